From an optimization exercise on the open Yosys and OpenROAD flow, aimed at small area; shortcuts taken in it are not production practice. At most, simulation tests tie the RTL to the original design; equivalence was not proved. Runs are listed by start time; runs that overlapped did not see each other's results, and the first one shown may already differ from the original design. The series may have gaps, and a smaller design here may also do less where the tests do not look. Function not checked in runs 2 to 11: the RTL went through the layout flow alone. Power and IR drop assume default switching activity.

===== design.v =====
`timescale 1ns / 1ps
module fifo #(parameter WIDTH=64, parameter DEPTH=8)(input clk, res_n, shift_in, shift_out,
                                                    input [WIDTH-1:0] data_in,
                                                    output reg full, empty,
                                                    output reg [WIDTH-1:0] data_out);
    reg [WIDTH-1:0] mem [0:DEPTH-1];
    reg [2:0] rd, wr;
    reg [3:0] cnt;
    always @(posedge clk) begin
        full <= (cnt == DEPTH);
        empty <= (cnt == 0);
        data_out <= mem[rd];
        if (res_n && shift_in)
            mem[wr] <= data_in;
        if (!res_n) begin
            rd <= 3'd0;
            wr <= 3'd0;
            cnt <= 4'd0;
        end else begin
            if (shift_out) rd <= rd + 3'd1;
            if (shift_in) wr <= wr + 3'd1;
            cnt <= cnt + {3'd0, shift_in} - {3'd0, shift_out};
        end
    end
endmodule

===== run.sh =====
#!/bin/bash
# synth_recipe.tcl (not shown) runs the flow's synth.tcl, then flattens the netlist and writes it again
# the make line also repeats each setting of config.mk as NAME=value (left out here)
make -C /OpenROAD-flow-scripts/flow DESIGN_CONFIG=/design/flow/config.mk WORK_HOME=/design/flow/orfs CLKGATE_MAP_FILE= SYNTH_SCRIPT=/design/flow/synth_recipe.tcl finish

===== config.mk =====
export PLATFORM = sky130hd
export DESIGN_NAME = fifo
export DESIGN_NICKNAME = fifo
export VERILOG_FILES = /design/flow/design.v
export SDC_FILE = /design/flow/constraint.sdc
export NUM_CORES = 4
export LEC_CHECK = 0
export CAP_MARGIN = 20
export CORE_MARGIN = 2
export CORE_UTILIZATION = 40
export PLACE_DENSITY = 0.6
export SLEW_MARGIN = 20

===== constraint.sdc =====
create_clock -name core_clock -period 5.0 [get_ports {clk}]
set_input_delay 1.0000 -clock core_clock [delete_from_list [all_inputs] [get_ports {clk}]]
set_output_delay 1.0000 -clock core_clock [all_outputs]
set_load 0.01 [all_outputs]

==> results of run 1 <==
-- how the worst min path moves through the flow --
stage | to | slack (ns) | cells past startpoint
2_1_floorplan | empty$_DFF_P_ | 0.49 | 2
3_3_place_gp | empty$_DFF_P_ | 0.53 | 2
3_5_place_dp | full$_DFF_P_ | 0.53 | 2
4_1_cts | full$_DFF_P_ | 0.52 | 2
5_1_grt | full$_DFF_P_ | 0.55 | 2
6_report | full$_DFF_P_ | 0.52 | 2
-- through the flow --
step / setup TNS, ns / area (sq um)
2_1_floorplan: -135.45 / 21100
3_3_place_gp: 0 / 23400
3_5_place_dp: 0 / 23400
4_1_cts: 0 / 25200
5_1_grt: 0 / 25200
6_report: 0 / 25200
-- where the power goes --
part           leakage, nW  switching (mW)  internal (mW)
Sequential            5.27          0.0970           5.49
Combinational         1.76           0.343          0.469
Clock                0.911            1.79           2.43
-- layer usage --
layer / track usage, % / vias up / share of wire, %
met5: 0 / - / 0.020
met4: 4.05 / 2 / 1.9
met3: 3.15 / 64 / 5.1
met2: 25.2 / 190 / 50
met1: 20.0 / 4833 / 43
li1: - / 4008 / -
-- cell families (layout without fill, tap and decap cells) --
group | after synthesis | after routing | share of synthesized area [%]
buf+inv | 43 | 272 | 1.21
compound gates | 2 | 2 | 0.0592
simple gates | 29 | 29 | 0.723
flops | 588 | 588 | 80.0
other cells | 0 | 2 | 0
fa+ha+maj | 9 | 9 | 0.569
mux | 195 | 195 | 17.2
xor+xnor | 5 | 5 | 0.207
-- synth_stat cells, drive strengths merged, types with 2 or more instances --
library cell / number
edfxtp: 512
mux4: 128
dfxtp: 76
mux2: 64
buf: 25
clkbuf: 11
ha: 8
inv: 7
and2: 6
nand2: 6
nor2: 4
nor3: 4
mux2i: 3
nor2b: 3
xnor2: 3
and3: 2
nand2b: 2
xor2: 2
-- cell type report --
| class | count | area (sq um) | share of cell area [%] |
|---|---|---|---|
| flip-flops and latches | 588 | 16900 | 67.0 |
| repair buffers | 153 | 1530 | 6.07 |
| multi-input cells | 240 | 4030 | 16.0 |
| clock buffers | 77 | 1570 | 6.24 |
| inverters | 7 | 26.3 | 0.104 |
| clock inverters | 35 | 305 | 1.21 |
| diodes | 2 | 5.00 | 0.0198 |
| well taps | 688 | 861 | 3.41 |
-- worst max-delay path, stage by stage --
cell	delay, ns
clkdlybuf4s50_1	0.46
buf_4	0.18
or3b_2	0.53
nor2_4	0.12
buf_4	0.65
-- flip-flops by register name (all words and copies together), names as in the netlist --
| register | cells |
|---|---|
| full | 1 |
| empty | 1 |
| mem | 512 |
| data_out | 64 |
| rd | 3 |
| cnt | 4 |
| wr | 3 |
==> flow_metrics.tcl, run 1 <==
set metrics [dict create \
    r2r-end "data_out[36]$_DFF_P_" \
    core_area_sq_um 52300 \
    cts-hold-fix-buffers 0 \
    grt_pass1_vias 9883 \
    regToRegStartpoint "rd[0]$_SDFFE_PN0P_" \
    synth-seq-cells 588 \
    dp_cells 1676 \
    crit_arrival_ns 2.96 \
    cts.clk_slew.worst_paths_ns 0.06 \
    path_class "input port to flop" \
    power_mw 10.6 \
    worstMarginPinSlew_ns 0.964 \
    run_status "no timing/DRC/antenna violations" \
    post_cts_buffers 0 \
    synth_top_cell_area_share_pct 72.8 \
    yosysWarnings 1 \
    synth_edf_count 512 \
    worstHoldStart "cnt[0]$_SDFF_PN0_" \
    rsz0062_at_grt "false" \
    final_util_pct 48.2 \
    rows 84 \
    reg2regPathDepth 3 \
    grt_max_degree 73 \
    grt_usage_pct 15.0 \
    clk_path_buf_depth 3 \
    ys_seq_area_share_pct 80.0 \
    fmax_ghz 0.365 \
    cts_tree "done" \
    pre_cts_slack_ns 1.61 \
    crit_start "res_n" \
    crit_path_end "mem[4][27]$_DFFE_PP_" \
    nFillCells 4295 \
    gr-total-overflow 0 \
    cts_sinks 588 \
    ff2ff_setup_slack_ns 2.50 \
    initialDrtViolationCount 621 \
    hp-class "flop to flop" \
    crit_path_start_kind "input port" \
    avgSynthCellArea_sq_um 24.2 \
    finalCritPeriodShare_pct 54.8 \
    p_per_area_nw_per_um2 421 \
    netlist_instances 871 \
    final_common_cell "edfxtp_1" \
    fin_nets 1126 \
    hold_viol_final 0 \
    via_per_inst 5.08 \
    clk_latency_ns 0.62 \
    crit_fanout 45 \
    syn_area_sq_um 21100 \
    cts_resized 0 \
    cp_data_required_time_ns 5.22 \
    leakage_nw 7.94 \
    place_hpwl_um 21700 \
    relSlewSlack_pct 35.7 \
    cts_inserted_buffers 59 \
    final_cell_mix "edfxtp_1, clkdlybuf4s50_1, mux4_2" \
    maxSlewViolCount 0 \
    min_period_ns 2.74 \
    h-tree-depth 2 \
    drive_above_1_share_pct 27.7 \
    port_buffers 133 \
    vias 9097 \
    die-area_sq_um 54600 \
    die_y_um 234 \
    drc 0 \
    synth-main-ff-cell "edfxtp_1" \
    async_flop_share_pct 0 \
    timing.final.ws_setup_ns 2.26 \
    yosysTopAreaCell "edfxtp_1" \
    end_kind "flop" \
    ant_nets 0 \
    grt_pass1_wl_um 60900 \
    routabilityCongestion 0.665 \
    syn2layout_area_growth_pct 19.5 \
    fp.dieW_um 234 \
    wl_per_cell_um 22.3 \
    skew_ns 0.0310 \
    drv_cap 0 \
    fin_cells 1790 \
    start_util_pct 40.3 \
    root_buffer "clkbuf_16" \
    io_pins 134 \
    peakVddDrop_v 0.000296 \
    antenna_found_initial 2 \
    synth_area_leaders "edfxtp_1, mux4_2, dfxtp_1" \
    ys_types 26 \
    hold_ws_ns 0.523 \
    first_pass_iters 4 \
    setup_viol 0 \
    routed_wl_um 39900 \
]
==> run 2, diff against run 1 <==
--- a/design.v
+++ b/design.v
@@ -4,20 +4,28 @@
                                                     output reg full, empty,
                                                     output reg [WIDTH-1:0] data_out);
     reg [WIDTH-1:0] mem [0:DEPTH-1];
-    reg [2:0] rd, wr;
+    reg [DEPTH-1:0] rd;    
+    reg [2:0] wr;
     reg [3:0] cnt;
+    reg [WIDTH-1:0] head;
+    integer i;
+    always @(*) begin
+        head = {WIDTH{1'b0}};
+        for (i = 0; i < DEPTH; i = i + 1)
+            head = head | (mem[i] & {WIDTH{rd[i]}});
+    end
     always @(posedge clk) begin
         full <= (cnt == DEPTH);
         empty <= (cnt == 0);
-        data_out <= mem[rd];
+        data_out <= head;
         if (res_n && shift_in)
             mem[wr] <= data_in;
         if (!res_n) begin
-            rd <= 3'd0;
+            rd <= {{(DEPTH-1){1'b0}}, 1'b1};
             wr <= 3'd0;
             cnt <= 4'd0;
         end else begin
-            if (shift_out) rd <= rd + 3'd1;
+            if (shift_out) rd <= {rd[DEPTH-2:0], rd[DEPTH-1]};
             if (shift_in) wr <= wr + 3'd1;
             cnt <= cnt + {3'd0, shift_in} - {3'd0, shift_out};
         end
==> flow_metrics.tcl, run 2 <==
set metrics [dict create \
    routabilityCongestion 0.747 \
    via_per_inst 5.44 \
    cp_data_required_time_ns 5.31 \
    cpPeakStageDelay_ns 0.73 \
    final.setup.tns_ns 0 \
    fin_cells 1909 \
    relSlewSlack_pct 27.1 \
    drv_cap 0 \
    end_kind "flop" \
    maxSlewViolCount 0 \
    final_util_pct 48.3 \
    crit_fanout 23 \
    cts_inserted_buffers 58 \
    peakVddDrop_v 0.000279 \
    reg_top3 "mem (512), data_out (64), rd (8)" \
    rsz0062_at_grt "false" \
    fmax_ghz 0.354 \
    hold_viol_final 0 \
    fin_nets 1262 \
    routed_wl_um 44600 \
    ys_types 25 \
    path_class "input port to flop" \
    netlist_top_cells_count "edfxtp_1, a22oi_1, dfxtp_1, nand4_1, buf_6" \
    netlist_instances 1035 \
    run_status "no timing/DRC/antenna violations" \
    p_per_area_nw_per_um2 432 \
    largest_register_ffs 512 \
    place_hpwl_um 23100 \
    cts_resized 0 \
    h-tree-depth 2 \
    synth-seq-cells 593 \
    path_cells "clkdlybuf4s50_1, nand2b_1, nor2_4, buf_4" \
    fp.dieW_um 230 \
    start_util_pct 40.6 \
    io_pins 134 \
    cts_sinks 593 \
    vias 10392 \
    yosysTopAreaCell "edfxtp_1" \
    die_y_um 230 \
    first_pass_iters 7 \
    syn_area_sq_um 20300 \
    synth_area_leaders "edfxtp_1, a22oi_1, dfxtp_1" \
    cts_tree "done" \
    async_flop_share_pct 0 \
    finalCritPeriodShare_pct 56.5 \
    rows 82 \
    post_cts_buffers 0 \
    clk_latency_ns 0.62 \
    dp_cells 1798 \
    grt_pass1_vias 10775 \
    worstMarginPinSlew_ns 1.09 \
    crit_arrival_ns 3.13 \
    timing.final.ws_setup_ns 2.17 \
    port_buffers 133 \
    final_common_cell "edfxtp_1" \
    gr-total-overflow 0 \
    hp-class "flop to flop" \
    avgSynthCellArea_sq_um 19.7 \
    antenna_found_initial 3 \
    grt_max_degree 67 \
    wl_per_cell_um 23.4 \
    final_cell_mix "edfxtp_1, a22oi_1, clkdlybuf4s50_1" \
    clk_path_buf_depth 3 \
    core_area_sq_um 50200 \
    synth-main-ff-cell "edfxtp_1" \
    crit_slowest_cell "nor2_4" \
    drive_above_1_share_pct 11.4 \
    drc 0 \
    synth_top_cell_area_share_pct 75.6 \
    die-area_sq_um 52700 \
    grt_usage_pct 16.8 \
    pre_cts_slack_ns 1.50 \
    grt_pass1_wl_um 67100 \
    synth.most_common_cell "edfxtp_1" \
    syn2layout_area_growth_pct 19.1 \
    ys_seq_area_share_pct 83.5 \
    cts-hold-fix-buffers 0 \
    cts.clk_slew.worst_paths_ns 0.06 \
    crit_path_start_kind "input port" \
    root_buffer "clkbuf_16" \
    initialDrtViolationCount 858 \
    synth_edf_count 512 \
    leakage_nw 7.58 \
    min_period_ns 2.83 \
    setup_viol 0 \
    power_mw 10.5 \
    skew_ns 0.0283 \
    ant_nets 0 \
    regMostFlops "mem" \
    yosysWarnings 1 \
]
run 2: per-layer routing:
metal  up-vias  track usage, %  share of wire [%]
met5         -               0              0.054
met4         4            4.95                2.0
met3        68            2.66                5.4
met2       312            28.0                 49
met1      5409            22.7                 43
li1       4599               -                  -
run 2: through the flow:
stage	cell area [sq um]	hold WS, ns
after floorplan	20400	0.440
after global routing	24200	0.519
after detailed placement	22300	0.461
after global placement	22300	0.474
final	24200	0.488
after CTS	24200	0.491
run 2: cell type report:
class                           count  area, sq um
Tap cell                          672          841
Clock inverter                     36          393
Sequential cell                   593        17000
Fill cell                        4082        25900
Clock buffer                       74         1540
Antenna cell                        1         2.50
Inverter                            7         26.3
Multi-Input combinational cell    376         2920
Timing Repair Buffer              150         1480
run 2: worst max-delay path: cells and delay by family:
kind | cells | cell delay [ns]
buffers and inverters | 2 | 1.06
AND/OR/NAND/NOR | 2 | 1.05
run 2: cell families after synthesis:
| kind of cell | after synthesis | share of synthesized area (%) |
|---|---|---|
| adders and majority gates | 8 | 0.529 |
| xor gates and xnor gates | 3 | 0.129 |
| DFF | 593 | 83.5 |
| and+or+nand+nor | 97 | 2.84 |
| muxes | 10 | 0.492 |
| AOI/OAI and AO/OA | 258 | 10.0 |
| buffers and inverters | 66 | 2.49 |
run 2: worst paths after layout:
| path | start | to | slack [ns] | cells past startpoint |
|---|---|---|---|---|
| setup / recovery | shift_in | mem[3][8]$_DFFE_PP_ | 2.17 | 4 |
| hold / removal | mem[5][50]$_DFFE_PP_ | data_out[50]$_DFF_P_ | 0.49 | 2 |
| setup reg to reg | wr[0]$_SDFFE_PN0P_ | mem[3][8]$_DFFE_PP_ | 2.76 | 3 |
| hold reg to reg | mem[5][50]$_DFFE_PP_ | data_out[50]$_DFF_P_ | 0.49 | 2 |
run 2: power by group:
group,switching [mW],internal (mW)
Sequential,0.0921,5.51
Clock,1.82,2.55
Combinational,0.255,0.250
==> run 3, diff against run 2 <==
--- a/config.mk
+++ b/config.mk
@@ -7,6 +7,9 @@
 export LEC_CHECK = 0
 export CAP_MARGIN = 20
 export CORE_MARGIN = 2
-export CORE_UTILIZATION = 40
-export PLACE_DENSITY = 0.6
+export CORE_UTILIZATION = 60
+export CTS_BUF_LIST = sky130_fd_sc_hd__clkbuf_8
+export CTS_CLUSTER_DIAMETER = 40
+export CTS_CLUSTER_SIZE = 16
+export PLACE_DENSITY = 0.75
 export SLEW_MARGIN = 20
==> flow_metrics.tcl, run 3 <==
set metrics [dict create \
    run_status "no timing/DRC/antenna violations" \
    relSlewSlack_pct 27.4 \
    cp_data_required_time_ns 5.28 \
    syn2layout_area_growth_pct 14.7 \
    grt_usage_pct 23.0 \
    fin_nets 1259 \
    diodes 0 \
    yosysTopAreaCell "edfxtp_1" \
    root_buffer "clkbuf_8" \
    drv_cap 0 \
    synth-xor-area-share_pct 0.129 \
    gr-total-overflow 0 \
    rows 67 \
    fp.dieW_um 188 \
    hold_ws_ns 0.479 \
    path_class "input port to flop" \
    drive_above_1_share_pct 11.9 \
    crit_fanout 47 \
    first_pass_iters 5 \
    drc 0 \
    h-tree-depth 2 \
    cts_tree "done" \
    avgSynthCellArea_sq_um 19.7 \
    routed_wl_um 39900 \
    core_area_sq_um 33400 \
    grt_pass1_wl_um 61200 \
    fmax_ghz 0.352 \
    switching_share_pct 21.7 \
    async_flop_share_pct 0 \
    cts.clk_slew.worst_paths_ns 0.09 \
    wl_per_cell_um 23.8 \
    netlist_instances 1035 \
    pwr-share-seq_pct 59.9 \
    min_period_ns 2.84 \
    via_per_inst 6.11 \
    final.setup.tns_ns 0 \
    ys_seq_area_share_pct 83.5 \
    port_buffers 133 \
    final_util_pct 69.8 \
    cts-hold-fix-buffers 0 \
    skew_ns 0.0204 \
    synth_fa_ha_area_share_pct 0.529 \
    synth-seq-cells 593 \
    io_pins 134 \
    finalCritPeriodShare_pct 56.8 \
    die_y_um 188 \
    cts_inserted_buffers 58 \
    synth-main-ff-cell "edfxtp_1" \
    timing.final.ws_setup_ns 2.16 \
    final_common_cell "edfxtp_1" \
    reg_top3 "mem (512), data_out (64), rd (8)" \
    worstMarginPinSlew_ns 1.09 \
    antenna_found_initial 2 \
    synth_top_family_by_area "compound AO/OA/AOI/OAI gates" \
    crit_path_start_kind "input port" \
    p_per_area_nw_per_um2 400 \
    clk_path_buf_depth 3 \
    crit_arrival_ns 3.12 \
    hold_viol_final 0 \
    cts_resized 0 \
    synth_compound_area_share_pct 10.0 \
    die-area_sq_um 35400 \
    netlist_top_cells_count "edfxtp_1, a22oi_1, dfxtp_1, nand4_1, buf_6" \
    synth_area_leaders "edfxtp_1, a22oi_1, dfxtp_1" \
    syn_area_sq_um 20300 \
    hp-class "flop to flop" \
    grt_max_degree 67 \
    final_cell_mix "edfxtp_1, a22oi_1, clkdlybuf4s50_1" \
    p_comb_share_pct 5.3 \
    routabilityCongestion 0.725 \
    maxSlewViolCount 0 \
    place_hpwl_um 19900 \
    initialDrtViolationCount 1143 \
    end_kind "flop" \
    synth.most_common_cell "edfxtp_1" \
    synth_edf_count 512 \
    ant_nets 0 \
    rsz0062_at_grt "false" \
    ys_types 25 \
    regMostFlops "mem" \
    p_int_mw 7.30 \
    grt_pass1_vias 10434 \
    start_util_pct 60.8 \
    cts_sinks 593 \
    largest_register_ffs 512 \
    synthMuxAreaShare_pct 0.492 \
    clk_latency_ns 0.62 \
    synth_top_cell_area_share_pct 75.6 \
    post_cts_buffers 0 \
    power_mw 9.33 \
    leakage_nw 7.32 \
    p_switching_mw 2.03 \
    peakVddDrop_v 0.000279 \
    pre_cts_slack_ns 1.53 \
    yosysWarnings 1 \
    clkPwrFrac_pct 34.7 \
    setup_viol 0 \
    vias 10265 \
    synthSimpleGateAreaFrac_pct 2.84 \
]
==> run 3: final timing paths <==
check,startpoint,to,slack (ns),depth (start not counted)
setup / recovery,res_n,mem[0][52]$_DFFE_PP_,2.16,5
hold / removal,mem[6][9]$_DFFE_PP_,data_out[9]$_DFF_P_,0.48,2
setup reg to reg,wr[0]$_SDFFE_PN0P_,mem[0][52]$_DFFE_PP_,2.72,3
hold reg to reg,mem[6][9]$_DFFE_PP_,data_out[9]$_DFF_P_,0.48,2
==> run 3: area by class of cell <==
cell class | instances | area [sq um]
clock inverter | 46 | 458
timing repair buffer | 147 | 1470
multi-input combinational | 376 | 2920
clock buffer | 63 | 867
fill | 2035 | 10100
sequential | 593 | 17000
inverter | 7 | 26.3
tap | 448 | 561
==> run 3: metal layers <==
metal  up-vias  global-route usage (%)  wire (um)
li1       4581                       -          -
met5         -                       0         27
met1      5160                    32.3      16600
met2       455                    37.3      19400
met4         4                    6.72        736
met3        65                    4.42       3210
==> run 3: logic make-up (layout without fill, tap and decap cells) <==
logic type / after synthesis / after routing
XOR/XNOR: 3 / 3
AND/OR/NAND/NOR: 97 / 97
multiplexers: 10 / 10
adder cells (fa/ha/maj): 8 / 8
AO/OA/AOI/OAI: 258 / 258
buffers and inverters: 66 / 263
flip-flops: 593 / 593
==> run 3: stage by stage <==
| step | area [sq um] | cells |
|---|---|---|
| 2_1_floorplan | 20400 | 1035 |
| 3_3_place_gp | 22000 | 1571 |
| 3_5_place_dp | 22000 | 1571 |
| 4_1_cts | 23300 | 1680 |
| 5_1_grt | 23300 | 1680 |
| 6_report | 23300 | 1680 |
==> run 3: power by group through the flow <==
| stage | combinational [mW] | sequential (mW) | clock [mW] |
|---|---|---|---|
| floorplan | 0.217 | 5.69 | 0 |
| global placement | 0.485 | 5.70 | 0 |
| detailed placement | 0.496 | 5.70 | 0 |
| CTS | 0.501 | 5.59 | 3.29 |
| global route | 0.546 | 5.60 | 3.48 |
| finish | 0.498 | 5.59 | 3.24 |
==> run 3: critical path: stages <==
cell             delay, ns
clkdlybuf4s50_1       0.45
buf_4                 0.20
or3b_1                0.46
nor2_4                0.59
buf_12                0.38
==> run 4, diff against run 3 <==
==> config.mk (replaced) <==
export PLATFORM = sky130hd
export DESIGN_NAME = fifo
export DESIGN_NICKNAME = fifo
export VERILOG_FILES = /design/flow/design.v
export SDC_FILE = /design/flow/constraint.sdc
export NUM_CORES = 4
export LEC_CHECK = 0
export CAP_MARGIN = 0
export CORE_MARGIN = 2
export CORE_UTILIZATION = 60
export CTS_BUF_LIST = sky130_fd_sc_hd__clkbuf_16
export CTS_CLUSTER_DIAMETER = 60
export CTS_CLUSTER_SIZE = 30
export PLACE_DENSITY = 0.75
export SLEW_MARGIN = 0
==> flow_metrics.tcl, run 4 <==
set metrics [dict create \
    run_status "no timing/DRC/antenna violations" \
    grt_pass1_vias 10123 \
    drc 0 \
    avgSynthCellArea_sq_um 19.7 \
    setup_viol 0 \
    syn2layout_area_growth_pct 13.6 \
    register_area_sq_um 17000 \
    synth_top_cell_area_share_pct 75.6 \
    final_cell_area_sq_um 23100 \
    vias 10116 \
    synth_top_family_by_area "compound AO/OA/AOI/OAI gates" \
    yosysWarnings 1 \
    skew_ns 0.0276 \
    finalCritPeriodShare_pct 57.2 \
    pre_cts_slack_ns 1.53 \
    power_mw 8.98 \
    grt_usage_pct 22.4 \
    yosysTopAreaCell "edfxtp_1" \
    ant_nets 0 \
    synth_compound_area_share_pct 10.0 \
    clk_latency_ns 0.60 \
    ys_seq_area_share_pct 83.5 \
    place_area_sq_um 22000 \
    netlist_instances 1035 \
    port_buffers 133 \
    hold_viol_final 0 \
    crit_fanout 47 \
    path_cells "clkdlybuf4s50_1, buf_4, or3b_1, nor2_4, buf_12" \
    synth-main-ff-cell "edfxtp_1" \
    clk_path_buf_depth 3 \
    synth_edf_count 512 \
    reg_top3 "mem (512), data_out (64), rd (8)" \
    grt_pass1_wl_um 60100 \
    synthSimpleGateAreaFrac_pct 2.84 \
    gr-total-overflow 0 \
    cpPeakStageDelay_ns 0.57 \
    place_hpwl_um 19900 \
    netlist_top_cells_count "edfxtp_1, a22oi_1, dfxtp_1, nand4_1, buf_6" \
    peakVddDrop_v 0.000306 \
    maxSlewViolCount 0 \
    via_per_inst 6.21 \
    cts-hold-fix-buffers 0 \
    syn_area_sq_um 20300 \
    min_period_ns 2.86 \
    nFillCells 2057 \
    rsz0062_at_grt "false" \
    cts.clk_slew.worst_paths_ns 0.10 \
    crit_slowest_cell "nor2_4" \
    cts_resized 0 \
    root_buffer "clkbuf_16" \
    ys_types 25 \
    cts_tree "done" \
    synth-seq-cells 593 \
    drive_above_1_share_pct 8.81 \
    io_pins 134 \
    final_cell_mix "edfxtp_1, a22oi_1, clkdlybuf4s50_1" \
    routed_wl_um 39300 \
    post_cts_buffers 0 \
    synthMuxAreaShare_pct 0.492 \
    leakage_nw 7.15 \
    fin_nets 1232 \
    start_util_pct 60.8 \
    final.setup.tns_ns 0 \
    async_flop_share_pct 0 \
    die-area_sq_um 35400 \
    die_y_um 188 \
    first_pass_iters 6 \
    synth_area_leaders "edfxtp_1, a22oi_1, dfxtp_1" \
    rows 67 \
    p_per_area_nw_per_um2 389 \
    routabilityCongestion 0.725 \
    crit_arrival_ns 3.12 \
    cts_sinks 593 \
    regMostFlops "mem" \
    final_common_cell "edfxtp_1" \
    synth.most_common_cell "edfxtp_1" \
    cts_inserted_buffers 31 \
    antenna_found_initial 2 \
    end_kind "flop" \
    synth_fa_ha_area_share_pct 0.529 \
    path_class "input port to flop" \
    largest_register_ffs 512 \
    crit_path_start_kind "input port" \
    timing.final.ws_setup_ns 2.14 \
    fmax_ghz 0.350 \
    core_area_sq_um 33400 \
    worstMarginPinSlew_ns 1.08 \
    cp_data_required_time_ns 5.26 \
    grt_max_degree 67 \
    synth-xor-area-share_pct 0.129 \
    final_util_pct 69.1 \
    wl_per_cell_um 24.1 \
    h-tree-depth 1 \
    relSlewSlack_pct 28.1 \
    hp-class "flop to flop" \
    fp.dieW_um 188 \
    drv_cap 0 \
    initialDrtViolationCount 1133 \
    multi_input_area_sq_um 2920 \
]
[run 4: cell count changes in the layout (fill, tap and decap cells not counted), moves of 2 or more]
cell        before  now
inv_1           17   10
bufinv_16        6    0
clkinv_8         0    6
clkinv_2         8    2
clkinvlp_4       2    0
clkbuf_8        63    0
clkinv_1         3    1
clkbuf_16        0   31
inv_6            6    2
inv_12           1    4
[run 4: worst paths after layout]
kind / slack (ns) / endpoint / depth (start not counted) / startpoint
min: 0.48 / data_out[9]$_DFF_P_ / 2 / mem[6][9]$_DFFE_PP_
min reg2reg: 0.48 / data_out[9]$_DFF_P_ / 2 / mem[6][9]$_DFFE_PP_
max reg2reg: 2.73 / mem[0][41]$_DFFE_PP_ / 3 / wr[0]$_SDFFE_PN0P_
max: 2.14 / mem[0][41]$_DFFE_PP_ / 5 / res_n
[run 4: area by class of cell]
type | count | share of cell area (%)
clock inverters | 27 | 1.39
multi-input cells | 376 | 12.6
flip-flops and latches | 593 | 73.7
inverters | 7 | 0.114
well taps | 448 | 2.43
clock buffers | 31 | 3.36
repair buffers | 147 | 6.38
diodes | 1 | 0.0108
[run 4: cell families after synthesis]
group / count (synthesis)
adders and majority gates: 8
AOI/OAI and AO/OA: 258
and+or+nand+nor: 97
DFF: 593
buffers and inverters: 66
xor gates and xnor gates: 3
muxes: 10
[run 4: metal layers]
metal | track usage [%] | up-vias | part of all wire, %
li1 | - | 4514 | -
met1 | 32.7 | 5138 | 43
met2 | 36.6 | 410 | 48
met3 | 2.99 | 52 | 7.2
met4 | 5.24 | 2 | 1.8
met5 | 0 | - | 0.033
[run 4: power breakdown]
| part | internal, mW | switching [mW] | total (mW) |
|---|---|---|---|
| sequential | 5.50 | 0.0894 | 5.59 |
| clock | 1.25 | 1.65 | 2.90 |
| combinational | 0.251 | 0.245 | 0.496 |
| total | 7.00 | 1.98 | 8.98 |
[run 4: through the flow]
| step | hold WS (ns) | cells |
|---|---|---|
| 2_1_floorplan | 0.440 | 1035 |
| 3_3_place_gp | 0.456 | 1571 |
| 3_5_place_dp | 0.458 | 1571 |
| 4_1_cts | 0.480 | 1629 |
| 5_1_grt | 0.487 | 1630 |
| 6_report | 0.480 | 1630 |
[run 4: critical path, delay by kind of cell]
kind                   cells  cell delay (ns)
buffers and inverters      3             1.04
and+or+nand+nor            2             1.03
==> run 5, diff against run 4 <==
==> flow/run.sh (new file) <==
#!/bin/bash
# Standard layout, with the port buffers made from the smallest buffer cell.
set -euo pipefail
export BUFFER_PORTS_ARGS="-buffer_cell sky130_fd_sc_hd__buf_1"
bash standard.sh finish > standard_flow.log 2>&1
==> standard.sh (new file) <==
#!/bin/bash
# synth_recipe.tcl (not shown) runs the flow's synth.tcl, then flattens the netlist and writes it again
# the make line also repeats each setting of config.mk as NAME=value (left out here)
make -C /OpenROAD-flow-scripts/flow DESIGN_CONFIG=/design/flow/config.mk WORK_HOME=/design/flow/orfs CLKGATE_MAP_FILE= SYNTH_SCRIPT=/design/flow/synth_recipe.tcl "${@:-finish}"
removed: run.sh
==> flow_metrics.tcl, run 5 <==
set metrics [dict create \
    synth-main-ff-cell "edfxtp_1" \
    ff2ff_setup_slack_ns 2.57 \
    synth_top_cell_area_share_pct 75.6 \
    regToRegStartpoint "wr[0]$_SDFFE_PN0P_" \
    cts_tree "done" \
    cts_resized 0 \
    setup_viol 0 \
    drive_above_1_share_pct 8.58 \
    antenna_found_initial 3 \
    fin_nets 1229 \
    initialDrtViolationCount 981 \
    min_period_ns 2.93 \
    die_y_um 188 \
    grt_pass1_vias 10363 \
    die-area_sq_um 35400 \
    root_buffer "clkbuf_16" \
    netlist_top_cells_count "edfxtp_1, a22oi_1, dfxtp_1, nand4_1, buf_6" \
    clk_latency_ns 0.59 \
    run_status "no timing/DRC/antenna violations" \
    r2r-end "mem[4][11]$_DFFE_PP_" \
    timing.final.ws_setup_ns 2.07 \
    start_util_pct 60.8 \
    syn_area_sq_um 20300 \
    met3_usage_pct 3.63 \
    yosysWarnings 1 \
    peakVddDrop_v 0.000418 \
    cts_inserted_buffers 30 \
    grt_pass1_wl_um 61400 \
    avgSynthCellArea_sq_um 19.7 \
    rsz0062_at_grt "false" \
    yosysTopAreaCell "edfxtp_1" \
    grt_usage_pct 22.8 \
    crit_fanout 29 \
    p_switching_mw 1.95 \
    skew_ns 0.0180 \
    drc 0 \
    async_flop_share_pct 0 \
    final_cell_area_sq_um 22300 \
    final.setup.tns_ns 0 \
    worstHoldStart "mem[4][57]$_DFFE_PP_" \
    gr-usage-met2_pct 37.5 \
    gr-total-overflow 0 \
    path_cells "buf_1, or3b_1, nor2_4, buf_4" \
    synth.most_common_cell "edfxtp_1" \
    path_class "input port to flop" \
    finalCritPeriodShare_pct 58.6 \
    busiest_layer "met2" \
    fp.dieW_um 188 \
    clk_path_buf_depth 3 \
    place_area_sq_um 21100 \
    final_cell_mix "edfxtp_1, a22oi_1, buf_1" \
    grt_max_degree 67 \
    cpPeakStageDelay_ns 0.60 \
    synth-seq-cells 593 \
    routabilityCongestion 0.741 \
    reg_top3 "mem (512), data_out (64), rd (8)" \
    p_int_mw 7.07 \
    end_kind "flop" \
    wl_per_cell_um 24.8 \
    hold_depth 2 \
    core_area_sq_um 33400 \
    netlist_instances 1035 \
    clkPwrFrac_pct 33.8 \
    p_per_area_nw_per_um2 405 \
    regMostFlops "mem" \
    io_pins 134 \
    cts-hold-fix-buffers 0 \
    hold_end "data_out[57]$_DFF_P_" \
    power_mw 9.03 \
    drv_cap 0 \
    switching_share_pct 21.6 \
    crit_path_start_kind "input port" \
    rows 67 \
    cts.clk_slew.worst_paths_ns 0.10 \
    maxSlewViolCount 0 \
    relSlewSlack_pct 26.9 \
    fmax_ghz 0.341 \
    vias 10194 \
    place_hpwl_um 20600 \
    final_util_pct 66.7 \
    crit_arrival_ns 3.16 \
    h-tree-depth 1 \
    routed_wl_um 40300 \
    crit_slowest_cell "nor2_4" \
    pre_cts_slack_ns 1.43 \
    via_per_inst 6.27 \
    hp-class "flop to flop" \
    synth_edf_count 512 \
    leakage_nw 6.79 \
    post_cts_buffers 0 \
    final_common_cell "edfxtp_1" \
    ant_nets 0 \
    worstMarginPinSlew_ns 1.10 \
    cts_sinks 593 \
    largest_register_ffs 512 \
    cp_data_required_time_ns 5.23 \
    ys_types 25 \
    nFillCells 2166 \
    first_pass_iters 5 \
    ys_seq_area_share_pct 83.5 \
    port_buffers 133 \
    reg2regPathDepth 3 \
    grtUsageMet1_pct 32.5 \
    synth_area_leaders "edfxtp_1, a22oi_1, dfxtp_1" \
    p_comb_share_pct 4.2 \
    pwr-share-seq_pct 62.0 \
    syn2layout_area_growth_pct 9.59 \
    hold_viol_final 0 \
]
-- run 5: cell counts after synthesis --
Identical to the previous run, type by type.
-- run 5: how the worst max path moves through the flow --
stage,startpoint,end,slack (ns)
floorplan,res_n,mem[0][0]$_DFFE_PP_,0.47
CTS,res_n,mem[4][11]$_DFFE_PP_,2.03
global route,res_n,mem[4][11]$_DFFE_PP_,1.93
detailed placement,res_n,mem[4][11]$_DFFE_PP_,1.43
finish,res_n,mem[4][11]$_DFFE_PP_,2.07
global placement,res_n,mem[4][6]$_DFFE_PP_,1.53
-- run 5: worst max-delay path: cells and delay by family --
family,cells,cell delay [ns]
simple gates,2,1.11
buf+inv,2,1.03
-- run 5: power groups by stage --
stage | Sequential, mW | Clock, mW | Combinational, mW
5_1_grt | 5.61 | 3.28 | 0.423
2_1_floorplan | 5.69 | 0 | 0.217
6_report | 5.60 | 3.05 | 0.380
3_3_place_gp | 5.70 | 0 | 0.370
4_1_cts | 5.60 | 3.10 | 0.383
3_5_place_dp | 5.71 | 0 | 0.381
-- run 5: cell families (layout without fill, tap and decap cells) --
group                      count (synthesis)  in the layout  share of synthesized area [%]
DFF                                      593            593                           83.5
AOI/OAI and AO/OA                        258            258                           10.0
and+or+nand+nor                           97             97                           2.84
buffers and inverters                     66            208                           2.49
muxes                                     10             10                          0.492
adders and majority gates                  8              8                          0.529
xor gates and xnor gates                   3              3                          0.129
other                                      0              2                              0
-- run 5: metrics by stage --
stage / cells / hold slack, ns
final: 1627 / 0.483
after global routing: 1625 / 0.503
after CTS: 1625 / 0.486
after detailed placement: 1569 / 0.454
after global placement: 1569 / 0.453
after floorplan: 1035 / 0.440
-- run 5: layout make-up --
class	count	area, sq um	share of cell area, %
sequential	593	17000	76.4
clock buffer	31	776	3.48
inverter	7	26.3	0.118
tap	448	561	2.51
antenna	2	5.00	0.0224
multi-input combinational	376	2920	13.1
timing repair buffer	145	614	2.75
clock inverter	25	370	1.66
-- run 5: layer usage --
layer	vias to the layer above	part of all wire [%]
met4	4	1.8
met3	61	7.2
met5	-	0.077
li1	4515	-
met1	5213	42
met2	401	49
==> run 6, diff against run 5 <==
==> flow/run.sh (replaced) <==
#!/bin/bash
set -euo pipefail
export BUFFER_PORTS_ARGS="-buffer_cell sky130_fd_sc_hd__buf_1"
export CTS_ARGS="-sink_clustering_enable -repair_clock_nets -sink_clustering_size 30 -sink_clustering_max_diameter 60 -buf_list {sky130_fd_sc_hd__clkbuf_16} -dont_use_dummy_load"
bash standard.sh finish > standard_flow.log 2>&1
==> flow_metrics.tcl, run 6 <==
set metrics [dict create \
    vias 10141 \
    root_buffer "clkbuf_16" \
    gr-total-overflow 0 \
    yosysTopAreaCell "edfxtp_1" \
    largest_register_ffs 512 \
    grt_max_degree 67 \
    relSlewSlack_pct 26.1 \
    nFillCells 2206 \
    cp_data_required_time_ns 5.19 \
    final_common_cell "edfxtp_1" \
    maxSlewViolCount 0 \
    finalCritPeriodShare_pct 59.6 \
    io_pins 134 \
    rows 67 \
    final_util_pct 65.5 \
    synth-main-ff-cell "edfxtp_1" \
    final_cell_mix "edfxtp_1, a22oi_1, buf_1" \
    crit_arrival_ns 3.17 \
    grt_usage_pct 22.6 \
    wl_per_cell_um 25.0 \
    hp-class "flop to flop" \
    cts_sinks 593 \
    routabilityCongestion 0.741 \
    cts.clk_slew.worst_paths_ns 0.08 \
    path_class "input port to flop" \
    setup_viol 0 \
    netlist_top_cells_count "edfxtp_1, a22oi_1, dfxtp_1, nand4_1, buf_6" \
    initialDrtViolationCount 972 \
    register_area_sq_um 17000 \
    regMostFlops "mem" \
    min_period_ns 2.98 \
    h-tree-depth 1 \
    path_cells "buf_1, or3b_1, nor2_4, buf_4" \
    port_buffers 133 \
    crit_path_start_kind "input port" \
    p_int_mw 6.70 \
    leakage_nw 6.61 \
    fmax_ghz 0.335 \
    clk_latency_ns 0.59 \
    first_pass_iters 5 \
    synth_area_leaders "edfxtp_1, a22oi_1, dfxtp_1" \
    p_comb_share_pct 4.5 \
    cpPeakStageDelay_ns 0.61 \
    async_flop_share_pct 0 \
    place_hpwl_um 20600 \
    start_util_pct 60.8 \
    synth.most_common_cell "edfxtp_1" \
    switching_share_pct 20.0 \
    crit_fanout 29 \
    clk_path_buf_depth 3 \
    drc 0 \
    yosysWarnings 1 \
    synth_edf_count 512 \
    hold_viol_final 0 \
    fp.dieW_um 188 \
    skew_ns 0.0475 \
    fin_nets 1229 \
    ys_seq_area_share_pct 83.5 \
    grt_pass1_vias 10380 \
    multi_input_area_sq_um 2920 \
    avgSynthCellArea_sq_um 19.7 \
    routed_wl_um 40100 \
    p_switching_mw 1.68 \
    end_kind "flop" \
    p_per_area_nw_per_um2 383 \
    core_area_sq_um 33400 \
    cts-hold-fix-buffers 0 \
    clkPwrFrac_pct 28.7 \
    cts_resized 0 \
    cts_inserted_buffers 30 \
    crit_slowest_cell "nor2_4" \
    run_status "no timing/DRC/antenna violations" \
    worstMarginPinSlew_ns 1.11 \
    synth-seq-cells 593 \
    netlist_instances 1035 \
    rsz0062_at_grt "false" \
    pwr-share-seq_pct 66.7 \
    power_mw 8.38 \
    final.setup.tns_ns 0 \
    reg_top3 "mem (512), data_out (64), rd (8)" \
    via_per_inst 6.33 \
    cts_tree "done" \
    syn2layout_area_growth_pct 7.66 \
    hold_ws_ns 0.456 \
    peakVddDrop_v 0.000350 \
    post_cts_buffers 0 \
    antenna_found_initial 3 \
    ant_nets 0 \
    place_area_sq_um 21100 \
    final_cell_area_sq_um 21900 \
    drive_above_1_share_pct 6.78 \
    drv_cap 0 \
    ys_types 25 \
    die-area_sq_um 35400 \
    syn_area_sq_um 20300 \
    synth_top_cell_area_share_pct 75.6 \
    grt_pass1_wl_um 60900 \
    die_y_um 188 \
]
==> run 6: cells by family after synthesis <==
kind of cell / count (synthesis) / synth area share (%)
flops: 593 / 83.5
compound gates: 258 / 10.0
simple gates: 97 / 2.84
buf+inv: 66 / 2.49
mux: 10 / 0.492
fa+ha+maj: 8 / 0.529
xor+xnor: 3 / 0.129
==> run 6: worst paths after layout <==
path                                            from                   end  slack, ns  cells past startpoint
worst max-delay path                           res_n  mem[4][11]$_DFFE_PP_       2.02                      4
worst min-delay path            mem[5][10]$_DFFE_PP_  data_out[10]$_DFF_P_       0.46                      2
worst max register to register    wr[1]$_SDFFE_PN0P_  mem[4][11]$_DFFE_PP_       2.57                      3
worst min register to register  mem[5][10]$_DFFE_PP_  data_out[10]$_DFF_P_       0.46                      2
==> run 6: power by group through the flow <==
stage	logic [mW]	registers, mW	clock network, mW
after CTS	0.383	5.60	2.45
after global routing	0.423	5.61	2.62
after global placement	0.370	5.70	0
after floorplan	0.217	5.69	0
after detailed placement	0.381	5.71	0
final	0.380	5.60	2.41
==> run 6: cell type report <==
cell class,instances,area share [%]
sequential,593,77.7
inverter,7,0.120
timing repair buffer,145,2.80
tap,448,2.56
multi-input combinational,376,13.3
clock buffer,30,3.43
antenna,3,0.0343
==> run 6: routing by layer <==
| layer | track usage [%] | part of all wire (%) |
|---|---|---|
| met5 | 0 | 0.060 |
| met4 | 5.45 | 1.7 |
| met3 | 3.89 | 8.3 |
| met2 | 37.2 | 49 |
| met1 | 32.0 | 41 |
==> run 6: critical path, delay by kind of cell <==
kind / cells / cell delay, ns
buffers and inverters: 2 / 1.05
AND/OR/NAND/NOR: 2 / 1.11
==> run 6: per-stage QoR <==
stage | setup slack, ns | cells
finish | 2.02 | 1602
global route | 1.88 | 1599
CTS | 1.99 | 1599
detailed placement | 1.43 | 1569
global placement | 1.53 | 1569
floorplan | 0.471 | 1035
==> run 7, diff against run 6 <==
==> flow/run.sh (replaced) <==
#!/bin/bash
set -euo pipefail
export BUFFER_PORTS_ARGS="-buffer_cell sky130_fd_sc_hd__buf_1"
export CTS_ARGS="-sink_clustering_enable -repair_clock_nets -sink_clustering_size 20 -sink_clustering_max_diameter 50 -buf_list {sky130_fd_sc_hd__clkbuf_8 sky130_fd_sc_hd__clkbuf_16} -root_buf sky130_fd_sc_hd__clkbuf_16 -sink_clustering_buffer sky130_fd_sc_hd__clkbuf_8 -dont_use_dummy_load"
bash standard.sh finish > standard_flow.log 2>&1
==> flow_metrics.tcl, run 7 <==
set metrics [dict create \
    cts_resized 0 \
    crit_start "res_n" \
    core_area_sq_um 33400 \
    wl_per_cell_um 24.8 \
    synth_compound_area_share_pct 10.0 \
    ys_types 25 \
    cts_tree "done" \
    yosysWarnings 1 \
    h-tree-depth 2 \
    routed_wl_um 40100 \
    place_area_sq_um 21100 \
    hold_viol_final 0 \
    regMostFlops "mem" \
    final_cell_area_sq_um 21800 \
    reg2regPathDepth 3 \
    io_pins 134 \
    clk_path_buf_depth 3 \
    skew_ns 0.0481 \
    avgSynthCellArea_sq_um 19.7 \
    path_class "input port to flop" \
    final_util_pct 65.1 \
    grt_pass1_vias 10403 \
    setup_viol 0 \
    worstMarginPinSlew_ns 1.09 \
    ff2ff_setup_slack_ns 2.55 \
    syn2layout_area_growth_pct 7.00 \
    first_pass_iters 5 \
    via_per_inst 6.30 \
    reg_top3 "mem (512), data_out (64), rd (8)" \
    end_kind "flop" \
    r2r-end "mem[4][49]$_DFFE_PP_" \
    synthSimpleGateAreaFrac_pct 2.84 \
    critical_path_buf_inv_count 2 \
    rows 67 \
    regToRegStartpoint "wr[0]$_SDFFE_PN0P_" \
    fp.dieW_um 188 \
    gr-total-overflow 0 \
    p_per_area_nw_per_um2 374 \
    netlist_instances 1035 \
    nFillCells 2224 \
    leakage_nw 6.56 \
    synth_edf_count 512 \
    fin_nets 1240 \
    port_buffers 133 \
    cts_inserted_buffers 41 \
    rsz0062_at_grt "false" \
    power_mw 8.15 \
    path_cells "buf_1, or3b_1, nor2_4, buf_4" \
    initialDrtViolationCount 908 \
    cts_sinks 593 \
    final_common_cell "edfxtp_1" \
    crit_family "simple AND/OR/NAND/NOR gates" \
    drive_above_1_share_pct 7.66 \
    fmax_ghz 0.330 \
    crit_path_start_kind "input port" \
    grt_usage_pct 22.7 \
    root_buffer "clkbuf_16" \
    timing.final.ws_setup_ns 1.97 \
    ant_nets 0 \
    vias 10161 \
    post_cts_buffers 0 \
    ys_seq_area_share_pct 83.5 \
    synth_fa_ha_area_share_pct 0.529 \
    peakVddDrop_v 0.000275 \
    clk_latency_ns 0.53 \
    netlist_top_cells_count "edfxtp_1, a22oi_1, dfxtp_1, nand4_1, buf_6" \
    cts.clk_slew.worst_paths_ns 0.11 \
    min_period_ns 3.03 \
    finalCritPeriodShare_pct 60.6 \
    synth-seq-cells 593 \
    run_status "no timing/DRC/antenna violations" \
    worstHoldStart "mem[6][5]$_DFFE_PP_" \
    pre_cts_slack_ns 1.43 \
    final.setup.tns_ns 0 \
    routabilityCongestion 0.741 \
    synth.most_common_cell "edfxtp_1" \
    die_y_um 188 \
    hp-class "flop to flop" \
    synth_area_leaders "edfxtp_1, a22oi_1, dfxtp_1" \
    maxSlewViolCount 0 \
    die-area_sq_um 35400 \
    synth_top_cell_area_share_pct 75.6 \
    hold_end "data_out[5]$_DFF_P_" \
    async_flop_share_pct 0 \
    final_cell_mix "edfxtp_1, a22oi_1, buf_1" \
    drc 0 \
    drv_cap 0 \
    synthMuxAreaShare_pct 0.492 \
    place_hpwl_um 20600 \
    synth_top_family_by_area "compound AO/OA/AOI/OAI gates" \
    largest_register_ffs 512 \
    crit_slowest_cell "nor2_4" \
    yosysTopAreaCell "edfxtp_1" \
    relSlewSlack_pct 27.1 \
    crit_fanout 29 \
    antenna_found_initial 3 \
    cpPeakStageDelay_ns 0.60 \
    synth-xor-area-share_pct 0.129 \
    hold_depth 2 \
    syn_area_sq_um 20300 \
    grt_pass1_wl_um 61100 \
    cp_data_required_time_ns 5.14 \
    synth-main-ff-cell "edfxtp_1" \
    start_util_pct 60.8 \
    cts-hold-fix-buffers 0 \
    crit_arrival_ns 3.17 \
    grt_max_degree 67 \
]
==> run 7: cell types whose count changed in the layout (fill, tap and decap cells not counted) <==
cell       delta
diode_2       -1
clkbuf_16    -25
clkbuf_8     +36
==> run 7: how the worst max path moves through the flow <==
stage	endpoint	slack, ns	depth (start not counted)
final	mem[4][49]$_DFFE_PP_	1.97	4
after global routing	mem[4][49]$_DFFE_PP_	1.86	4
after CTS	mem[4][42]$_DFFE_PP_	1.95	4
after detailed placement	mem[4][11]$_DFFE_PP_	1.43	4
after global placement	mem[4][6]$_DFFE_PP_	1.53	4
after floorplan	mem[0][0]$_DFFE_PP_	0.47	2
==> run 7: cell families (layout without fill, tap and decap cells) <==
kind of cell    after synthesis  in the layout
mux                          10             10
compound gates              258            258
xor+xnor                      3              3
simple gates                 97             97
buf+inv                      66            193
other cells                   0              2
fa+ha+maj                     8              8
flops                       593            593
==> run 7: cell type report <==
class / count / area [sq um] / share of cell area [%]
Sequential cell: 593 / 17000 / 78.2
Multi-Input combinational cell: 376 / 2920 / 13.4
Clock buffer: 41 / 621 / 2.85
Timing Repair Buffer: 145 / 614 / 2.82
Tap cell: 448 / 561 / 2.57
Inverter: 7 / 26.3 / 0.121
Antenna cell: 2 / 5.00 / 0.0230
==> run 7: metal layers <==
metal / global-route usage, % / wire length, um / up-vias
li1: - / - / 4492
met1: 31.8 / 16600 / 5160
met4: 6.21 / 761 / 4
met5: 0 / 27 / -
met2: 37.3 / 19600 / 443
met3: 4.34 / 3030 / 62
==> run 7: per-stage QoR <==
step	cells	hold WS, ns
floorplan	1035	0.440
global placement	1569	0.453
detailed placement	1569	0.454
CTS	1610	0.469
global route	1610	0.487
finish	1612	0.474
==> run 7: power by group <==
part	switching [mW]	internal, mW
Sequential	0.0961	5.50
Clock	1.34	0.834
Combinational	0.237	0.141
Total	1.67	6.47
==> run 7: worst reg2reg max path, delay by kind of cell, from the launching register on <==
family,cells,cell delay [ns]
buf+inv,1,0.53
flops,1,0.43
simple gates,2,1.10
==> run 8, diff against run 7 <==
==> flow/run.sh (replaced) <==
#!/bin/bash
set -euo pipefail
export BUFFER_PORTS_ARGS="-buffer_cell sky130_fd_sc_hd__buf_1"
export CTS_ARGS="-sink_clustering_enable -repair_clock_nets -sink_clustering_size 12 -sink_clustering_max_diameter 30 -buf_list {sky130_fd_sc_hd__clkbuf_4 sky130_fd_sc_hd__clkbuf_8} -root_buf sky130_fd_sc_hd__clkbuf_8 -sink_clustering_buffer sky130_fd_sc_hd__clkbuf_4 -dont_use_dummy_load"
bash standard.sh finish > standard_flow.log 2>&1
==> flow_metrics.tcl, run 8 <==
set metrics [dict create \
    post_cts_buffers 0 \
    leakage_nw 6.68 \
    largest_register_ffs 512 \
    crit_path_start_kind "input port" \
    vias 10454 \
    worstMarginPinSlew_ns 1.10 \
    drc 0 \
    cts_sinks 593 \
    cpPeakStageDelay_ns 0.59 \
    crit_fanout 29 \
    run_status "no timing/DRC/antenna violations" \
    routed_wl_um 40600 \
    ys_seq_area_share_pct 83.5 \
    antenna_found_initial 3 \
    grt_pass1_vias 10813 \
    rows 67 \
    cts_tree "done" \
    start_util_pct 60.8 \
    syn2layout_area_growth_pct 7.61 \
    hold_viol_final 0 \
    synth_top_cell_area_share_pct 75.6 \
    place_hpwl_um 20600 \
    peakVddDrop_v 0.000251 \
    io_pins 134 \
    clkPwrFrac_pct 28.2 \
    synth.most_common_cell "edfxtp_1" \
    pwr-share-seq_pct 67.2 \
    final.setup.tns_ns 0 \
    nFillCells 2254 \
    crit_slowest_cell "nor2_4" \
    yosysWarnings 1 \
    grt_usage_pct 23.2 \
    synth-main-ff-cell "edfxtp_1" \
    port_buffers 133 \
    p_per_area_nw_per_um2 380 \
    die_y_um 188 \
    hp-class "flop to flop" \
    rsz0062_at_grt "false" \
    async_flop_share_pct 0 \
    cts-hold-fix-buffers 0 \
    relSlewSlack_pct 26.9 \
    final_cell_mix "edfxtp_1, a22oi_1, buf_1" \
    fp.dieW_um 188 \
    drive_above_1_share_pct 11.5 \
    path_cells "buf_1, or3b_1, nor2_4, buf_4" \
    finalCritPeriodShare_pct 59.6 \
    min_period_ns 2.98 \
    routabilityCongestion 0.741 \
    synth-seq-cells 593 \
    regMostFlops "mem" \
    core_area_sq_um 33400 \
    netlist_instances 1035 \
    cts_resized 0 \
    final_common_cell "edfxtp_1" \
    die-area_sq_um 35400 \
    drv_cap 0 \
    gr-total-overflow 0 \
    fmax_ghz 0.335 \
    synth_area_leaders "edfxtp_1, a22oi_1, dfxtp_1" \
    setup_viol 0 \
    synth_edf_count 512 \
    p_int_mw 6.57 \
    grt_max_degree 67 \
    h-tree-depth 3 \
    grt_pass1_wl_um 61900 \
    initialDrtViolationCount 992 \
    cts.clk_slew.worst_paths_ns 0.07 \
    cts_inserted_buffers 92 \
    via_per_inst 6.29 \
    end_kind "flop" \
    yosysTopAreaCell "edfxtp_1" \
    syn_area_sq_um 20300 \
    path_class "input port to flop" \
    cp_data_required_time_ns 5.18 \
    switching_share_pct 21.1 \
    avgSynthCellArea_sq_um 19.7 \
    p_switching_mw 1.75 \
    first_pass_iters 5 \
    root_buffer "clkbuf_8" \
    ys_types 25 \
    clk_latency_ns 0.64 \
    reg_top3 "mem (512), data_out (64), rd (8)" \
    maxSlewViolCount 0 \
    critical_path_buf_inv_count 2 \
    p_comb_share_pct 4.5 \
    crit_arrival_ns 3.16 \
    crit_family "simple AND/OR/NAND/NOR gates" \
    fin_nets 1291 \
    ant_nets 0 \
    netlist_top_cells_count "edfxtp_1, a22oi_1, dfxtp_1, nand4_1, buf_6" \
    clk_path_buf_depth 3 \
    final_util_pct 65.5 \
    wl_per_cell_um 24.4 \
    skew_ns 0.113 \
]
[run 8: changes by cell type in the layout (fill, tap and decap cells not counted)]
cell,before,now
diode_2,2,1
clkbuf_16,5,0
clkbuf_4,0,83
clkbuf_8,36,9
[run 8: cell families (layout without fill, tap and decap cells)]
group / Yosys count / in the layout / share of synthesized area [%]
adder cells (fa/ha/maj): 8 / 8 / 0.529
AND/OR/NAND/NOR: 97 / 97 / 2.84
flip-flops: 593 / 593 / 83.5
other: 0 / 1 / 0
XOR/XNOR: 3 / 3 / 0.129
AO/OA/AOI/OAI: 258 / 258 / 10.0
buffers and inverters: 66 / 244 / 2.49
multiplexers: 10 / 10 / 0.492
[run 8: area by class of cell]
cell class | instances | area (sq um) | area share (%)
sequential | 593 | 17000 | 77.8
multi-input combinational | 376 | 2920 | 13.3
clock buffer | 92 | 747 | 3.41
timing repair buffer | 145 | 614 | 2.81
tap | 448 | 561 | 2.56
inverter | 7 | 26.3 | 0.120
antenna | 1 | 2.50 | 0.0114
[run 8: power groups by stage]
stage	sequential (mW)	clock, mW	combinational, mW
floorplan	5.69	0	0.217
CTS	5.60	2.41	0.382
finish	5.60	2.35	0.378
global route	5.61	2.63	0.422
global placement	5.70	0	0.370
detailed placement	5.71	0	0.381
[run 8: stage by stage]
step | power (mW) | setup slack [ns] | hold WS (ns) | cells | instance area (sq um)
detailed placement | 6.09 | 1.43 | 0.454 | 1569 | 21100
global placement | 6.07 | 1.53 | 0.453 | 1569 | 21100
finish | 8.33 | 2.02 | 0.438 | 1662 | 21900
floorplan | 5.90 | 0.471 | 0.440 | 1035 | 20400
CTS | 8.39 | 2.00 | 0.442 | 1661 | 21900
global route | 8.66 | 1.90 | 0.451 | 1661 | 21900
[run 8: metal layers]
layer | global-route usage [%] | share of wire, % | up-vias
met5 | 0 | 0.059 | -
met4 | 8.39 | 2.1 | 4
met3 | 5.93 | 7.9 | 66
met2 | 37.2 | 49 | 461
met1 | 31.3 | 41 | 5294
li1 | - | - | 4629
[run 8: path summary, 6_finish.rpt]
path                             start  cells past startpoint  slack [ns]              endpoint
setup / recovery                 res_n                      4        2.02  mem[4][43]$_DFFE_PP_
hold / removal    mem[5][24]$_DFFE_PP_                      2        0.44  data_out[24]$_DFF_P_
setup reg to reg    wr[0]$_SDFFE_PN0P_                      3        2.53  mem[4][43]$_DFFE_PP_
hold reg to reg   mem[5][24]$_DFFE_PP_                      2        0.44  data_out[24]$_DFF_P_
[run 8: worst min-delay path: cells and delay by family (launching register included)]
family | cells | cell delay, ns
AOI/OAI and AO/OA | 1 | 0.06
DFF | 1 | 0.32
and+or+nand+nor | 1 | 0.09
==> run 9, diff against run 8 <==
==> flow/run.sh (replaced) <==
#!/bin/bash
set -euo pipefail
export BUFFER_PORTS_ARGS="-buffer_cell sky130_fd_sc_hd__buf_1"
export CTS_ARGS="-sink_clustering_enable -repair_clock_nets -sink_clustering_size 26 -sink_clustering_max_diameter 45 -buf_list {sky130_fd_sc_hd__clkbuf_8} -root_buf sky130_fd_sc_hd__clkbuf_8 -sink_clustering_buffer sky130_fd_sc_hd__clkbuf_8 -dont_use_dummy_load"
bash standard.sh finish > standard_flow.log 2>&1
==> flow_metrics.tcl, run 9 <==
set metrics [dict create \
    synth-seq-cells 593 \
    grt_usage_pct 22.9 \
    antenna_found_initial 3 \
    netlist_top_cells_count "edfxtp_1, a22oi_1, dfxtp_1, nand4_1, buf_6" \
    async_flop_share_pct 0 \
    port_buffers 133 \
    syn_area_sq_um 20300 \
    gr-total-overflow 0 \
    cts-hold-fix-buffers 0 \
    synth_area_leaders "edfxtp_1, a22oi_1, dfxtp_1" \
    drc 0 \
    final_common_cell "edfxtp_1" \
    first_pass_iters 5 \
    crit_path_end "mem[4][49]$_DFFE_PP_" \
    rows 67 \
    reg2regPathDepth 3 \
    path_class "input port to flop" \
    io_pins 134 \
    cts_resized 0 \
    via_per_inst 6.30 \
    die_y_um 188 \
    crit_arrival_ns 3.16 \
    synth_edf_count 512 \
    p_per_area_nw_per_um2 373 \
    skew_ns 0.0733 \
    crit_fanout 29 \
    drv_cap 0 \
    grt_pass1_vias 10448 \
    crit_path_start_kind "input port" \
    wl_per_cell_um 24.8 \
    cts_inserted_buffers 45 \
    place_hpwl_um 20600 \
    grt_max_degree 67 \
    cp_data_required_time_ns 5.19 \
    root_buffer "clkbuf_8" \
    end_kind "flop" \
    netlist_instances 1035 \
    finalCritPeriodShare_pct 59.4 \
    nFillCells 2225 \
    clk_latency_ns 0.60 \
    ys_types 25 \
    maxSlewViolCount 0 \
    worstMarginPinSlew_ns 1.07 \
    start_util_pct 60.8 \
    syn2layout_area_growth_pct 7.01 \
    hold_viol_final 0 \
    vias 10186 \
    ant_nets 0 \
    leakage_nw 6.56 \
    yosysTopAreaCell "edfxtp_1" \
    routed_wl_um 40200 \
    cts.clk_slew.worst_paths_ns 0.12 \
    routabilityCongestion 0.741 \
    ff2ff_setup_slack_ns 2.54 \
    final.setup.tns_ns 0 \
    cts_tree "done" \
    grt_pass1_wl_um 61200 \
    hp-class "flop to flop" \
    power_mw 8.12 \
    setup_viol 0 \
    reg_top3 "mem (512), data_out (64), rd (8)" \
    synth.most_common_cell "edfxtp_1" \
    synth_top_cell_area_share_pct 75.6 \
    largest_register_ffs 512 \
    cts_sinks 593 \
    avgSynthCellArea_sq_um 19.7 \
    run_status "no timing/DRC/antenna violations" \
    final_cell_mix "edfxtp_1, a22oi_1, buf_1" \
    crit_start "res_n" \
    fp.dieW_um 188 \
    yosysWarnings 1 \
    post_cts_buffers 0 \
    fmax_ghz 0.336 \
    ys_seq_area_share_pct 83.5 \
    regToRegStartpoint "wr[0]$_SDFFE_PN0P_" \
    die-area_sq_um 35400 \
    drive_above_1_share_pct 7.98 \
    r2r-end "mem[4][49]$_DFFE_PP_" \
    fin_nets 1244 \
    min_period_ns 2.97 \
    core_area_sq_um 33400 \
    multi_input_area_sq_um 2920 \
    regMostFlops "mem" \
    relSlewSlack_pct 28.5 \
    rsz0062_at_grt "false" \
    peakVddDrop_v 0.000300 \
    synth-main-ff-cell "edfxtp_1" \
    h-tree-depth 2 \
    initialDrtViolationCount 934 \
    clk_path_buf_depth 3 \
    register_area_sq_um 17000 \
]
## run 9: cell counts after synthesis
Identical to the previous run, type by type.
## run 9: power by group
part	switching [mW]	internal [mW]	total (mW)
Clock	1.34	0.807	2.15
Combinational	0.237	0.141	0.378
Sequential	0.0967	5.50	5.60
## run 9: logic make-up (layout without fill, tap and decap cells)
family | after synthesis | count (layout) | synth area share, %
AND/OR/NAND/NOR | 97 | 97 | 2.84
XOR/XNOR | 3 | 3 | 0.129
buffers and inverters | 66 | 197 | 2.49
flip-flops | 593 | 593 | 83.5
AO/OA/AOI/OAI | 258 | 258 | 10.0
multiplexers | 10 | 10 | 0.492
other | 0 | 3 | 0
adder cells (fa/ha/maj) | 8 | 8 | 0.529
## run 9: final cells by class
type	count	share of cell area [%]
diodes	3	0.0345
clock buffers	45	2.84
inverters	7	0.121
multi-input cells	376	13.4
flip-flops and latches	593	78.2
well taps	448	2.57
repair buffers	145	2.82
## run 9: worst min path at each step
stage | startpoint | to | slack (ns) | cells past startpoint
after floorplan | mem[6][0]$_DFFE_PP_ | data_out[0]$_DFF_P_ | 0.44 | 2
after global placement | mem[4][5]$_DFFE_PP_ | data_out[5]$_DFF_P_ | 0.45 | 2
after detailed placement | mem[4][5]$_DFFE_PP_ | data_out[5]$_DFF_P_ | 0.45 | 2
after CTS | mem[0][5]$_DFFE_PP_ | data_out[5]$_DFF_P_ | 0.45 | 2
after global routing | mem[0][5]$_DFFE_PP_ | data_out[5]$_DFF_P_ | 0.48 | 2
final | mem[0][5]$_DFFE_PP_ | data_out[5]$_DFF_P_ | 0.45 | 2
## run 9: routing by layer
layer,GRT usage [%],up-vias,share of wire (%)
met5,0,-,0.060
met4,7.12,4,2.3
met3,4.57,76,7.0
met2,37.1,391,49
met1,31.9,5217,42
li1,-,4498,-
## run 9: through the flow
step,util (%),worst slack (ns),area [sq um],cells,hold WS [ns]
final,65.1,2.03,21800,1617,0.452
after global routing,65.1,1.92,21800,1614,0.477
after CTS,65.1,2.02,21800,1614,0.452
after detailed placement,63.2,1.43,21100,1569,0.454
after global placement,63.2,1.53,21100,1569,0.453
after floorplan,-,0.471,20400,1035,0.440
## run 9: worst max-delay path, cell delays in order
cell and delay, ns:
buf_1 0.51, or3b_1 0.50, nor2_4 0.60, buf_4 0.53
==> run 10, diff against run 9 <==
==> flow/run.sh (replaced) <==
#!/bin/bash
set -euo pipefail
export BUFFER_PORTS_ARGS="-buffer_cell sky130_fd_sc_hd__buf_1"
export REMOVE_ABC_BUFFERS=1
export CTS_ARGS="-sink_clustering_enable -repair_clock_nets -sink_clustering_size 20 -sink_clustering_max_diameter 50 -buf_list {sky130_fd_sc_hd__clkbuf_8 sky130_fd_sc_hd__clkbuf_16} -root_buf sky130_fd_sc_hd__clkbuf_16 -sink_clustering_buffer sky130_fd_sc_hd__clkbuf_8 -dont_use_dummy_load"
bash standard.sh finish > standard_flow.log 2>&1
--- a/config.mk
+++ b/config.mk
@@ -8,8 +8,6 @@
 export CAP_MARGIN = 0
 export CORE_MARGIN = 2
 export CORE_UTILIZATION = 60
-export CTS_BUF_LIST = sky130_fd_sc_hd__clkbuf_16
-export CTS_CLUSTER_DIAMETER = 60
-export CTS_CLUSTER_SIZE = 30
+export GPL_TIMING_DRIVEN = 0
 export PLACE_DENSITY = 0.75
 export SLEW_MARGIN = 0
==> flow_metrics.tcl, run 10 <==
set metrics [dict create \
    crit_top_cell "buf_6" \
    nFillCells 2213 \
    synth_top_cell_area_share_pct 75.6 \
    synth-main-ff-cell "edfxtp_1" \
    port_buffers 133 \
    antenna_found_initial 4 \
    crit_slowest_cell "nor3_2" \
    p_comb_share_pct 5.3 \
    final_cell_mix "edfxtp_1, a22oi_1, buf_1" \
    cts_sinks 593 \
    cts-hold-fix-buffers 0 \
    die-area_sq_um 35400 \
    cts_resized 0 \
    fin_cells 1645 \
    rsz0062_at_grt "false" \
    regMostFlops "mem" \
    reg_top3 "mem (512), data_out (64), rd (8)" \
    min_period_ns 3.09 \
    cp_data_required_time_ns 5.20 \
    regToRegStartpoint "wr[0]$_SDFFE_PN0P_" \
    grt_usage_pct 23.6 \
    final_cell_area_sq_um 22400 \
    core_area_sq_um 33400 \
    synth.most_common_cell "edfxtp_1" \
    power_mw 8.17 \
    ys_seq_area_share_pct 83.5 \
    crit_family "buffers and inverters" \
    syn2layout_area_growth_pct 10.0 \
    ant_nets 0 \
    crit_start "res_n" \
    relSlewSlack_pct 36.8 \
    cts.clk_slew.worst_paths_ns 0.10 \
    maxSlewViolCount 0 \
    worstMarginPinSlew_ns 0.946 \
    first_pass_iters 6 \
    routabilityCongestion 0.705 \
    via_per_inst 6.29 \
    run_status "no timing/DRC/antenna violations" \
    initialDrtViolationCount 920 \
    ys_types 25 \
    hp-class "flop to flop" \
    fmax_ghz 0.324 \
    routed_wl_um 42000 \
    die_y_um 188 \
    worstHoldStart "mem[5][51]$_DFFE_PP_" \
    drv_cap 0 \
    crit_arrival_ns 3.29 \
    finalCritPeriodShare_pct 61.8 \
    vias 10344 \
    rows 67 \
    path_class "input port to flop" \
    cts_inserted_buffers 41 \
    p_int_mw 6.49 \
    grt_pass1_wl_um 62200 \
    path_cells "buf_1, nand2_1, nor3_2, buf_8, buf_6, buf_4, buf_6" \
    p_per_area_nw_per_um2 365 \
    clk_latency_ns 0.53 \
    async_flop_share_pct 0 \
    netlist_top_cells_count "edfxtp_1, a22oi_1, dfxtp_1, nand4_1, buf_6" \
    final_util_pct 67.0 \
    cpPeakStageDelay_ns 0.67 \
    crit_fanout 20 \
    end_kind "flop" \
    switching_share_pct 20.5 \
    leakage_nw 6.84 \
    pwr-share-seq_pct 68.1 \
    dp_cells 1603 \
    grt_pass1_vias 10438 \
    netlist_instances 1035 \
    post_cts_buffers 0 \
    hold_viol_final 0 \
    avgSynthCellArea_sq_um 19.7 \
    yosysWarnings 1 \
    clk_path_buf_depth 3 \
    grt_max_degree 63 \
    syn_area_sq_um 20300 \
    place_hpwl_um 24500 \
    root_buffer "clkbuf_16" \
    yosysTopAreaCell "edfxtp_1" \
    synth_edf_count 512 \
    place_area_sq_um 21800 \
    final_common_cell "edfxtp_1" \
    final.setup.tns_ns 0 \
    drive_above_1_share_pct 10.3 \
    largest_register_ffs 512 \
    clkPwrFrac_pct 26.6 \
    skew_ns 0.0470 \
    wl_per_cell_um 25.5 \
    crit_path_start_kind "input port" \
    io_pins 134 \
    fp.dieW_um 188 \
    cts_tree "done" \
    peakVddDrop_v 0.000247 \
    gr-total-overflow 0 \
    start_util_pct 60.8 \
    drc 0 \
    synth-seq-cells 593 \
    critical_path_buf_inv_count 5 \
    h-tree-depth 2 \
    synth_area_leaders "edfxtp_1, a22oi_1, dfxtp_1" \
    p_switching_mw 1.68 \
    setup_viol 0 \
    fin_nets 1274 \
]
==> run 10: final cells by class <==
class	instances	area (sq um)	share of cell area (%)
multi-input combinational	376	2900	12.9
sequential	593	17000	76.0
tap	448	561	2.50
timing repair buffer	179	1260	5.63
clock buffer	41	621	2.77
antenna	1	2.50	0.0112
inverter	7	26.3	0.117
==> run 10: final timing paths <==
| path | endpoint | slack [ns] | cells past startpoint |
|---|---|---|---|
| setup reg to reg | mem[1][18]$_DFFE_PP_ | 2.51 | 6 |
| setup / recovery | mem[1][18]$_DFFE_PP_ | 1.91 | 7 |
| hold reg to reg | data_out[51]$_DFF_P_ | 0.46 | 2 |
| hold / removal | data_out[51]$_DFF_P_ | 0.46 | 2 |
==> run 10: power groups by stage <==
stage	logic, mW	clock network (mW)	registers (mW)
after global placement	0.354	0	5.72
after CTS	0.441	2.22	5.56
after detailed placement	0.439	0	5.67
final	0.436	2.17	5.56
after global routing	0.480	2.37	5.57
after floorplan	0.170	0	5.71
==> run 10: cell families (layout without fill, tap and decap cells) <==
group | Yosys count | after routing | share of synthesized area (%)
flip-flops | 593 | 593 | 83.5
buffers and inverters | 66 | 227 | 2.49
XOR/XNOR | 3 | 3 | 0.129
adder cells (fa/ha/maj) | 8 | 8 | 0.529
AND/OR/NAND/NOR | 97 | 97 | 2.84
other | 0 | 1 | 0
AO/OA/AOI/OAI | 258 | 258 | 10.0
multiplexers | 10 | 10 | 0.492
==> run 10: worst reg2reg max path, stage by stage (launching register included) <==
cell     delay, ns
dfxtp_1       0.49
nand2_1       0.15
nor3_2        0.67
buf_8         0.24
buf_6         0.19
buf_4         0.24
buf_6         0.21
==> run 10: metrics by stage <==
| step | worst slack (ns) | hold slack, ns |
|---|---|---|
| after floorplan | -1.06 | 0.440 |
| after global placement | -6.08 | 0.453 |
| after detailed placement | 1.38 | 0.457 |
| after CTS | 1.91 | 0.453 |
| after global routing | 1.73 | 0.461 |
| final | 1.91 | 0.457 |
==> run 10: routing by layer <==
layer | up-vias | share of wire, % | GRT usage [%]
li1 | 4564 | - | -
met1 | 5307 | 41 | 31.9
met2 | 417 | 50 | 40.2
met3 | 50 | 7.4 | 4.38
met4 | 6 | 1.3 | 5.63
met5 | - | 0.098 | 0
==> run 11, diff against run 10 <==
==> flow/run.sh (replaced) <==
#!/bin/bash
set -euo pipefail
export BUFFER_PORTS_ARGS="-buffer_cell sky130_fd_sc_hd__buf_1"
export CTS_ARGS="-sink_clustering_enable -repair_clock_nets -buf_list {sky130_fd_sc_hd__clkbuf_8} -root_buf sky130_fd_sc_hd__clkbuf_8 -sink_clustering_buffer sky130_fd_sc_hd__clkbuf_8 -dont_use_dummy_load"
bash standard.sh finish > standard_flow.log 2>&1
--- a/config.mk
+++ b/config.mk
@@ -7,7 +7,6 @@
 export LEC_CHECK = 0
 export CAP_MARGIN = 0
 export CORE_MARGIN = 2
-export CORE_UTILIZATION = 60
-export GPL_TIMING_DRIVEN = 0
-export PLACE_DENSITY = 0.75
+export CORE_UTILIZATION = 75
+export PLACE_DENSITY = 0.85
 export SLEW_MARGIN = 0
==> flow_metrics.tcl, run 11 <==
set metrics [dict create \
    cts.clk_slew.worst_paths_ns 0.06 \
    crit_arrival_ns 2.83 \
    setup_viol 0 \
    place_hpwl_um 20900 \
    finalCritPeriodShare_pct 51.7 \
    start_util_pct 75.9 \
    async_flop_share_pct 0 \
    clk_latency_ns 0.59 \
    r2r-end "mem[4][4]$_DFFE_PP_" \
    multi_input_area_sq_um 2920 \
    final_util_pct 83.0 \
    synth_edf_count 512 \
    ff2ff_setup_slack_ns 2.65 \
    via_per_inst 6.89 \
    cts_sinks 593 \
    hold_viol_final 0 \
    peakVddDrop_v 0.000407 \
    path_class "input port to flop" \
    vias 10672 \
    dp_cells 1463 \
    fmax_ghz 0.387 \
    post_cts_buffers 0 \
    drive_above_1_share_pct 11.1 \
    grt_usage_pct 29.7 \
    cts_tree "done" \
    reg_top3 "mem (512), data_out (64), rd (8)" \
    cts-hold-fix-buffers 0 \
    end_kind "flop" \
    ys_seq_area_share_pct 83.5 \
    syn_area_sq_um 20300 \
    hold_ws_ns 0.453 \
    min_period_ns 2.58 \
    worstMarginPinSlew_ns 1.12 \
    port_buffers 133 \
    h-tree-depth 3 \
    run_status "no timing/DRC/antenna violations" \
    drv_cap 0 \
    relSlewSlack_pct 25.1 \
    synth-main-ff-cell "edfxtp_1" \
    hp-class "flop to flop" \
    gr-total-overflow 0 \
    grt_pass1_vias 11231 \
    grt_max_degree 67 \
    netlist_top_cells_count "edfxtp_1, a22oi_1, dfxtp_1, nand4_1, buf_6" \
    final_common_cell "edfxtp_1" \
    cts_resized 0 \
    ys_types 25 \
    crit_path_end "mem[7][55]$_DFFE_PP_" \
    clk_path_buf_depth 3 \
    wl_per_cell_um 26.5 \
    initialDrtViolationCount 1251 \
    first_pass_iters 5 \
    synth.most_common_cell "edfxtp_1" \
    crit_path_start_kind "input port" \
    maxSlewViolCount 0 \
    avgSynthCellArea_sq_um 19.7 \
    p_per_area_nw_per_um2 404 \
    fin_cells 1550 \
    skew_ns 0.0406 \
    yosysTopAreaCell "edfxtp_1" \
    syn2layout_area_growth_pct 9.27 \
    regToRegStartpoint "wr[0]$_SDFFE_PN0P_" \
    nFillCells 1170 \
    yosysWarnings 1 \
    root_buffer "clkbuf_8" \
    rows 60 \
    final_cell_area_sq_um 22200 \
    netlist_instances 1035 \
    place_area_sq_um 21100 \
    io_pins 134 \
    largest_register_ffs 512 \
    register_area_sq_um 17000 \
    synth-seq-cells 593 \
    core_area_sq_um 26800 \
    cts_inserted_buffers 85 \
    final.setup.tns_ns 0 \
    grt_pass1_wl_um 62800 \
    rsz0062_at_grt "false" \
    fin_nets 1285 \
    reg2regPathDepth 3 \
    leakage_nw 6.86 \
    die_y_um 169 \
    fp.dieW_um 169 \
    synth_area_leaders "edfxtp_1, a22oi_1, dfxtp_1" \
    regMostFlops "mem" \
    routed_wl_um 41100 \
    die-area_sq_um 28500 \
    final_cell_mix "edfxtp_1, a22oi_1, buf_1" \
    synth_top_cell_area_share_pct 75.6 \
    drc 0 \
    antenna_found_initial 3 \
    ant_nets 0 \
    crit_fanout 42 \
    routabilityCongestion 0.804 \
    cp_data_required_time_ns 5.24 \
    crit_start "shift_in" \
]
run 11: cell counts after synthesis:
No cell type changed its count.
run 11: logic make-up (layout without fill, tap and decap cells):
kind of cell               count (synthesis)  count (layout)  synth area share [%]
muxes                                     10              10                 0.492
xor gates and xnor gates                   3               3                 0.129
other                                      0               2                     0
DFF                                      593             593                  83.5
AOI/OAI and AO/OA                        258             258                  10.0
and+or+nand+nor                           97              97                  2.84
adders and majority gates                  8               8                 0.529
buffers and inverters                     66             238                  2.49
run 11: worst min-delay path by stage:
stage / start / endpoint / slack, ns / cells past startpoint
6_report: mem[4][4]$_DFFE_PP_ / data_out[4]$_DFF_P_ / 0.45 / 2
3_3_place_gp: mem[6][16]$_DFFE_PP_ / data_out[16]$_DFF_P_ / 0.45 / 2
5_1_grt: mem[7][4]$_DFFE_PP_ / data_out[4]$_DFF_P_ / 0.46 / 2
2_1_floorplan: mem[6][0]$_DFFE_PP_ / data_out[0]$_DFF_P_ / 0.44 / 2
3_5_place_dp: mem[6][20]$_DFFE_PP_ / data_out[20]$_DFF_P_ / 0.45 / 2
4_1_cts: mem[4][4]$_DFFE_PP_ / data_out[4]$_DFF_P_ / 0.44 / 2
run 11: stage by stage:
| stage | setup slack, ns | power (mW) |
|---|---|---|
| 2_1_floorplan | 0.471 | 5.90 |
| 3_3_place_gp | 1.85 | 6.06 |
| 3_5_place_dp | 1.80 | 6.09 |
| 4_1_cts | 2.38 | 9.02 |
| 5_1_grt | 2.29 | 9.23 |
| 6_report | 2.42 | 8.98 |
run 11: critical path: stages:
cell	delay (ns)
buf_1	0.27
nand2_1	0.34
nor2_4	0.80
buf_12	0.36
run 11: metal layers:
| metal | up-vias | part of all wire [%] | GRT usage, % | routed length, um |
|---|---|---|---|---|
| met4 | 2 | 3.2 | 12.7 | 1330 |
| met2 | 633 | 50 | 49.8 | 20700 |
| met1 | 5345 | 38 | 39.2 | 15400 |
| met5 | - | 0.027 | 0 | 11 |
| li1 | 4584 | - | - | - |
| met3 | 108 | 8.8 | 5.73 | 3590 |
run 11: power by group:
part	leakage, nW	internal, mW	total, mW	switching (mW)
combinational	0.939	0.142	0.383	0.241
sequential	5.31	5.51	5.61	0.0954
clock	0.611	1.50	2.99	1.49
total	6.86	7.15	8.98	1.82
run 11: area by class of cell:
type / count / area share (%)
antenna: 2 / 0.0225
clock buffer: 85 / 5.26
inverter: 7 / 0.118
multi-input combinational: 376 / 13.1
sequential: 593 / 76.6
tap: 341 / 1.92
timing repair buffer: 146 / 2.97
==> run 12, diff against run 11 <==
==> design.v (replaced) <==
`timescale 1ns / 1ps
module fifo #(parameter WIDTH=64, parameter DEPTH=8)(input clk, res_n, shift_in, shift_out,
                                                    input [WIDTH-1:0] data_in,
                                                    output reg full, empty,
                                                    output reg [WIDTH-1:0] data_out);
    reg [WIDTH-1:0] mem [0:DEPTH-1];
    reg [3:0] rp, wp;    
    reg last_push;
    function [7:0] jdec(input [3:0] q);
        begin
            jdec[0] = ~q[3] & ~q[0];
            jdec[1] =  q[0] & ~q[1];
            jdec[2] =  q[1] & ~q[2];
            jdec[3] =  q[2] & ~q[3];
            jdec[4] =  q[3] &  q[0];
            jdec[5] =  q[1] & ~q[0];
            jdec[6] =  q[2] & ~q[1];
            jdec[7] =  q[3] & ~q[2];
        end
    endfunction
    wire [7:0] rd = jdec(rp);
    wire [7:0] wr = jdec(wp);
    wire ptr_eq = (rp == wp);
    wire [WIDTH-1:0] n0, n1, head;
    genvar b;
    generate
        for (b = 0; b < WIDTH; b = b + 1) begin : RD
            fifo_aoi222 A0 (.a1(mem[0][b]), .a2(rd[0]), .b1(mem[1][b]), .b2(rd[1]),
                            .c1(mem[2][b]), .c2(rd[2]), .y(n0[b]));
            fifo_aoi222 A1 (.a1(mem[3][b]), .a2(rd[3]), .b1(mem[4][b]), .b2(rd[4]),
                            .c1(mem[5][b]), .c2(rd[5]), .y(n1[b]));
            fifo_or22n2 A2 (.a1(mem[6][b]), .a2(rd[6]), .b1(mem[7][b]), .b2(rd[7]),
                            .n0(n0[b]), .n1(n1[b]), .y(head[b]));
        end
    endgenerate
    integer i;
    always @(posedge clk) begin
        full <= ptr_eq & last_push;
        empty <= ptr_eq & ~last_push;
        data_out <= head;
        for (i = 0; i < DEPTH; i = i + 1)
            if (res_n && shift_in && wr[i])
                mem[i] <= data_in;
        if (!res_n) begin
            rp <= 4'd0;
            wp <= 4'd0;
            last_push <= 1'b0;
        end else begin
            if (shift_out) rp <= {rp[2:0], ~rp[3]};
            if (shift_in) wp <= {wp[2:0], ~wp[3]};
            if (shift_in != shift_out) last_push <= shift_in;
        end
    end
endmodule
module fifo_aoi222 (input a1, a2, b1, b2, c1, c2, output y);
    assign y = ~((a1 & a2) | (b1 & b2) | (c1 & c2));
endmodule
module fifo_or22n2 (input a1, a2, b1, b2, n0, n1, output y);
    assign y = ~n0 | ~n1 | (a1 & a2) | (b1 & b2);
endmodule
==> flow/run.sh (replaced) <==
#!/bin/bash
# The standard layout (standard.sh: the standard flow's own synthesis and ORFS flow), with
# two changes: the port buffers use the smallest buffer cell, and the clock
# tree uses clkbuf_8 sink buffers, set cluster sizes and no dummy loads.
# ORFS writes each step's full log under orfs/logs; make's output goes to
# standard_flow.log here.
set -euo pipefail
export BUFFER_PORTS_ARGS="-buffer_cell sky130_fd_sc_hd__buf_1"
export CTS_ARGS="-sink_clustering_enable -repair_clock_nets -sink_clustering_size 20 -sink_clustering_max_diameter 50 -buf_list {sky130_fd_sc_hd__clkbuf_8 sky130_fd_sc_hd__clkbuf_16} -root_buf sky130_fd_sc_hd__clkbuf_16 -sink_clustering_buffer sky130_fd_sc_hd__clkbuf_8 -dont_use_dummy_load"
bash standard.sh finish > standard_flow.log 2>&1
--- a/config.mk
+++ b/config.mk
@@ -7,6 +7,8 @@
 export LEC_CHECK = 0
 export CAP_MARGIN = 0
 export CORE_MARGIN = 2
-export CORE_UTILIZATION = 75
-export PLACE_DENSITY = 0.85
+export CORE_UTILIZATION = 60
+export PLACE_DENSITY = 0.75
 export SLEW_MARGIN = 0
+export SYNTH_HIERARCHICAL = 1
+export SYNTH_MINIMUM_KEEP_SIZE = 0
==> flow_metrics.tcl, run 12 <==
set metrics [dict create \
    clk_path_buf_depth 3 \
    cts_tree "done" \
    gr-total-overflow 0 \
    drv_cap 0 \
    synth.most_common_cell "edfxtp_1" \
    first_pass_iters 10 \
    syn_area_sq_um 19300 \
    rows 65 \
    grtUsageMet1_pct 30.8 \
    die-area_sq_um 33600 \
    core_area_sq_um 31600 \
    p_int_mw 6.37 \
    fp.dieW_um 183 \
    grt_pass1_wl_um 56800 \
    start_util_pct 61.0 \
    ys_seq_area_share_pct 87.5 \
    final.setup.tns_ns 0 \
    syn2layout_area_growth_pct 9.66 \
    routed_wl_um 37900 \
    worstMarginPinSlew_ns 1.24 \
    largest_register_ffs 512 \
    netlist_top_cells_count "edfxtp_1, a222oi_1, dfxtp_1, a22oi_1, nand3_1" \
    hp-class "flop to flop" \
    synth-seq-cells 587 \
    crit_path_start_kind "input port" \
    final_util_pct 66.9 \
    reg2regPathDepth 4 \
    crit_arrival_ns 2.71 \
    ant_nets 0 \
    hold_viol_final 0 \
    dp_cells 1443 \
    fin_nets 1152 \
    crit_path_end "mem[0][20]$_DFFE_PP_" \
    final_cell_area_sq_um 21200 \
    cts_resized 0 \
    grt_max_degree 65 \
    regMostFlops "mem" \
    switching_share_pct 20.3 \
    ff2ff_setup_slack_ns 2.49 \
    drc 0 \
    netlist_instances 892 \
    rsz0062_at_grt "false" \
    p_switching_mw 1.62 \
    final_common_cell "edfxtp_1" \
    place_area_sq_um 20500 \
    crit_fanout 45 \
    grt_pass1_vias 9793 \
    antenna_found_initial 2 \
    clkPwrFrac_pct 27.1 \
    met3_usage_pct 3.83 \
    hold_ws_ns 0.397 \
    finalCritPeriodShare_pct 50.8 \
    fin_cells 1486 \
    io_pins 134 \
    skew_ns 0.0684 \
    place_hpwl_um 20000 \
    port_buffers 133 \
    h-tree-depth 2 \
    end_kind "flop" \
    wl_per_cell_um 25.5 \
    min_period_ns 2.54 \
    yosysWarnings 9 \
    async_flop_share_pct 0 \
    pwr-share-seq_pct 68.5 \
    vias 9822 \
    final_cell_mix "edfxtp_1, buf_1, a222oi_1" \
    peakVddDrop_v 0.000271 \
    p_per_area_nw_per_um2 378 \
    synth_top_cell_area_share_pct 79.7 \
    die_y_um 183 \
    path_class "input port to flop" \
    gr-usage-met2_pct 37.7 \
    r2r-end "data_out[13]$_DFF_P_" \
    drive_above_1_share_pct 7.21 \
    clk_latency_ns 0.52 \
    leakage_nw 6.50 \
    via_per_inst 6.61 \
    initialDrtViolationCount 1542 \
    avgSynthCellArea_sq_um 21.6 \
    cts.clk_slew.worst_paths_ns 0.11 \
    cp_data_required_time_ns 5.17 \
    crit_start "shift_in" \
    p_comb_share_pct 4.4 \
    root_buffer "clkbuf_16" \
    cts_sinks 587 \
    cts-hold-fix-buffers 0 \
    regToRegStartpoint "rp[2]$_SDFFE_PN0P_" \
    synth_area_leaders "edfxtp_1, dfxtp_1, a222oi_1" \
    routabilityCongestion 0.696 \
    cts_inserted_buffers 41 \
    fmax_ghz 0.394 \
    setup_viol 0 \
    post_cts_buffers 0 \
    maxSlewViolCount 0 \
    synth_edf_count 512 \
    run_status "no timing/DRC/antenna violations" \
    synth-main-ff-cell "edfxtp_1" \
    relSlewSlack_pct 16.9 \
    yosysTopAreaCell "edfxtp_1" \
    ys_types 24 \
    grt_usage_pct 22.6 \
    reg_top3 "mem (512), data_out (64)" \
    busiest_layer "met2" \
]
run 12: worst max-delay path, cell delays in order:
cell     delay (ns)
buf_1          0.33
nor2b_1        0.27
nand2_1        0.14
nor2_4         0.55
buf_12         0.37
run 12: stage by stage:
| stage | worst slack, ns | power, mW |
|---|---|---|
| finish | 2.46 | 7.99 |
| global route | 2.35 | 8.24 |
| CTS | 2.44 | 8.03 |
| detailed placement | 1.92 | 5.94 |
| global placement | 1.95 | 5.93 |
| floorplan | -1.59 | 5.75 |
run 12: metal layers:
layer | vias up | share of wire, %
met5 | - | 0
met4 | 0 | 2.6
met3 | 74 | 8.1
met2 | 474 | 49
met1 | 4972 | 40
li1 | 4302 | -
run 12: logic make-up after synthesis:
group           after synthesis  synth area share, %
compound gates              194                 9.20
xor+xnor                      4                0.182
fa+ha+maj                     1               0.0519
buf+inv                       4               0.0907
flops                       587                 87.5
mux                           6                0.311
simple gates                 96                 2.70
run 12: modules after synthesis, one instance, submodules excluded:
module	cell area [sq um]	flops+latches
fifo_aoi222	10.0	0
fifo_or22n2	12.5	0
fifo	17200	587
run 12: area by class of cell:
| cell class | instances | area (sq um) |
|---|---|---|
| timing repair buffer | 152 | 654 |
| tap | 402 | 503 |
| sequential | 587 | 16900 |
| multi-input combinational | 301 | 2490 |
| antenna | 2 | 5.00 |
| clock buffer | 41 | 621 |
| fill | 2037 | 10500 |
| inverter | 1 | 3.75 |
run 12: worst min path at each step:
| stage | startpoint | to | slack, ns | cells after the start |
|---|---|---|---|---|
| 2_1_floorplan | last_push$_SDFFE_PN0P_ | empty$_DFF_P_ | 0.41 | 1 |
| 4_1_cts | last_push$_SDFFE_PN0P_ | empty$_DFF_P_ | 0.40 | 1 |
| 3_3_place_gp | last_push$_SDFFE_PN0P_ | empty$_DFF_P_ | 0.42 | 1 |
| 6_report | last_push$_SDFFE_PN0P_ | empty$_DFF_P_ | 0.40 | 1 |
| 3_5_place_dp | last_push$_SDFFE_PN0P_ | empty$_DFF_P_ | 0.43 | 1 |
| 5_1_grt | last_push$_SDFFE_PN0P_ | empty$_DFF_P_ | 0.42 | 1 |
run 12: power by group through the flow:
| stage | registers [mW] | logic [mW] | clock network [mW] |
|---|---|---|---|
| 3_3_place_gp | 5.58 | 0.347 | 0 |
| 5_1_grt | 5.48 | 0.388 | 2.38 |
| 4_1_cts | 5.47 | 0.357 | 2.20 |
| 3_5_place_dp | 5.58 | 0.356 | 0 |
| 2_1_floorplan | 5.61 | 0.143 | 0 |
| 6_report | 5.47 | 0.354 | 2.17 |
==> run 13, diff against run 12 <==
==> flow/run.sh (replaced) <==
#!/bin/bash
# The standard layout (standard.sh: the standard flow's own synthesis and ORFS flow), with
# two changes: the port buffers use the smallest buffer cell, and the clock
# tree uses clkbuf_8 sink buffers, set cluster sizes and no dummy loads.
# ORFS writes each step's full log under orfs/logs; make's output goes to
# standard_flow.log here.
set -euo pipefail
export BUFFER_PORTS_ARGS="-buffer_cell sky130_fd_sc_hd__buf_1"
export CTS_ARGS="-sink_clustering_enable -repair_clock_nets -sink_clustering_size 20 -sink_clustering_max_diameter 70 -buf_list {sky130_fd_sc_hd__clkbuf_8} -root_buf sky130_fd_sc_hd__clkbuf_8 -sink_clustering_buffer sky130_fd_sc_hd__clkbuf_8 -dont_use_dummy_load"
bash standard.sh finish > standard_flow.log 2>&1
--- a/config.mk
+++ b/config.mk
@@ -7,8 +7,8 @@
 export LEC_CHECK = 0
 export CAP_MARGIN = 0
 export CORE_MARGIN = 2
-export CORE_UTILIZATION = 60
-export PLACE_DENSITY = 0.75
+export CORE_UTILIZATION = 70
+export PLACE_DENSITY = 0.85
 export SLEW_MARGIN = 0
 export SYNTH_HIERARCHICAL = 1
 export SYNTH_MINIMUM_KEEP_SIZE = 0
==> flow_metrics.tcl, run 13 <==
set metrics [dict create \
    via_per_inst 7.01 \
    port_buffers 133 \
    post_cts_buffers 0 \
    cp_data_required_time_ns 5.24 \
    relSlewSlack_pct 22.3 \
    synth.most_common_cell "edfxtp_1" \
    p_per_area_nw_per_um2 370 \
    final_cell_area_sq_um 20900 \
    synth_edf_count 512 \
    setup_viol 0 \
    ys_seq_area_share_pct 87.5 \
    grt_pass1_vias 9990 \
    clk_path_buf_depth 3 \
    final_common_cell "edfxtp_1" \
    io_pins 134 \
    synth-seq-cells 587 \
    crit_family "simple AND/OR/NAND/NOR gates" \
    skew_ns 0.0550 \
    peakVddDrop_v 0.000289 \
    core_area_sq_um 27000 \
    largest_register_ffs 512 \
    drive_above_1_share_pct 6.60 \
    die_y_um 170 \
    crit_arrival_ns 2.93 \
    fin_nets 1145 \
    worstMarginPinSlew_ns 1.16 \
    initialDrtViolationCount 1566 \
    synth_top_cell_area_share_pct 79.7 \
    critical_path_buf_inv_count 2 \
    cts.clk_slew.worst_paths_ns 0.10 \
    hold_viol_final 0 \
    cts-hold-fix-buffers 0 \
    clk_latency_ns 0.56 \
    path_class "input port to flop" \
    crit_start "shift_in" \
    h-tree-depth 2 \
    routabilityCongestion 0.706 \
    drc 0 \
    hold_ws_ns 0.440 \
    run_status "no timing/DRC/antenna violations" \
    regMostFlops "mem" \
    cpPeakStageDelay_ns 0.76 \
    grt_usage_pct 26.4 \
    crit_fanout 36 \
    wl_per_cell_um 26.8 \
    syn2layout_area_growth_pct 8.50 \
    cts_sinks 587 \
    ant_nets 0 \
    grt_max_degree 65 \
    regToRegStartpoint "rp[2]$_SDFFE_PN0P_" \
    end_kind "flop" \
    hp-class "flop to flop" \
    grt_pass1_wl_um 56400 \
    gr-total-overflow 0 \
    netlist_instances 892 \
    reg_top3 "mem (512), data_out (64)" \
    crit_slowest_cell "nor2_4" \
    min_period_ns 2.69 \
    worstHoldStart "last_push$_SDFFE_PN0P_" \
    cts_inserted_buffers 35 \
    power_mw 7.74 \
    leakage_nw 6.42 \
    first_pass_iters 15 \
    start_util_pct 71.4 \
    syn_area_sq_um 19300 \
    die-area_sq_um 28900 \
    crit_path_start_kind "input port" \
    routed_wl_um 38000 \
    synth-main-ff-cell "edfxtp_1" \
    async_flop_share_pct 0 \
    cts_resized 0 \
    fmax_ghz 0.372 \
    place_area_sq_um 20400 \
    nFillCells 1417 \
    antenna_found_initial 1 \
    rows 60 \
    path_cells "buf_1, nor2b_1, nand2_1, nor2_4, buf_12" \
    final_cell_mix "edfxtp_1, buf_1, a222oi_1" \
    ys_types 24 \
    fp.dieW_um 170 \
    yosysTopAreaCell "edfxtp_1" \
    root_buffer "clkbuf_8" \
    finalCritPeriodShare_pct 53.8 \
    place_hpwl_um 20200 \
    cts_tree "done" \
    drv_cap 0 \
    yosysWarnings 9 \
    rsz0062_at_grt "false" \
    synth_area_leaders "edfxtp_1, dfxtp_1, a222oi_1" \
    avgSynthCellArea_sq_um 21.6 \
    netlist_top_cells_count "edfxtp_1, a222oi_1, dfxtp_1, a22oi_1, nand3_1" \
    vias 9935 \
    maxSlewViolCount 0 \
]
## run 13: cell counts after synthesis
Identical to the previous run, type by type.
## run 13: modules after synthesis, one instance, submodules excluded
module       cells  times used
fifo           636           1
fifo_aoi222      1         128
fifo_or22n2      2          64
## run 13: cells by family (layout without fill, tap and decap cells)
family,count (synthesis),in the layout,synth area share [%]
and+or+nand+nor,96,96,2.70
xor gates and xnor gates,4,4,0.182
buffers and inverters,4,187,0.0907
muxes,6,6,0.311
DFF,587,587,87.5
adders and majority gates,1,1,0.0519
AOI/OAI and AO/OA,194,194,9.20
other,0,1,0
## run 13: per-layer routing
layer	GRT usage, %	wire, um	up-vias
met1	35.8	14100	4955
li1	-	-	4290
met5	0	0	-
met3	4.81	3860	70
met2	44.6	19200	620
met4	8.66	848	0
## run 13: area by class of cell
type / instances / area [sq um] / area share (%)
sequential: 587 / 16900 / 80.6
clock buffer: 35 / 482 / 2.30
tap: 341 / 427 / 2.04
timing repair buffer: 151 / 647 / 3.09
multi-input combinational: 301 / 2490 / 11.9
antenna: 1 / 2.50 / 0.0120
inverter: 1 / 3.75 / 0.0179
## run 13: power by group
part           switching, mW  internal [mW]  total, mW
Sequential            0.0438           5.43       5.48
Combinational          0.247          0.110      0.357
Clock                   1.27          0.638       1.90
## run 13: worst paths after layout
path | to | slack (ns) | cells after the start
setup reg to reg | data_out[6]$_DFF_P_ | 2.50 | 4
setup / recovery | mem[0][39]$_DFFE_PP_ | 2.31 | 5
hold reg to reg | empty$_DFF_P_ | 0.44 | 1
hold / removal | empty$_DFF_P_ | 0.44 | 1
## run 13: through the flow
| stage | util, % | cells | TNS [ns] | setup slack (ns) |
|---|---|---|---|---|
| after floorplan | - | 892 | -505.20 | -1.59 |
| after global placement | 75.7 | 1381 | 0 | 1.85 |
| after detailed placement | 75.7 | 1381 | 0 | 1.73 |
| after CTS | 77.4 | 1416 | 0 | 2.32 |
| after global routing | 77.4 | 1416 | 0 | 2.19 |
| final | 77.5 | 1417 | 0 | 2.31 |
==> run 14, diff against run 13 <==
--- a/design.v
+++ b/design.v
@@ -6,20 +6,24 @@
     reg [WIDTH-1:0] mem [0:DEPTH-1];
     reg [3:0] rp, wp;    
     reg last_push;
-    function [7:0] jdec(input [3:0] q);
-        begin
-            jdec[0] = ~q[3] & ~q[0];
-            jdec[1] =  q[0] & ~q[1];
-            jdec[2] =  q[1] & ~q[2];
-            jdec[3] =  q[2] & ~q[3];
-            jdec[4] =  q[3] &  q[0];
-            jdec[5] =  q[1] & ~q[0];
-            jdec[6] =  q[2] & ~q[1];
-            jdec[7] =  q[3] & ~q[2];
-        end
-    endfunction
-    wire [7:0] rd = jdec(rp);
-    wire [7:0] wr = jdec(wp);
+    wire [7:0] rd, wr;
+    wire push = res_n & shift_in;
+    fifo_dec2 #(.IA(1), .IB(1)) RD0 (.a(rp[3]), .b(rp[0]), .y(rd[0]));
+    fifo_dec2 #(.IA(0), .IB(1)) RD1 (.a(rp[0]), .b(rp[1]), .y(rd[1]));
+    fifo_dec2 #(.IA(0), .IB(1)) RD2 (.a(rp[1]), .b(rp[2]), .y(rd[2]));
+    fifo_dec2 #(.IA(0), .IB(1)) RD3 (.a(rp[2]), .b(rp[3]), .y(rd[3]));
+    fifo_dec2 #(.IA(0), .IB(0)) RD4 (.a(rp[3]), .b(rp[0]), .y(rd[4]));
+    fifo_dec2 #(.IA(0), .IB(1)) RD5 (.a(rp[1]), .b(rp[0]), .y(rd[5]));
+    fifo_dec2 #(.IA(0), .IB(1)) RD6 (.a(rp[2]), .b(rp[1]), .y(rd[6]));
+    fifo_dec2 #(.IA(0), .IB(1)) RD7 (.a(rp[3]), .b(rp[2]), .y(rd[7]));
+    fifo_dec3 #(.IA(1), .IB(1)) WR0 (.a(wp[3]), .b(wp[0]), .c(push), .y(wr[0]));
+    fifo_dec3 #(.IA(0), .IB(1)) WR1 (.a(wp[0]), .b(wp[1]), .c(push), .y(wr[1]));
+    fifo_dec3 #(.IA(0), .IB(1)) WR2 (.a(wp[1]), .b(wp[2]), .c(push), .y(wr[2]));
+    fifo_dec3 #(.IA(0), .IB(1)) WR3 (.a(wp[2]), .b(wp[3]), .c(push), .y(wr[3]));
+    fifo_dec3 #(.IA(0), .IB(0)) WR4 (.a(wp[3]), .b(wp[0]), .c(push), .y(wr[4]));
+    fifo_dec3 #(.IA(0), .IB(1)) WR5 (.a(wp[1]), .b(wp[0]), .c(push), .y(wr[5]));
+    fifo_dec3 #(.IA(0), .IB(1)) WR6 (.a(wp[2]), .b(wp[1]), .c(push), .y(wr[6]));
+    fifo_dec3 #(.IA(0), .IB(1)) WR7 (.a(wp[3]), .b(wp[2]), .c(push), .y(wr[7]));
     wire ptr_eq = (rp == wp);
     wire [WIDTH-1:0] n0, n1, head;
     genvar b;
@@ -39,7 +43,7 @@
         empty <= ptr_eq & ~last_push;
         data_out <= head;
         for (i = 0; i < DEPTH; i = i + 1)
-            if (res_n && shift_in && wr[i])
+            if (wr[i])
                 mem[i] <= data_in;
         if (!res_n) begin
             rp <= 4'd0;
@@ -58,3 +62,9 @@
 module fifo_or22n2 (input a1, a2, b1, b2, n0, n1, output y);
     assign y = ~n0 | ~n1 | (a1 & a2) | (b1 & b2);
 endmodule
+module fifo_dec2 #(parameter IA=0, parameter IB=0) (input a, b, output y);
+    assign y = (a ^ IA[0]) & (b ^ IB[0]);
+endmodule
+module fifo_dec3 #(parameter IA=0, parameter IB=0) (input a, b, c, output y);
+    assign y = (a ^ IA[0]) & (b ^ IB[0]) & c;
+endmodule
--- a/config.mk
+++ b/config.mk
@@ -7,8 +7,8 @@
 export LEC_CHECK = 0
 export CAP_MARGIN = 0
 export CORE_MARGIN = 2
-export CORE_UTILIZATION = 70
-export PLACE_DENSITY = 0.85
+export CORE_UTILIZATION = 60
+export PLACE_DENSITY = 0.75
 export SLEW_MARGIN = 0
 export SYNTH_HIERARCHICAL = 1
 export SYNTH_MINIMUM_KEEP_SIZE = 0
==> flow_metrics.tcl, run 14 <==
set metrics [dict create \
    crit_arrival_ns 2.97 \
    crit_path_start_kind "input port" \
    fin_nets 1139 \
    end_kind "flop" \
    yosysWarnings 9 \
    largest_register_ffs 512 \
    yosysTopAreaCell "edfxtp_1" \
    synth-seq-cells 587 \
    cts-hold-fix-buffers 0 \
    run_status "no timing/DRC/antenna violations" \
    gr-total-overflow 0 \
    relSlewSlack_pct 10.5 \
    core_area_sq_um 31600 \
    rows 65 \
    p_per_area_nw_per_um2 371 \
    ys_seq_area_share_pct 87.2 \
    clk_latency_ns 0.59 \
    final.setup.tns_ns 0 \
    hold_ws_ns 0.434 \
    synth_edf_count 512 \
    busiest_layer "met2" \
    multi_input_area_sq_um 2500 \
    grt_pass1_wl_um 57800 \
    drc 0 \
    skew_ns 0.0456 \
    nFillCells 2050 \
    port_buffers 133 \
    worstMarginPinSlew_ns 1.34 \
    ant_nets 0 \
    path_class "input port to flop" \
    met3_usage_pct 4.12 \
    first_pass_iters 10 \
    netlist_top_cells_count "edfxtp_1, a222oi_1, dfxtp_1, a22oi_1, nand3_1" \
    avgSynthCellArea_sq_um 21.7 \
    maxSlewViolCount 0 \
    start_util_pct 61.2 \
    ys_types 23 \
    routed_wl_um 37800 \
    fin_cells 1472 \
    clk_path_buf_depth 3 \
    reg2regPathDepth 4 \
    die-area_sq_um 33700 \
    regMostFlops "mem" \
    wl_per_cell_um 25.7 \
    dp_cells 1436 \
    cp_data_required_time_ns 5.26 \
    drv_cap 0 \
    netlist_instances 890 \
    cts_tree "done" \
    reg_top3 "mem (512), data_out (64)" \
    drive_above_1_share_pct 6.27 \
    grt_pass1_vias 10020 \
    setup_viol 0 \
    min_period_ns 2.71 \
    register_area_sq_um 16900 \
    grtUsageMet1_pct 33.2 \
    synth.most_common_cell "edfxtp_1" \
    rsz0062_at_grt "false" \
    cts_inserted_buffers 35 \
    post_cts_buffers 0 \
    syn_area_sq_um 19400 \
    async_flop_share_pct 0 \
    root_buffer "clkbuf_8" \
    via_per_inst 6.70 \
    antenna_found_initial 5 \
    synth_area_leaders "edfxtp_1, dfxtp_1, a222oi_1" \
    peakVddDrop_v 0.000236 \
    crit_fanout 55 \
    cts_resized 0 \
    hp-class "flop to flop" \
    h-tree-depth 2 \
    fmax_ghz 0.369 \
    synth-main-ff-cell "edfxtp_1" \
    final_common_cell "edfxtp_1" \
    vias 9869 \
    cts_sinks 587 \
    synth_top_cell_area_share_pct 79.4 \
    hold_viol_final 0 \
    hold_depth 2 \
    place_hpwl_um 20200 \
    cts.clk_slew.worst_paths_ns 0.11 \
    io_pins 134 \
    grt_usage_pct 22.7 \
    routabilityCongestion 0.742 \
    gr-usage-met2_pct 36.4 \
    final_cell_mix "edfxtp_1, buf_1, a222oi_1" \
    initialDrtViolationCount 1638 \
    fp.dieW_um 184 \
    leakage_nw 6.41 \
    finalCritPeriodShare_pct 54.2 \
    syn2layout_area_growth_pct 8.35 \
    grt_max_degree 65 \
    die_y_um 184 \
]
==> run 14: changes by cell type in the layout (fill, tap and decap cells not counted), sizes merged, moves of 2 or more <==
cell,previous run,this run
nor2b,15,13
nand2,2,0
nor3b,5,1
and3b,0,6
buf,151,146
and2,4,6
==> run 14: per-stage QoR <==
step	power (mW)	instance area (sq um)	utilization, %	setup WS [ns]
after floorplan	5.76	19400	-	0.627
after global placement	5.94	20500	64.7	1.79
after detailed placement	5.95	20500	64.7	1.70
after CTS	7.81	21000	66.3	2.29
after global routing	8.02	21000	66.3	2.17
final	7.78	21000	66.3	2.29
==> run 14: layout make-up <==
type | count | area share (%)
diodes | 1 | 0.0119
clock buffers | 35 | 2.30
inverters | 2 | 0.0358
multi-input cells | 299 | 11.9
flip-flops and latches | 587 | 80.5
well taps | 402 | 2.40
repair buffers | 146 | 2.85
==> run 14: final timing paths <==
kind / startpoint / to / slack [ns]
worst min-delay path: mem[4][18]$_DFFE_PP_ / data_out[18]$_DFF_P_ / 0.43
worst max register to register: rp[1]$_SDFFE_PN0P_ / data_out[60]$_DFF_P_ / 2.36
worst max-delay path: shift_in / mem[7][19]$_DFFE_PP_ / 2.29
worst min register to register: mem[4][18]$_DFFE_PP_ / data_out[18]$_DFF_P_ / 0.43
==> run 14: cell families after synthesis <==
group                      count (synthesis)  share of synthesized area [%]
DFF                                      587                           87.2
AOI/OAI and AO/OA                        193                           9.13
and+or+nand+nor                           94                           2.96
muxes                                      7                          0.362
xor gates and xnor gates                   4                          0.181
buffers and inverters                      4                          0.103
adders and majority gates                  1                         0.0582
==> run 14: Yosys stat by module (local to each module, per instance), a selection <==
module	times used	flops+latches
fifo_or22n2	64	0
fifo	1	587
fifo_aoi222	128	0
==> run 14: worst max-delay path, cell delays in order <==
cell,delay [ns]
buf_1,0.29
and2_1,0.35
and3b_4,0.97
buf_4,0.34
==> run 14: power by group <==
part	total (mW)	internal, mW	switching, mW
logic	0.366	0.111	0.255
registers	5.48	5.44	0.0381
clock network	1.93	0.638	1.30
total	7.78	6.19	1.59
==> run 14: layer usage <==
layer | vias to the layer above | wire length (um)
li1 | 4281 | -
met1 | 4983 | 15200
met2 | 541 | 18400
met3 | 56 | 3480
met4 | 8 | 652
met5 | - | 53

static timing again, ports no longer ideal:
Ports are ideal in the flow. The routed layouts listed here were re-timed in OpenROAD.
Step 1, drivers: a clkbuf_16 drives clk and a buf_2 each remaining input, both assumed.
Step 2 moves the port delays by t, midway between the first and last clock arrival at a register: inputs arrive t later, outputs are due t later. That takes back most of the time a late clock gives input paths.
a / b / c = no drivers / after step 1 / after step 2; a / b = the first two.
| run | t, ns | setup WS [ns] | worst data-port slew with drivers (ns) | cell pins on the clock port's net |
|---|---|---|---|---|
| run 1 | 0.661 | 2.260 / 2.293 / 1.631 | 0.10 | 1 |
| run 2 | 0.658 | 2.174 / 2.189 / 1.531 | 0.09 | 1 |
| run 3 | 0.659 | 2.159 / 2.181 / 1.522 | 0.09 | 1 |
| run 4 | 0.637 | 2.142 / 2.168 / 1.531 | 0.11 | 1 |
| run 5 | 0.635 | 2.069 / 2.093 / 1.458 | 0.08 | 1 |
| run 6 | 0.615 | 2.019 / 2.039 / 1.425 | 0.08 | 1 |
| run 7 | 0.557 | 1.969 / 1.990 / 1.433 | 0.08 | 1 |
| run 8 | 0.633 | 2.018 / 2.038 / 1.404 | 0.08 | 1 |
| run 9 | 0.619 | 2.028 / 2.047 / 1.428 | 0.08 | 1 |
| run 10 | 0.559 | 1.912 / 1.939 / 1.380 | 0.08 | 1 |
| run 11 | 0.617 | 2.415 / 2.439 / 1.821 | 0.10 | 1 |
| run 12 | 0.539 | 2.461 / 2.475 / 1.935 | 0.08 | 1 |
| run 13 | 0.580 | 2.312 / 2.334 / 1.754 | 0.08 | 1 |
| run 14 | 0.612 | 2.289 / 2.313 / 1.701 | 0.09 | 1 |
After both steps setup and hold are still met in every run listed. For run 2, which loses most, drivers alone change the setup slack by +0.015 ns; drivers and shift together by -0.643 ns.
